Source: an optimization exercise on an open RTL-to-GDS flow (aim: small area and a short achievable clock period). Production flows keep margins and buffers that such runs may drop.
The RTL was checked by simulation tests, not by an equivalence proof against the original design.
The runs stand in the order in which they began. Some may have run side by side, so a run need not build on the results above it, and the first need not be the original design.
Not every run is shown, and edits may drop behaviour that the tests do not exercise.
Power and IR drop assume default switching activity.

===== constraint.sdc =====
create_clock -name core_clock -period 9.0 [get_ports {clk}]
set_input_delay 1.8000 -clock core_clock [delete_from_list [all_inputs] [get_ports {clk}]]
set_output_delay 1.8000 -clock core_clock [all_outputs]
set_load 0.01 [all_outputs]

===== run.sh =====
#!/bin/bash
# synth_recipe.tcl (not shown) runs the flow's synth.tcl, then flattens the netlist and writes it again
# the make line also repeats each setting of config.mk as NAME=value (left out here)
make -C /OpenROAD-flow-scripts/flow DESIGN_CONFIG=/design/flow/config.mk WORK_HOME=/design/flow/orfs CLKGATE_MAP_FILE= SYNTH_SCRIPT=/design/flow/synth_recipe.tcl finish

===== design.v =====
module pc_prefix_adder(
    input   [31:0] curr_pc,
    output  [31:0] pc_plus_4
);
    wire carry;
    cla_16 low_16bit(
        .src1       (curr_pc[15:0]),
        .src2       (16'h4),
        .carry_in   (1'b0),
        .sub_flag   (1'b0),
        .sum        (pc_plus_4[15:0]),
        .carry_out  (carry)
    );
    cla_16 high_16bit(
        .src1       (curr_pc[31:16]),
        .src2       (16'h0),
        .carry_in   (carry),
        .sub_flag   (1'b0),
        .sum        (pc_plus_4[31:16]),
        .carry_out  ( )
    );
endmodule
module cla_16(
    input [15:0] src1,
    input [15:0] src2,
    input carry_in,
    input sub_flag,
    output [15:0] sum,
    output carry_out
);
    wire carry;
    cla_08 low_8bit(
        .src1       (src1[7:0]),
        .src2       (src2[7:0]),
        .carry_in   (carry_in),
        .sub_flag   (sub_flag),
        .sum        (sum[7:0]),
        .carry_out  (carry)
    );
    cla_08 high_8bit(
        .src1       (src1[15:8]),
        .src2       (src2[15:8]),
        .carry_in   (carry),
        .sub_flag   (sub_flag),
        .sum        (sum[15:8]),
        .carry_out  (carry_out)
    );
endmodule
module cla_08(
    input [7:0] src1,
    input [7:0] src2,
    input carry_in,
    input sub_flag,
    output [7:0] sum,
    output carry_out
);
    wire carry;
    cla_04 low_4bit(
        .src1       (src1[3:0]),
        .src2       (src2[3:0]),
        .carry_in   (carry_in),
        .sub_flag   (sub_flag),
        .sum        (sum[3:0]),
        .carry_out  (carry)
    );
    cla_04 high_4bit(
        .src1       (src1[7:4]),
        .src2       (src2[7:4]),
        .carry_in   (carry),
        .sub_flag   (sub_flag),
        .sum        (sum[7:4]),
        .carry_out  (carry_out)
    );
endmodule
module cla_04(
    input [3:0] src1,
    input [3:0] src2,
    input carry_in,
    input sub_flag,
    output [3:0] sum,
    output carry_out
);
    wire [3:0] _src2;
    wire [3:0] gen;  
    wire [3:0] pro;  
    wire [3:0] carry;
    assign _src2 = sub_flag ? ~src2 : src2;  
    assign gen = src1 & _src2;   
    assign pro = src1 ^ _src2;   
    assign carry[0] = gen[0] | pro[0] & carry_in;
    assign carry[1] = gen[1] | pro[1] & carry[0];
    assign carry[2] = gen[2] | pro[2] & carry[1];
    assign carry[3] = gen[3] | pro[3] & carry[2];
    assign carry_out = carry[3];
    fa fa_00(
        .src1       (src1[0]),
        .src2       (_src2[0]),
        .carry_in   (carry_in),
        .sum        (sum[0]),
        .carry_out  ()   
    );
    fa fa_01(
        .src1       (src1[1]),
        .src2       (_src2[1]),
        .carry_in   (carry[0]),
        .sum        (sum[1]),
        .carry_out  ()   
    );
    fa fa_02(
        .src1       (src1[2]),
        .src2       (_src2[2]),
        .carry_in   (carry[1]),
        .sum        (sum[2]),
        .carry_out  ()   
    );
    fa fa_03(
        .src1       (src1[3]),
        .src2       (_src2[3]),
        .carry_in   (carry[2]),
        .sum        (sum[3]),
        .carry_out  ()   
    );
endmodule
module fa(
    input src1,
    input src2,
    input carry_in,
    output sum,
    output carry_out
);
    assign sum = ((src1 ^ src2) ^ carry_in);
    assign carry_out = (src1 & src2) | (src2 & carry_in) | (carry_in & src1);
endmodule
module extend_logic(
    input   [31:0]    instr,       
    input   [2:0]     imm_src,     
    output  [31:0]    imm_extend   
);
    localparam OPC_LOAD = 7'b000_0011;  
    localparam OPC_STOR = 7'b010_0011;  
    localparam IMM_I    = 3'b000;    
    localparam IMM_S    = 3'b001;    
    localparam IMM_B    = 3'b010;    
    localparam IMM_J    = 3'b011;    
    localparam IMM_U    = 3'b100;    
    localparam F3_SLLI  = 3'b001;
    localparam F3_SRxI  = 3'b101;
    reg [31:0] ext_value;
    wire [6:0]  opcode;
    wire [2:0]  funct3;
    wire        uimm_ext;
    assign opcode    = instr[6:0];
    assign funct3    = instr[14:12];
    assign uimm_ext = (  
        (opcode != OPC_LOAD) &&
        (opcode != OPC_STOR) &&
        ((funct3 == F3_SLLI) || (funct3 == F3_SRxI))
    );
    always @(*)begin
        case(imm_src)
            IMM_I: begin
                if(uimm_ext)         
                    ext_value = {27'h0, instr[24:20]};
                else                 
                    ext_value = {{20{instr[31]}}, instr[31:20]};
            end
            IMM_S: begin  
                ext_value = {{20{instr[31]}}, instr[31:25], instr[11:7]};
            end
            IMM_B: begin  
                ext_value = {{20{instr[31]}}, instr[7], instr[30:25], instr[11:8], 1'b0};
            end
            IMM_J: begin  
                ext_value = {{12{instr[31]}}, instr[31], instr[19:12], instr[20],instr[30:21], 1'b0};
            end
            IMM_U: begin  
                ext_value = {instr[31:12], 12'h0};
            end
            default: begin
                ext_value = 32'h0;
            end
        endcase
    end
    assign imm_extend = ext_value;
endmodule
module reg_file(
    input               clk,
    input               we,
    input   [4  : 0]    rs1,
    input   [4  : 0]    rs2,
    input   [4  : 0]    rd_addr,
    input   [31  : 0]   rd_data,
    output  [31 : 0]    rd1,
    output  [31 : 0]    rd2
);
reg [31:0] mem [0:31];
assign rd1 = (rs1 == 5'h0) ? 32'h0 : mem[rs1];
assign rd2 = (rs2 == 5'h0) ? 32'h0 : mem[rs2];
genvar idx;
generate
    for(idx = 1; idx < 32; idx = idx + 1)begin: REG_FILE
        always @(posedge clk)begin
            if((idx == rd_addr) && (we))begin
                mem[idx] <= rd_data;
            end
        end
    end
endgenerate
endmodule
`timescale 1ns/1ns
module IF_stage#(
    parameter PC_RESET_VALUE = 32'h0
)(
    input   clk,
    input   n_rst,
    input   [1:0]   PC_src,
    input   [31:0]  next_pc,
    input   [31:0]  jump_pc,
    input   [31:0]  branch_pc,
    output  [31:0]  curr_pc,
    output  [31:0]  pc_plus_4
);
    reg [31:0]  PC;
    reg [31:0]  PC_reg;
    assign curr_pc      =   PC_reg;   
    always @(*)begin
        case(PC_src)
            2'b00:      PC = next_pc;
            2'b01:      PC = jump_pc;
            2'b10:      PC = branch_pc;
            default:    PC = PC_RESET_VALUE;
        endcase 
    end
    always @(posedge clk or negedge n_rst)begin
        if(!n_rst)
            PC_reg <= PC_RESET_VALUE;
        else
            PC_reg <= PC;
    end
    pc_prefix_adder u_pc_plus_4(
        .curr_pc    (PC_reg),
        .pc_plus_4  (pc_plus_4)
    );      
endmodule
`timescale 1ns/1ns
module ID_stage(
    input   clk,
    input   n_rst,
    input           RegWrite,
    input   [2:0]   Imm_Src,
    input   [31:0]  instr,
    input   [31:0]  curr_pc_in,
    input   [31:0]  pc_plus_4_in,
    input   [31:0]  reg_wdata,
    output  [31:0] RD1,
    output  [31:0] RD2,
    output  [31:0] imm_value,
    output  [31:0] curr_pc_out,
    output  [31:0] pc_plus_4_out
);
    wire [4:0] rs1  = instr[19:15];
    wire [4:0] rs2  = instr[24:20];
    wire [4:0] rd   = instr[11:7];
    assign curr_pc_out      = curr_pc_in;
    assign pc_plus_4_out    = pc_plus_4_in;
    reg_file u_register_file(
        .clk        (clk),
        .we         (RegWrite),
        .rs1        (rs1),
        .rs2        (rs2),
        .rd_addr    (rd),
        .rd_data    (reg_wdata),
        .rd1        (RD1),
        .rd2        (RD2)
    );
    extend_logic u_extend_logic(
        .instr      (instr),
        .imm_src    (Imm_Src),
        .imm_extend (imm_value)
    );
endmodule
`timescale 1ns/1ns
module if_id_top(
    input           clk,
    input           n_rst,
    input   [1:0]   PC_src,
    input           RegWrite,
    input   [2:0]   Imm_Src,
    input   [31:0]  next_pc,
    input   [31:0]  jump_pc,
    input   [31:0]  branch_pc,
    input   [31:0]  instr,
    input   [31:0]  reg_wdata,
    output  [31:0]  curr_pc,
    output  [31:0]  pc_plus_4,
    output  [31:0]  RD1,
    output  [31:0]  RD2,
    output  [31:0]  imm_value
);
    wire [31:0] if_curr_pc;
    wire [31:0] if_pc_plus_4;
    IF_stage #(
        .PC_RESET_VALUE (32'h0)
    ) u_IF_stage(
        .clk        (clk),
        .n_rst      (n_rst),
        .PC_src     (PC_src),
        .next_pc    (next_pc),
        .jump_pc    (jump_pc),
        .branch_pc  (branch_pc),
        .curr_pc    (if_curr_pc),
        .pc_plus_4  (if_pc_plus_4)
    );
    ID_stage u_ID_stage(
        .clk            (clk),
        .n_rst          (n_rst),
        .RegWrite       (RegWrite),
        .Imm_Src        (Imm_Src),
        .instr          (instr),
        .curr_pc_in     (if_curr_pc),
        .pc_plus_4_in   (if_pc_plus_4),
        .reg_wdata      (reg_wdata),
        .RD1            (RD1),
        .RD2            (RD2),
        .imm_value      (imm_value),
        .curr_pc_out    (curr_pc),
        .pc_plus_4_out  (pc_plus_4)
    );
endmodule

===== config.mk =====
export PLATFORM = sky130hd
export DESIGN_NAME = if_id_top
export DESIGN_NICKNAME = if_id_top
export VERILOG_FILES = /design/flow/design.v
export SDC_FILE = /design/flow/constraint.sdc
export NUM_CORES = 8
export LEC_CHECK = 0
export CAP_MARGIN = 20
export CORE_MARGIN = 2
export CORE_UTILIZATION = 40
export SLEW_MARGIN = 20

==> flow_metrics.env, run 1 <==
export IMPL_viasPerCell=7.80
export IMPL_worstMarginPinSlew_ns=1.40
export IMPL_grt_pass1_wl_mm=340
export IMPL_dr_wl_met3_mm=49.5
export IMPL_rsz0062_at_grt="false"
export IMPL_ant_nets=0
export IMPL_critical_path_class="register to output port"
export IMPL_highest_layer="met5"
export IMPL_cts_hold_buf=0
export IMPL_die_area_um2=120000
export IMPL_wl_per_cell_um=47.7
export IMPL_critPathSlowestCell="clkdlybuf4s50_1"
export IMPL_grt_max_degree=45
export IMPL_yosysWarnings=36
export IMPL_ys_flop_type="edfxtp_1"
export IMPL_wl_met2_mm=102
export IMPL_gp_congestion=1.01
export IMPL_tritoncts="built"
export IMPL_rows=125
export IMPL_track_usage_pct=41.9
export IMPL_async_reset_ff_share_pct=3.13
export IMPL_synth_edf_count=992
export IMPL_yosys_area_top_type="edfxtp_1"
export IMPL_min_path_type="input pin to async pin"
export IMPL_netlist_instances=3452
export IMPL_cts_buffer_depth=3
export IMPL_area_delta_synth_final_pct=20.4
export IMPL_route_vias_total=42500
export IMPL_gr_total_overflow=0
export IMPL_portBuffers=326
export IMPL_worstPathRequired_ns=7.20
export IMPL_max_freq_mhz=117
export IMPL_first_iter_violations=10900
export IMPL_clock_sink_count=1024
export IMPL_final_nets=3986
export IMPL_cts_root_buf="clkbuf_16"
export IMPL_route_detailed_drc=0
export IMPL_ios=328
export IMPL_routed_wl_mm=260
export IMPL_drive_above_1_share_pct=14.5
export IMPL_p_leak_nw=18.5
export IMPL_synth_area_leaders="edfxtp_1, a22oi_1, mux2i_1"
export IMPL_synth_seq_cells=1024
export IMPL_relSlewSlack_pct=6.34
export IMPL_largest_reg_flops=992
export IMPL_crit_top_cell="ha_1"
export IMPL_fin_tns_setup_ns=0
export IMPL_die_y_um=346
export IMPL_instances_no_fill=5456
export IMPL_dp_cells=5201
export IMPL_vdd_drop_max_uv=163
export IMPL_ctsResizeCount=0
export IMPL_yosysSeqAreaShare_pct=65.3
export IMPL_syn_area_um2=46800
export IMPL_clk_pin_slew_worst_paths_ns=0.06
export IMPL_power_density_nw_per_um2=197
export IMPL_final_cell_mix="edfxtp_1, a22oi_1, clkdlybuf4s50_1"
export IMPL_syn_area_per_cell_um2=13.6
export IMPL_core_um2=116000
export IMPL_startpoint_type="register"
export IMPL_cp_max_fo=3
export IMPL_setup_violations=0
export IMPL_first_pass_iters=13
export IMPL_hold_viol=0
export IMPL_grt_pass1_vias=38500
export IMPL_finalCriticalPeriod_ns=8.55
export IMPL_max_stage_delay_ns=0.52
export IMPL_cts_setup_buffers=0
export IMPL_end_kind="output port"
export IMPL_antenna_found_initial=35
export IMPL_start_util_pct=40.3
export IMPL_cts_buffers_inserted=110
export IMPL_htreeDepth=3
export IMPL_finalCritPeriodShare_pct=95.0
export IMPL_arrival_ns=6.75
export IMPL_syn_nets=3648
export IMPL_slew_viol_final=0
export IMPL_wl_met1_mm=82.9
export IMPL_final_common_cell="edfxtp_1"
export IMPL_dp_hpwl_mm=154
export IMPL_die_x_um=346
export IMPL_synth_cell_type_count=79
export IMPL_maxCapViolCount=0
export IMPL_yosysTopAreaCellShare_pct=63.6
export IMPL_status="timing/DRC/antenna clean"
metal layers:
layer | vias to the layer above | global-route usage, %
met5 | - | 0.880
met3 | 1721 | 21.9
li1 | 14800 | -
met2 | 5620 | 57.0
met1 | 20300 | 50.1
met4 | 34 | 30.9
critical path, delay by kind of cell (launching register included):
| family | cells | cell delay [ns] |
|---|---|---|
| flip-flops | 1 | 0.39 |
| buffers and inverters | 1 | 0.52 |
| adder cells (fa/ha/maj) | 27 | 5.13 |
stage by stage:
| step | setup slack (ns) | total power, mW | hold WS [ns] | instance area [um2] | util (%) |
|---|---|---|---|---|---|
| detailed placement | 0.868 | 6.54 | 2.24 | 52600 | 45.3 |
| CTS | 0.107 | 11.0 | 1.49 | 56200 | 48.4 |
| global placement | 0.914 | 6.54 | 2.24 | 52600 | 45.3 |
| floorplan | 1.73 | 5.88 | 1.50 | 46800 | - |
| global route | 0.119 | 11.2 | 1.53 | 56300 | 48.4 |
| finish | 0.446 | 11.1 | 1.50 | 56400 | 48.5 |
report_power, final:
part / switching, mW / internal (mW)
sequential: 0.0425 / 5.30
clock: 1.99 / 2.59
combinational: 0.770 / 0.403
total: 2.81 / 8.30
cell usage after synthesis (11+ instances only):
cell / count
o21ai_0: 78
a221oi_1: 63
buf_2: 154
a21oi_1: 166
nand4_1: 84
nor2b_1: 24
and2_1: 14
nor2_2: 18
a21o_1: 19
a22o_1: 75
o22ai_1: 13
a222oi_1: 17
a31oi_1: 50
dfrtp_1: 32
a32oi_1: 25
ha_1: 28
nor4_1: 20
a22oi_1: 548
a211oi_1: 13
mux2_2: 38
mux2i_1: 140
and3_1: 24
clkbuf_1: 68
buf_4: 88
nand3_1: 45
nor2_1: 151
nor3_1: 66
nand2b_1: 23
nand2_1: 185
edfxtp_1: 992
a2111oi_0: 11
worst max path at each step:
stage	cells after the start	slack [ns]	to	start
detailed placement	30	0.87	pc_plus_4[31]	u_IF_stage.PC_reg[2]
global route	28	0.12	pc_plus_4[29]	u_IF_stage.PC_reg[2]
global placement	30	0.91	pc_plus_4[31]	u_IF_stage.PC_reg[2]
floorplan	30	1.73	pc_plus_4[31]	u_IF_stage.PC_reg[3]
CTS	30	0.11	pc_plus_4[31]	u_IF_stage.PC_reg[2]
finish	28	0.45	pc_plus_4[29]	u_IF_stage.PC_reg[2]
kinds of logic after synthesis:
group,after synthesis,share of synthesized area [%]
AO/OA/AOI/OAI,1161,17.9
flip-flops,1024,65.3
AND/OR/NAND/NOR,721,7.91
buffers and inverters,332,3.81
multiplexers,184,4.20
adder cells (fa/ha/maj),28,0.748
XOR/XNOR,2,0.0374
cell type report:
cell class / count / area (um2)
tap: 1524 / 1910
inverter: 10 / 37.5
sequential: 1024 / 30600
timing repair buffer: 548 / 5080
clock buffer: 143 / 2980
fill: 10000 / 59800
antenna: 46 / 115
clock inverter: 65 / 611
multi-input combinational: 2096 / 15000
==> run 2: changes to the inputs <==
==> design.v (replaced) <==
module pc_prefix_adder(
    input   [31:0] curr_pc,
    output  [31:0] pc_plus_4
);
    assign pc_plus_4 = {curr_pc[31:2] + 30'd1, curr_pc[1:0]};
endmodule
module ext_ao22(
    input   a0,
    input   b0,
    input   a1,
    input   b1,
    output  y
);
    assign y = (a0 & b0) | (a1 & b1);
endmodule
module extend_logic(
    input   [31:0]    instr,       
    input   [2:0]     imm_src,     
    output  [31:0]    imm_extend   
);
    localparam OPC_LOAD = 7'b000_0011;  
    localparam OPC_STOR = 7'b010_0011;  
    localparam IMM_I    = 3'b000;    
    localparam IMM_S    = 3'b001;    
    localparam IMM_B    = 3'b010;    
    localparam IMM_J    = 3'b011;    
    localparam IMM_U    = 3'b100;    
    localparam F3_SLLI  = 3'b001;
    localparam F3_SRxI  = 3'b101;
    wire [6:0]  opcode = instr[6:0];
    wire [2:0]  funct3 = instr[14:12];
    wire uimm_ext = (  
        (opcode != OPC_LOAD) &&
        (opcode != OPC_STOR) &&
        ((funct3 == F3_SLLI) || (funct3 == F3_SRxI))
    );
    wire is_i  = (imm_src == IMM_I);
    wire is_s  = (imm_src == IMM_S);
    wire is_b  = (imm_src == IMM_B);
    wire is_j  = (imm_src == IMM_J);
    wire is_u  = (imm_src == IMM_U);
    wire is_is = is_i & ~uimm_ext;               
    wire f_lo_i  = is_i | is_j;                  
    wire f_lo_s  = is_s | is_b;                  
    wire f_mid   = is_is | is_s | is_b | is_j;   
    wire f_sgn12 = is_is | is_s | is_b;          
    wire f_up12  = is_j | is_u;                  
    wire f_sgn20 = f_mid;                        
    wire f_31    = f_mid | is_u;                 
    wire [31:0] v;
    genvar k;
    ext_ao22 u_b0(.a0(is_i), .b0(instr[20]), .a1(is_s), .b1(instr[7]), .y(v[0]));
    generate
        for(k = 1; k < 5; k = k + 1)begin: LO
            ext_ao22 u_b(.a0(f_lo_i), .b0(instr[20+k]), .a1(f_lo_s), .b1(instr[7+k]), .y(v[k]));
        end
        for(k = 5; k < 11; k = k + 1)begin: MID
            assign v[k] = f_mid & instr[20+k];
        end
    endgenerate
    assign v[11] = ((is_is | is_s) & instr[31]) | (is_b & instr[7]) | (is_j & instr[20]);
    generate
        for(k = 12; k < 20; k = k + 1)begin: UP12
            ext_ao22 u_b(.a0(f_sgn12), .b0(instr[31]), .a1(f_up12), .b1(instr[k]), .y(v[k]));
        end
        for(k = 20; k < 31; k = k + 1)begin: UP20
            ext_ao22 u_b(.a0(f_sgn20), .b0(instr[31]), .a1(is_u), .b1(instr[k]), .y(v[k]));
        end
    endgenerate
    assign v[31] = f_31 & instr[31];
    assign imm_extend = v;
endmodule
module rf_aoi3(
    input   [2:0]   d,
    input   [2:0]   s,
    output          y_n
);
    assign y_n = ~|(d & s);
endmodule
module rf_and4(
    input   [3:0]   a,
    output          y
);
    assign y = &a;
endmodule
module rf_and3(
    input   [2:0]   a,
    output          y
);
    assign y = &a;
endmodule
module rf_nand3(
    input   [2:0]   a,
    output          y
);
    assign y = ~&a;
endmodule
module rf_rdbit(
    input   [31:1]  d,
    input   [31:1]  s,
    output          q
);
    wire [10:0] y_n;
    wire [2:0]  p;
    genvar g;
    generate
        for(g = 0; g < 10; g = g + 1)begin: A3
            rf_aoi3 u_aoi(.d(d[3*g+3:3*g+1]), .s(s[3*g+3:3*g+1]), .y_n(y_n[g]));
        end
    endgenerate
    assign y_n[10] = ~(d[31] & s[31]);
    rf_and4  u_a0(.a(y_n[3:0]),  .y(p[0]));
    rf_and4  u_a1(.a(y_n[7:4]),  .y(p[1]));
    rf_and3  u_a2(.a(y_n[10:8]), .y(p[2]));
    rf_nand3 u_n (.a(p), .y(q));
endmodule
module rf_inv(
    input   a,
    output  y
);
    assign y = ~a;
endmodule
module rf_nand2(
    input   [1:0]   a,
    output          y
);
    assign y = ~&a;
endmodule
module rf_nor2(
    input   [1:0]   a,
    output          y
);
    assign y = ~|a;
endmodule
module rf_dec(
    input   [4:0]   a,
    output  [31:1]  s_lo,
    output  [31:1]  s_hi
);
    wire [4:0] a_n;
    wire [3:0] pa_n;     
    wire [7:0] pb_n;     
    genvar g;
    generate
        for(g = 0; g < 5; g = g + 1)begin: LIT
            rf_inv u_inv(.a(a[g]), .y(a_n[g]));
        end
        for(g = 0; g < 4; g = g + 1)begin: PA
            rf_nand2 u_pa(.a({g[1] ? a[1] : a_n[1], g[0] ? a[0] : a_n[0]}), .y(pa_n[g]));
        end
        for(g = 0; g < 8; g = g + 1)begin: PB
            rf_nand3 u_pb(.a({g[2] ? a[4] : a_n[4], g[1] ? a[3] : a_n[3], g[0] ? a[2] : a_n[2]}), .y(pb_n[g]));
        end
        for(g = 1; g < 32; g = g + 1)begin: SEL
            rf_nor2 u_lo(.a({pb_n[g/4], pa_n[g%4]}), .y(s_lo[g]));
            rf_nor2 u_hi(.a({pb_n[g/4], pa_n[g%4]}), .y(s_hi[g]));
        end
    endgenerate
endmodule
module rf_wdec(
    input           we,
    input   [4:0]   a,
    output  [31:1]  w,
    output  [31:1]  w_n
);
    genvar g;
    generate
        for(g = 1; g < 32; g = g + 1)begin: D
            assign w[g]   = we & (a == g);
            assign w_n[g] = ~(we & (a == g));
        end
    endgenerate
endmodule
module reg_file(
    input               clk,
    input               we,
    input   [4  : 0]    rs1,
    input   [4  : 0]    rs2,
    input   [4  : 0]    rd_addr,
    input   [31  : 0]   rd_data,
    output  [31 : 0]    rd1,
    output  [31 : 0]    rd2
);
reg [31:0] mem [1:31];
wire [31:1] sel1_lo, sel1_hi, sel2_lo, sel2_hi;
rf_dec u_dec1(.a(rs1), .s_lo(sel1_lo), .s_hi(sel1_hi));
rf_dec u_dec2(.a(rs2), .s_lo(sel2_lo), .s_hi(sel2_hi));
genvar idx, b;
generate
    for(b = 0; b < 32; b = b + 1)begin: RD
        wire [31:1] col;
        for(idx = 1; idx < 32; idx = idx + 1)begin: C
            assign col[idx] = mem[idx][b];
        end
        rf_rdbit u_rd1(.d(col), .s(b < 16 ? sel1_lo : sel1_hi), .q(rd1[b]));
        rf_rdbit u_rd2(.d(col), .s(b < 16 ? sel2_lo : sel2_hi), .q(rd2[b]));
    end
endgenerate
wire [31:1] wr, wr_n;
rf_wdec u_wdec(.we(we), .a(rd_addr), .w(wr), .w_n(wr_n));
generate
    for(idx = 1; idx < 32; idx = idx + 1)begin: REG_FILE
        always @(posedge clk)begin
            mem[idx] <= (rd_data & {32{wr[idx]}}) | (mem[idx] & {32{wr_n[idx]}});
        end
    end
endgenerate
endmodule
`timescale 1ns/1ns
module pc_aoi222(
    input   [2:0]   s,
    input   [2:0]   d,
    output          y_n
);
    assign y_n = ~|(s & d);
endmodule
module IF_stage#(
    parameter PC_RESET_VALUE = 32'h0
)(
    input   clk,
    input   n_rst,
    input   [1:0]   PC_src,
    input   [31:0]  next_pc,
    input   [31:0]  jump_pc,
    input   [31:0]  branch_pc,
    output  [31:0]  curr_pc,
    output  [31:0]  pc_plus_4
);
    wire [31:0] PC_n;
    reg  [31:0] PC_reg;
    assign curr_pc      =   PC_reg;   
    wire [2:0] pc_sel = {PC_src == 2'b10, PC_src == 2'b01, PC_src == 2'b00};
    genvar k;
    generate
        for(k = 0; k < 32; k = k + 1)begin: MUX
            pc_aoi222 u_mux(
                .s      (pc_sel),
                .d      ({branch_pc[k], jump_pc[k], next_pc[k]}),
                .y_n    (PC_n[k])
            );
        end
    endgenerate
    always @(posedge clk or negedge n_rst)begin
        if(!n_rst)
            PC_reg <= PC_RESET_VALUE;
        else
            PC_reg <= ~PC_n;
    end
    pc_prefix_adder u_pc_plus_4(
        .curr_pc    (PC_reg),
        .pc_plus_4  (pc_plus_4)
    );      
endmodule
`timescale 1ns/1ns
module ID_stage(
    input   clk,
    input   n_rst,
    input           RegWrite,
    input   [2:0]   Imm_Src,
    input   [31:0]  instr,
    input   [31:0]  reg_wdata,
    output  [31:0] RD1,
    output  [31:0] RD2,
    output  [31:0] imm_value
);
    wire [4:0] rs1  = instr[19:15];
    wire [4:0] rs2  = instr[24:20];
    wire [4:0] rd   = instr[11:7];
    reg_file u_register_file(
        .clk        (clk),
        .we         (RegWrite),
        .rs1        (rs1),
        .rs2        (rs2),
        .rd_addr    (rd),
        .rd_data    (reg_wdata),
        .rd1        (RD1),
        .rd2        (RD2)
    );
    extend_logic u_extend_logic(
        .instr      (instr),
        .imm_src    (Imm_Src),
        .imm_extend (imm_value)
    );
endmodule
`timescale 1ns/1ns
module if_id_top(
    input           clk,
    input           n_rst,
    input   [1:0]   PC_src,
    input           RegWrite,
    input   [2:0]   Imm_Src,
    input   [31:0]  next_pc,
    input   [31:0]  jump_pc,
    input   [31:0]  branch_pc,
    input   [31:0]  instr,
    input   [31:0]  reg_wdata,
    output  [31:0]  curr_pc,
    output  [31:0]  pc_plus_4,
    output  [31:0]  RD1,
    output  [31:0]  RD2,
    output  [31:0]  imm_value
);
    IF_stage #(
        .PC_RESET_VALUE (32'h0)
    ) u_IF_stage(
        .clk        (clk),
        .n_rst      (n_rst),
        .PC_src     (PC_src),
        .next_pc    (next_pc),
        .jump_pc    (jump_pc),
        .branch_pc  (branch_pc),
        .curr_pc    (curr_pc),
        .pc_plus_4  (pc_plus_4)
    );
    ID_stage u_ID_stage(
        .clk            (clk),
        .n_rst          (n_rst),
        .RegWrite       (RegWrite),
        .Imm_Src        (Imm_Src),
        .instr          (instr),
        .reg_wdata      (reg_wdata),
        .RD1            (RD1),
        .RD2            (RD2),
        .imm_value      (imm_value)
    );
endmodule
==> flow/run.sh (new file) <==
#!/bin/bash
# Layout flow: the standard ORFS flow (standard.sh, synthesis unchanged),
# with two changes to how the layout is made:
#  - the input/output port buffers are sky130_fd_sc_hd__buf_1 (the resizer
#    upsizes those on critical paths) instead of the cell buffer_ports picks;
#  - clock tree synthesis uses clkbuf_16 with larger sink clusters and no
#    dummy loads.
set -euo pipefail
export BUFFER_PORTS_ARGS="-buffer_cell sky130_fd_sc_hd__buf_1"
export CTS_ARGS="-sink_clustering_enable -repair_clock_nets -dont_use_dummy_load -buf_list sky130_fd_sc_hd__clkbuf_16 -sink_clustering_size 24 -sink_clustering_max_diameter 60"
bash standard.sh finish > flow_make.log 2>&1
==> standard.sh (new file) <==
#!/bin/bash
# synth_recipe.tcl (not shown) runs the flow's synth.tcl, then flattens the netlist and writes it again
# the make line also repeats each setting of config.mk as NAME=value (left out here)
make -C /OpenROAD-flow-scripts/flow DESIGN_CONFIG=/design/flow/config.mk WORK_HOME=/design/flow/orfs CLKGATE_MAP_FILE= SYNTH_SCRIPT=/design/flow/synth_recipe.tcl "${@:-finish}"
--- a/config.mk
+++ b/config.mk
@@ -9,3 +9,6 @@
 export CORE_MARGIN = 2
-export CORE_UTILIZATION = 40
+export CORE_UTILIZATION = 60
+export PLACE_DENSITY = 0.72
+export SETUP_SLACK_MARGIN = 3.5
 export SLEW_MARGIN = 20
+export SYNTH_HIERARCHICAL = 1
removed: run.sh
==> flow_metrics.env, run 2 <==
export IMPL_status="timing/DRC/antenna clean"
export IMPL_critical_path_class="input pin to output port"
export IMPL_yosysTopAreaCellShare_pct=46.6
export IMPL_die_x_um=270
export IMPL_track_usage_pct=49.9
export IMPL_portBuffers=326
export IMPL_min_path_type="register to register"
export IMPL_cp_top_family="simple AND/OR/NAND/NOR gates"
export IMPL_finalClockSkew_ns=0
export IMPL_syn_nets=3887
export IMPL_synthTopCellsByCount="dfxtp_1, a22o_1, a222oi_1"
export IMPL_max_stage_delay_ns=0.49
export IMPL_tritoncts="built"
export IMPL_fillCellCount=4858
export IMPL_routed_wl_mm=200
export IMPL_crit_top_cell="buf_6"
export IMPL_clk_latency_ns=0.64
export IMPL_cts_root_buf="clkbuf_16"
export IMPL_hold_viol=0
export IMPL_seqPwrFrac_pct=56.4
export IMPL_yosys_area_top_type="dfxtp_1"
export IMPL_first_iter_violations=13400
export IMPL_hold_ws_ns=0.499
export IMPL_netlist_instances=3718
export IMPL_synth_edf_count=0
export IMPL_fin_tns_setup_ns=0
export IMPL_finalCriticalPeriod_ns=5.76
export IMPL_yosysSeqAreaShare_pct=48.5
export IMPL_grt_pass1_wl_mm=276
export IMPL_drive_above_1_share_pct=20.1
export IMPL_largest_reg_flops=992
export IMPL_yosysWarnings=9
export IMPL_die_area_um2=73200
export IMPL_start_util_pct=60.7
export IMPL_ant_nets=0
export IMPL_die_y_um=270
export IMPL_crit_buf_inv=5
export IMPL_worstPathRequired_ns=7.20
export IMPL_cts_buffer_depth=3
export IMPL_area_delta_synth_final_pct=18.0
export IMPL_pwr_share_clk_pct=26.4
export IMPL_setup_violations=0
export IMPL_relSlewSlack_pct=14.3
export IMPL_cp_max_fo=16
export IMPL_final_nets=4345
export IMPL_cts_hold_buf=0
export IMPL_synth_cell_type_count=44
export IMPL_r2r_setup_slack_ns=8.28
export IMPL_power_density_nw_per_um2=219
export IMPL_arrival_ns=3.96
export IMPL_p_sw_mw=3.27
export IMPL_critPathSlowestCell="a222oi_1"
export IMPL_viasPerCell=8.81
export IMPL_gr_total_overflow=0
export IMPL_syn_area_per_cell_um2=11.5
export IMPL_async_reset_ff_share_pct=3.13
export IMPL_vdd_drop_max_uv=194
export IMPL_finalCoreUtilization_pct=71.7
export IMPL_synth_seq_cells=1024
export IMPL_p_sw_share_pct=29.7
export IMPL_finalCritPeriodShare_pct=64.0
export IMPL_route_detailed_drc=0
export IMPL_core_um2=70100
export IMPL_clock_sink_count=1024
export IMPL_route_vias_total=45100
export IMPL_htreeDepth=3
export IMPL_startpoint_type="input pin"
export IMPL_first_pass_iters=15
export IMPL_grt_pass1_vias=42800
export IMPL_end_kind="output port"
export IMPL_syn_area_um2=42600
export IMPL_synth_area_leaders="dfxtp_1, a22o_1, a222oi_1"
export IMPL_clk_pin_slew_worst_paths_ns=0.06
export IMPL_cp_cell_sequence="buf_16, clkinvlp_4, buf_12, nand2_8, nor2_1, buf_6, a222oi_1, and4_4, nand3_4, buf_6"
export IMPL_final_common_cell="dfxtp_1"
export IMPL_maxCapViolCount=0
export IMPL_antenna_found_initial=4
export IMPL_ios=328
export IMPL_gp_congestion=0.989
export IMPL_max_freq_mhz=173
export IMPL_cts_buffers_inserted=68
export IMPL_ys_flop_type="dfxtp_1"
export IMPL_rsz0062_at_grt="true"
export IMPL_p_int_mw=7.73
export IMPL_power_frac_comb_pct=17.1
export IMPL_worstMarginPinSlew_ns=1.28
export IMPL_wl_per_cell_um=39.1
export IMPL_yosysMostFrequentCell="dfxtp_1"
export IMPL_grt_max_degree=33
export IMPL_antennaDiodeCount=0
export IMPL_final_cell_mix="dfxtp_1, a22o_1, a222oi_1"
export IMPL_slew_viol_final=0
export IMPL_dp_hpwl_mm=107
export IMPL_rows=97
export IMPL_p_leak_nw=19.6
-- run 2: cell count changes after synthesis, sizes merged, moves of 73 or more --
cell / delta
a21oi: -164
a222oi: +655
a22o: +941
a22oi: -548
and4: +122
dfxtp: +992
edfxtp: -992
mux2i: -139
nand4: -73
nor3: -73
o21ai: -77
-- run 2: per-stage QoR --
stage	instances	total power, mW	worst slack (ns)	cell area, um2
5_1_grt	5114	11.3	3.25	50300
4_1_cts	5028	10.6	3.45	48400
3_3_place_gp	4841	7.59	2.51	44200
3_5_place_dp	4841	7.74	2.41	44200
6_report	5114	11.0	3.24	50300
2_1_floorplan	3718	7.10	4.01	42600
-- run 2: cells by family (layout without fill, tap and decap cells) --
kind of cell    count (synthesis)  count (layout)  synth area share, %
fa+ha+maj                       1               1               0.0294
mux                             1               1               0.0235
flops                        1024            1024                 48.5
simple gates                  627             634                 8.34
compound gates               1695            1695                 36.9
buf+inv                       341             790                 5.58
xor+xnor                       29              29                0.596
-- run 2: metal layers --
metal / vias to the layer above / part of all wire, % / GRT usage (%)
met5: - / 0.052 / 1.64
met4: 8 / 9.4 / 38.0
met3: 1424 / 18 / 20.7
met2: 5251 / 40 / 70.2
met1: 21300 / 33 / 60.2
li1: 17100 / - / -
-- run 2: timing repair --
item,CTS,global route
setup buffers,111,69
setup endpoints to repair,72,72
pin swaps,118,183
endpoints found under the hold margin,0,0
resized for setup,294,326
gates cloned,8,17
-- run 2: path summary, 6_finish.rpt --
path | from | end | depth (start not counted)
max reg2reg | u_ID_stage.u_register_file.mem[27][4] | u_ID_stage.u_register_file.mem[27][4] | 1
min | u_ID_stage.u_register_file.mem[31][2] | u_ID_stage.u_register_file.mem[31][2] | 1
min reg2reg | u_ID_stage.u_register_file.mem[31][2] | u_ID_stage.u_register_file.mem[31][2] | 1
max in group asynchronous | n_rst | u_IF_stage.PC_reg[12] | 1
min in group asynchronous | n_rst | u_IF_stage.PC_reg[16] | 1
max | instr[15] | RD1[12] | 10
-- run 2: power groups by stage --
stage          Clock [mW]  Combinational, mW  Sequential (mW)
5_1_grt              3.05               1.95             6.27
3_3_place_gp            0               1.47             6.12
3_5_place_dp            0               1.53             6.21
4_1_cts              2.86               1.64             6.13
6_report             2.91               1.89             6.21
2_1_floorplan           0               1.07             6.02
-- run 2: cell type report --
type | instances | area [um2] | area share, %
multi-input cells | 2360 | 21200 | 42.3
flip-flops and latches | 1024 | 20700 | 41.1
repair buffers | 677 | 5290 | 10.5
clock buffers | 68 | 1700 | 3.38
well taps | 940 | 1180 | 2.34
inverters | 45 | 206 | 0.411
-- run 2: modules after synthesis, one instance, submodules excluded, a selection --
module           flops+latches  cell area (um2)  cells inside  times used
rf_aoi3                      0             10.0             1         640
rf_nand2                     0             3.75             1           8
rf_wdec                      0              492            96           1
rf_nor2                      0             3.75             1         124
reg_file                   992            30700          2266           1
extend_logic                 0              220            32           1
rf_inv                       0             3.75             1          10
rf_nand3                     0             5.00             1          80
rf_and3                      0             6.26             1          64
pc_prefix_adder              0              581            83           1
ext_ao22                     0             8.76             1          24
rf_and4                      0             8.76             1         128
pc_aoi222                    0             10.0             1          32
==> run 3: changes to the inputs <==
==> flow/run.sh (replaced) <==
#!/bin/bash
# Layout flow: the standard ORFS flow (standard.sh, synthesis unchanged),
# with two changes to how the layout is made:
#  - the input/output port buffers are sky130_fd_sc_hd__buf_1 (the resizer
#    upsizes those on critical paths) instead of the cell buffer_ports picks;
#  - clock tree synthesis uses clkbuf_8 with sink clusters of up to 16 and
#    no dummy loads.
set -euo pipefail
export BUFFER_PORTS_ARGS="-buffer_cell sky130_fd_sc_hd__buf_1"
export CTS_ARGS="-sink_clustering_enable -repair_clock_nets -dont_use_dummy_load -buf_list sky130_fd_sc_hd__clkbuf_8 -sink_clustering_size 16 -sink_clustering_max_diameter 50"
bash standard.sh finish > flow_make.log 2>&1
--- a/config.mk
+++ b/config.mk
@@ -9,4 +9,4 @@
 export CORE_MARGIN = 2
-export CORE_UTILIZATION = 60
-export PLACE_DENSITY = 0.72
+export CORE_UTILIZATION = 65
+export PLACE_DENSITY = 0.78
 export SETUP_SLACK_MARGIN = 3.5
==> flow_metrics.env, run 3 <==
export IMPL_async_reset_ff_share_pct=3.13
export IMPL_die_area_um2=67600
export IMPL_vdd_drop_max_uv=183
export IMPL_routed_wl_mm=193
export IMPL_finalCritPeriodShare_pct=64.7
export IMPL_max_freq_mhz=172
export IMPL_wl_per_cell_um=38.3
export IMPL_cts_root_buf="clkbuf_8"
export IMPL_clock_sink_count=1024
export IMPL_ios=328
export IMPL_arrival_ns=4.02
export IMPL_maxCapViolCount=0
export IMPL_synth_compound_area_share_pct=36.9
export IMPL_syn_nets=3887
export IMPL_viasPerCell=8.98
export IMPL_worstPathRequired_ns=7.20
export IMPL_netlist_instances=3718
export IMPL_rsz0062_at_grt="true"
export IMPL_worst_path_stages=9
export IMPL_reg2reg_from="u_ID_stage.u_register_file.mem[28][13]"
export IMPL_finalClockSkew_ns=0
export IMPL_critPathSlowestCell="a222oi_1"
export IMPL_gp_congestion=1.10
export IMPL_cp_cell_sequence="buf_12, clkinvlp_4, nand3_4, nor2_4, buf_6, a222oi_1, and4_1, nand3_2, buf_2"
export IMPL_syn_area_um2=42600
export IMPL_route_detailed_drc=0
export IMPL_synth_area_leaders="dfxtp_1, a22o_1, a222oi_1"
export IMPL_final_common_cell="dfxtp_1"
export IMPL_hold_viol=0
export IMPL_power_density_nw_per_um2=215
export IMPL_first_pass_iters=20
export IMPL_cp_max_fo=8
export IMPL_area_delta_synth_final_pct=15.2
export IMPL_ys_flop_type="dfxtp_1"
export IMPL_slew_viol_final=0
export IMPL_dp_slack_ns=2.59
export IMPL_holdPathStages=1
export IMPL_drive_above_1_share_pct=19.6
export IMPL_gr_total_overflow=0
export IMPL_yosysWarnings=9
export IMPL_dp_cells=4782
export IMPL_die_x_um=260
export IMPL_largest_reg_flops=992
export IMPL_crit_path_start="instr[18]"
export IMPL_end_kind="output port"
export IMPL_finalCriticalPeriod_ns=5.82
export IMPL_clk_pin_slew_worst_paths_ns=0.07
export IMPL_portBuffers=326
export IMPL_track_usage_pct=52.3
export IMPL_ant_nets=0
export IMPL_crit_buf_inv=4
export IMPL_rows=93
export IMPL_critical_path_class="input pin to output port"
export IMPL_first_iter_violations=15200
export IMPL_start_util_pct=66.0
export IMPL_hold_ws_ns=0.502
export IMPL_instances_no_fill=5048
export IMPL_fin_ws_ns=3.18
export IMPL_cts_buffer_depth=3
export IMPL_synth_top_family_by_area="compound AO/OA/AOI/OAI gates"
export IMPL_final_cell_mix="dfxtp_1, a22o_1, a222oi_1"
export IMPL_worstMarginPinSlew_ns=1.28
export IMPL_synth_simple_area_share_pct=8.34
export IMPL_yosys_area_top_type="dfxtp_1"
export IMPL_yosysSeqAreaShare_pct=48.5
export IMPL_status="timing/DRC/antenna clean"
export IMPL_htreeDepth=3
export IMPL_grt_max_degree=33
export IMPL_max_stage_delay_ns=0.63
export IMPL_core_um2=64600
export IMPL_synth_xor_area_share_pct=0.596
export IMPL_clk_latency_ns=0.79
export IMPL_yosysTopAreaCellShare_pct=46.6
export IMPL_startpoint_type="input pin"
export IMPL_dp_hpwl_mm=107
export IMPL_fin_tns_setup_ns=0
export IMPL_min_path_type="register to register"
export IMPL_grt_pass1_vias=42400
export IMPL_p_leak_nw=19.3
export IMPL_relSlewSlack_pct=14.8
export IMPL_synth_edf_count=0
export IMPL_final_nets=4358
export IMPL_yosys_area_share_adder_pct=0.0294
export IMPL_cp_top_family="simple AND/OR/NAND/NOR gates"
export IMPL_syn_area_per_cell_um2=11.5
export IMPL_synthTopCellsByCount="dfxtp_1, a22o_1, a222oi_1"
export IMPL_tritoncts="built"
export IMPL_cts_buffers_inserted=98
export IMPL_yosysMostFrequentCell="dfxtp_1"
export IMPL_min_from="u_ID_stage.u_register_file.mem[31][28]"
export IMPL_grt_pass1_wl_mm=268
export IMPL_route_vias_total=45300
export IMPL_synth_mux_area_share_pct=0.0235
export IMPL_synth_seq_cells=1024
export IMPL_rr_worst_depth=1
export IMPL_die_y_um=260
export IMPL_antenna_found_initial=9
export IMPL_synth_cell_type_count=44
export IMPL_setup_violations=0
[run 3: final timing paths]
check                                                         end  slack (ns)
min in group asynchronous                   u_IF_stage.PC_reg[16]        1.14
max                                                        RD1[3]        3.18
max reg2reg                u_ID_stage.u_register_file.mem[28][13]        8.26
min                        u_ID_stage.u_register_file.mem[31][28]        0.50
min reg2reg                u_ID_stage.u_register_file.mem[31][28]        0.50
max in group asynchronous                   u_IF_stage.PC_reg[26]        7.32
[run 3: per-module statistics from Yosys, one instance, submodules excluded, a selection]
module	cell area [um2]	cells inside	times used
reg_file	30700	2266	1
pc_prefix_adder	581	83	1
rf_wdec	492	96	1
extend_logic	220	32	1
pc_aoi222	10.0	1	32
rf_aoi3	10.0	1	640
ext_ao22	8.76	1	24
rf_and4	8.76	1	128
rf_and3	6.26	1	64
rf_nand3	5.00	1	80
rf_inv	3.75	1	10
rf_nand2	3.75	1	8
rf_nor2	3.75	1	124
rf_rdbit	3.75	1	64
[run 3: metal layers]
| layer | vias up | track usage [%] | wire length (um) |
|---|---|---|---|
| met5 | - | 0.926 | 121 |
| met4 | 12 | 41.2 | 20500 |
| met3 | 1543 | 22.8 | 35300 |
| met2 | 5417 | 71.9 | 74900 |
| met1 | 21300 | 63.5 | 62500 |
| li1 | 17100 | - | - |
[run 3: final cells by class]
| type | instances | area [um2] |
|---|---|---|
| fillers | 4202 | 15500 |
| multi-input cells | 2358 | 21000 |
| clock buffers | 98 | 1350 |
| inverters | 45 | 199 |
| well taps | 855 | 1070 |
| diodes | 6 | 15.0 |
| flip-flops and latches | 1024 | 20700 |
| repair buffers | 662 | 4760 |
[run 3: logic make-up after synthesis]
logic type / Yosys count
AO/OA/AOI/OAI: 1695
buffers and inverters: 341
XOR/XNOR: 29
multiplexers: 1
AND/OR/NAND/NOR: 627
adder cells (fa/ha/maj): 1
flip-flops: 1024
[run 3: report_power, final]
group          leakage [nW]  total (mW)  internal [mW]  switching (mW)
logic                  9.92        1.85          0.947           0.905
clock network         0.705        2.51          0.966            1.55
registers              8.66        6.21           5.42           0.784
total                  19.3        10.6           7.34            3.24
[run 3: stage by stage]
step	utilization (%)	power (mW)	instance area [um2]
detailed placement	68.5	7.74	44200
global placement	68.4	7.58	44200
finish	76.0	10.6	49100
floorplan	-	7.10	42600
CTS	72.8	10.2	47000
global route	76.0	10.8	49100
[run 3: repair_timing]
item                       CTS  global route
hold buffers                 0             0
hold endpoints to repair     0             0
pin swaps                   69           171
setup endpoints to repair   68            72
gates resized for setup    216           364
gates cloned                 5            16
buffers inserted            58            83
==> run 4: changes to the inputs <==
==> flow/run.sh (replaced) <==
#!/bin/bash
# Layout flow: the standard ORFS flow (standard.sh; synthesis, floorplan,
# tap cells and power grid unchanged), with these changes to how the layout
# is made:
#  - after the floorplan, place_array2.tcl places the register-file storage
#    (each flip-flop with the and-or hold multiplexer that drives it) in one
#    column block per bit, bits 0-15 in the lower half of the core and 16-31
#    in the upper half, on legal sites between the tap cells (FIRM); the
#    standard placement then places every other cell around them;
#  - io_pins.tcl puts the RD1/RD2 pins of each bit on the die edge next to
#    that bit's block (the other pins are placed by the standard pin placer);
#  - the input/output port buffers are sky130_fd_sc_hd__buf_1 (the resizer
#    upsizes those on critical paths);
#  - clock tree synthesis uses clkbuf_16 with sink clusters of up to 24 and
#    no dummy loads.
# Each tool's output goes to the ORFS logs under orfs/logs and to the
# *.log files written here.
set -euo pipefail
HERE=$(pwd)
export PA_BANDS=2 PA_GAP=0 PA_PITCH=30 PA_X0=61
export BUFFER_PORTS_ARGS="-buffer_cell sky130_fd_sc_hd__buf_1"
export CTS_ARGS="-sink_clustering_enable -repair_clock_nets -dont_use_dummy_load -buf_list sky130_fd_sc_hd__clkbuf_16 -sink_clustering_size 24 -sink_clustering_max_diameter 60"
export PRE_IO_PLACEMENT_TCL="$HERE/flow/io_pins.tcl"

bash standard.sh floorplan > flow_make_floorplan.log 2>&1

FP="$HERE/orfs/results/$FLOW_PLATFORM/if_id_top/base/2_floorplan.odb"
cp "$FP" "$HERE/2_floorplan_standard.odb"
ODB_IN="$HERE/2_floorplan_standard.odb" ODB_OUT="$FP" \
  openroad -no_init -exit "$HERE/flow/place_array2.tcl" > place_array.log 2>&1
rm -f "$HERE/2_floorplan_standard.odb"

bash standard.sh finish > flow_make.log 2>&1
==> flow/io_pins.tcl (new file) <==
# Put the two read-port output pins of each bit on the die edge next to that
# bit's register-file block (bits 0-15 along the bottom, 16-31 along the top),
# matching the block layout of place_array.tcl.
set blk [ord::get_db_block]
set site_w 0.46
set cx0 [expr {[lindex [[lindex [$blk getRows] 0] getOrigin] 0] / 1000.0}]
set bits_per_band [expr {32 / $::env(PA_BANDS)}]
for {set b 0} {$b < 32} {incr b} {
  set col [expr {$b % $bits_per_band}]
  set x1 [expr {$cx0 + ($::env(PA_X0) + $col * $::env(PA_PITCH)) * $site_w}]
  set x2 [expr {$x1 + $::env(PA_PITCH) * $site_w}]
  set edge [expr {$b < $bits_per_band ? "bottom" : "top"}]
  set_io_pin_constraint -pin_names [list "RD1\[$b\]" "RD2\[$b\]"] -region $edge:$x1-$x2
}
==> flow/place_array2.tcl (new file) <==
# Pre-place the register-file storage and the first level of its read
# multiplexers in one column block per bit (bits 0-15 in the lower half of
# the core, 16-31 in the upper half).  In a block, registers 3g+1..3g+3 take
# three rows (each flip-flop beside the and-or hold multiplexer driving its D
# pin) and the row after them holds the two and-or-invert cells (one per read
# port) that read those three registers.  Cells sit on legal sites between
# the tap cells and are marked FIRM; the standard placement places all other
# cells around them.
# usage: openroad -exit place_array2.tcl  (env ODB_IN, ODB_OUT, PA_*)
read_db $::env(ODB_IN)
set blk [ord::get_db_block]
set site_w 460
set rows [$blk getRows]
set nrows [llength $rows]
set cx0 [lindex [[lindex $rows 0] getOrigin] 0]

array set taps {}
foreach inst [$blk getInsts] {
  if {[string match "*tapvpwrvgnd*" [[$inst getMaster] getName]]} {
    set loc [$inst getLocation]
    set s [expr {([lindex $loc 0] - $cx0) / $site_w}]
    set w [expr {[[$inst getMaster] getWidth] / $site_w}]
    lappend taps([lindex $loc 1]) [list $s [expr {$s + $w}]]
  }
}

proc driver_of {it} {
  set net [$it getNet]
  if {$net == "NULL"} { return "" }
  foreach t [$net getITerms] { if {[$t isOutputSignal]} { return [$t getInst] } }
  return ""
}

# flip-flop / hold-mux pairs by register and bit
array set pair {}
array set ffpos {}
foreach inst [$blk getInsts] {
  if {[regexp {u_register_file\.mem(_n)?\\?\[(\d+)\\?\]\\?\[(\d+)\\?\]} [$inst getName] -> x r b]} {
    set pair($r,$b) [list $inst [driver_of [$inst findITerm D]]]
    set ffpos([$inst getName]) [list $r $b]
  }
}
puts "pairs found: [array size pair]"

# and-or-invert read cells by (group, bit)
array set aoi {}
foreach inst [$blk getInsts] {
  if {![string match "*a222oi*" [[$inst getMaster] getName]]} continue
  set regs {}
  set bit -1
  foreach it [$inst getITerms] {
    if {![$it isInputSignal]} continue
    set d [driver_of $it]
    if {$d != "" && [info exists ffpos([$d getName])]} {
      lassign $ffpos([$d getName]) r b
      lappend regs $r
      set bit $b
    }
  }
  if {[llength $regs] != 3} continue
  set g [expr {([lindex [lsort -integer $regs] 0] - 1) / 3}]
  lappend aoi($g,$bit) $inst
}
puts "aoi groups found: [array size aoi]"

proc overlaps {y s e} {
  global taps
  if {![info exists taps($y)]} { return -1 }
  foreach t $taps($y) {
    if {$s < [lindex $t 1] && [lindex $t 0] < $e} { return [lindex $t 1] }
  }
  return -1
}

# place the instances in list insts left to right in row ri from site xs
proc place_row {ri xs xe insts} {
  global rows cx0 site_w
  set row [lindex $rows $ri]
  set y [lindex [$row getOrigin] 1]
  set cur $xs
  foreach inst $insts {
    set w [expr {[[$inst getMaster] getWidth] / $site_w}]
    while {1} {
      if {$cur + $w > $xe} { error "row $ri full" }
      set t [overlaps $y $cur [expr {$cur + $w}]]
      if {$t < 0} break
      set cur $t
    }
    $inst setOrient [$row getOrient]
    $inst setLocation [expr {$cx0 + $cur * $site_w}] $y
    $inst setPlacementStatus FIRM
    set cur [expr {$cur + $w + $::env(PA_GAP)}]
  }
}

set pitch $::env(PA_PITCH)
set x0 $::env(PA_X0)
set half [expr {$nrows / 2}]
set nused 42
set placed 0
for {set b 0} {$b < 32} {incr b} {
  set band [expr {$b / 16}]
  set col [expr {$b % 16}]
  set xs [expr {$x0 + $col * $pitch}]
  set xe [expr {$xs + $pitch}]
  set r0 [expr {$band * $half + ($half - $nused) / 2}]
  set ri $r0
  for {set g 0} {$g < 11} {incr g} {
    for {set r [expr {3 * $g + 1}]} {$r <= 3 * $g + 3 && $r <= 31} {incr r} {
      place_row $ri [expr {$xs + 1}] $xe [lindex $pair($r,$b) 1]
      # hold mux and flip-flop abut
      set mx [lindex $pair($r,$b) 1]
      set ff [lindex $pair($r,$b) 0]
      set mloc [$mx getLocation]
      set mw [[$mx getMaster] getWidth]
      set row [lindex $rows $ri]
      $ff setOrient [$row getOrient]
      $ff setLocation [expr {[lindex $mloc 0] + $mw}] [lindex $mloc 1]
      $ff setPlacementStatus FIRM
      if {[overlaps [lindex $mloc 1] [expr {([lindex $mloc 0] + $mw - $cx0) / $site_w}] [expr {([lindex $mloc 0] + $mw + [[$ff getMaster] getWidth] - $cx0) / $site_w}]] >= 0} {
        error "flip-flop of x$r bit $b overlaps a tap"
      }
      incr placed
      incr ri
    }
    if {[info exists aoi($g,$b)]} {
      place_row $ri [expr {$xs + 1}] $xe $aoi($g,$b)
    }
    incr ri
  }
}
puts "placed $placed pairs"
write_db $::env(ODB_OUT)
--- a/config.mk
+++ b/config.mk
@@ -9,4 +9,4 @@
 export CORE_MARGIN = 2
-export CORE_UTILIZATION = 65
-export PLACE_DENSITY = 0.78
+export CORE_UTILIZATION = 60
+export PLACE_DENSITY = 0.72
 export SETUP_SLACK_MARGIN = 3.5
==> flow_metrics.env, run 4 <==
export IMPL_status="timing/DRC/antenna clean"
export IMPL_synth_area_leaders="dfxtp_1, a22o_1, a222oi_1"
export IMPL_p_int_mw=7.27
export IMPL_synth_cell_type_count=44
export IMPL_setup_violations=0
export IMPL_die_y_um=270
export IMPL_finalCoreUtilization_pct=66.0
export IMPL_relSlewSlack_pct=19.5
export IMPL_ys_flop_type="dfxtp_1"
export IMPL_syn_area_per_cell_um2=11.5
export IMPL_power_frac_comb_pct=14.6
export IMPL_track_usage_pct=37.9
export IMPL_die_x_um=270
export IMPL_yosysWarnings=9
export IMPL_pwr_share_clk_pct=23.3
export IMPL_worstPathRequired_ns=7.20
export IMPL_synth_seq_cells=1024
export IMPL_yosys_area_top_type="dfxtp_1"
export IMPL_gr_total_overflow=0
export IMPL_gp_congestion=0.945
export IMPL_finalCriticalPeriod_ns=5.53
export IMPL_grt_pass1_wl_mm=215
export IMPL_critical_path_class="input pin to output port"
export IMPL_async_reset_ff_share_pct=3.13
export IMPL_ant_nets=0
export IMPL_rows=97
export IMPL_crit_top_cell="buf_6"
export IMPL_end_kind="output port"
export IMPL_yosysSeqAreaShare_pct=48.5
export IMPL_first_pass_iters=20
export IMPL_syn_nets=3887
export IMPL_seqPwrFrac_pct=62.1
export IMPL_route_vias_total=37700
export IMPL_netlist_instances=3718
export IMPL_routed_wl_mm=147
export IMPL_portBuffers=326
export IMPL_viasPerCell=7.69
export IMPL_cts_buffers_inserted=53
export IMPL_max_freq_mhz=181
export IMPL_clock_sink_count=1024
export IMPL_clk_pin_slew_worst_paths_ns=0.07
export IMPL_cts_buffer_depth=3
export IMPL_drive_above_1_share_pct=10.5
export IMPL_p_sw_share_pct=26.9
export IMPL_fin_tns_setup_ns=0
export IMPL_htreeDepth=2
export IMPL_p_sw_mw=2.68
export IMPL_finalCritPeriodShare_pct=61.4
export IMPL_synth_edf_count=0
export IMPL_synthTopCellsByCount="dfxtp_1, a22o_1, a222oi_1"
export IMPL_die_area_um2=73200
export IMPL_finalClockSkew_ns=0
export IMPL_cts_root_buf="clkbuf_16"
export IMPL_yosysTopAreaCellShare_pct=46.6
export IMPL_cp_top_family="simple AND/OR/NAND/NOR gates"
export IMPL_route_detailed_drc=0
export IMPL_cp_max_fo=16
export IMPL_tritoncts="built"
export IMPL_vdd_drop_max_uv=183
export IMPL_crit_buf_inv=4
export IMPL_clk_latency_ns=0.59
export IMPL_ios=328
export IMPL_yosysMostFrequentCell="dfxtp_1"
export IMPL_largest_reg_flops=992
export IMPL_final_nets=4126
export IMPL_area_delta_synth_final_pct=8.72
export IMPL_grt_pass1_vias=32500
export IMPL_p_leak_nw=17.6
export IMPL_startpoint_type="input pin"
export IMPL_power_density_nw_per_um2=215
export IMPL_slew_viol_final=0
export IMPL_antenna_found_initial=6
export IMPL_hold_viol=0
export IMPL_max_stage_delay_ns=0.40
export IMPL_first_iter_violations=18300
export IMPL_final_cell_mix="dfxtp_1, a22o_1, a222oi_1"
export IMPL_total_power_mw=9.95
export IMPL_core_um2=70100
export IMPL_rsz0062_at_grt="true"
export IMPL_grt_max_degree=33
export IMPL_min_path_type="register to register"
export IMPL_maxCapViolCount=0
export IMPL_start_util_pct=60.7
export IMPL_arrival_ns=3.73
export IMPL_wl_per_cell_um=30.0
export IMPL_cp_cell_sequence="buf_6, clkinvlp_4, nand3_4, nor2_1, buf_6, a222oi_1, and4_1, nand3_1, buf_1"
export IMPL_critPathSlowestCell="a222oi_1"
export IMPL_syn_area_um2=42600
export IMPL_dp_hpwl_mm=105
export IMPL_final_common_cell="dfxtp_1"
export IMPL_worstMarginPinSlew_ns=1.20
==> run 4: area by class of cell <==
type / count / area [um2]
multi-input combinational: 2353 / 20200
timing repair buffer: 480 / 2770
sequential: 1024 / 20700
fill: 5521 / 23800
antenna: 5 / 12.5
inverter: 45 / 190
tap: 940 / 1180
clock buffer: 53 / 1330
==> run 4: timing repair <==
item | in CTS | in global routing
buffers inserted | 5 | 10
endpoints found under the setup margin | 72 | 49
endpoints found under the hold margin | 0 | 0
resized for setup | 41 | 60
hold buffers | 0 | 0
gates cloned | 0 | 1
pin swaps | 4 | 21
==> run 4: cells by family after synthesis <==
family / synth area share [%]
simple gates: 8.34
compound gates: 36.9
mux: 0.0235
flops: 48.5
buf+inv: 5.58
xor+xnor: 0.596
fa+ha+maj: 0.0294
==> run 4: Yosys stat by module (local to each module, per instance), excerpt <==
| module | flops+latches | copies in the design | cells inside |
|---|---|---|---|
| ext_ao22 | 0 | 24 | 1 |
| rf_rdbit | 0 | 64 | 1 |
| extend_logic | 0 | 1 | 32 |
| rf_nand3 | 0 | 80 | 1 |
| rf_nand2 | 0 | 8 | 1 |
| rf_and3 | 0 | 64 | 1 |
| pc_aoi222 | 0 | 32 | 1 |
| rf_wdec | 0 | 1 | 96 |
| rf_nor2 | 0 | 124 | 1 |
| rf_inv | 0 | 10 | 1 |
==> run 4: path summary, 6_finish.rpt <==
kind                                                             from                                    end  slack, ns  depth (start not counted)
min in group asynchronous                                       n_rst                  u_IF_stage.PC_reg[13]       1.34                          1
worst max-delay path                                        instr[23]                                RD2[16]       3.47                          9
max in group asynchronous                                       n_rst                  u_IF_stage.PC_reg[22]       7.07                          1
worst min register to register  u_ID_stage.u_register_file.mem[3][31]  u_ID_stage.u_register_file.mem[3][31]       0.50                          1
worst min-delay path            u_ID_stage.u_register_file.mem[3][31]  u_ID_stage.u_register_file.mem[3][31]       0.50                          1
worst max register to register  u_ID_stage.u_register_file.mem[10][0]  u_ID_stage.u_register_file.mem[10][0]       8.33                          1
==> run 4: stage by stage <==
| step | hold slack [ns] | cell area [um2] | instances | setup WS (ns) |
|---|---|---|---|---|
| finish | 0.503 | 46300 | 4900 | 3.47 |
| global placement | 0.487 | 44100 | 4815 | 3.20 |
| global route | 0.534 | 46300 | 4896 | 3.46 |
| detailed placement | 0.488 | 44100 | 4815 | 3.10 |
| CTS | 0.503 | 45600 | 4873 | 3.47 |
| floorplan | 0.461 | 42600 | 3718 | 4.01 |
==> run 4: power groups by stage <==
stage | clock, mW | sequential [mW] | combinational [mW]
detailed placement | 0 | 6.24 | 1.38
CTS | 2.34 | 6.13 | 1.39
global placement | 0 | 6.24 | 1.38
global route | 2.62 | 6.26 | 1.64
floorplan | 0 | 6.02 | 1.07
finish | 2.32 | 6.18 | 1.45
==> run 4: metal layers <==
layer / global-route usage [%] / vias up / routed length [um]
met5: 0 / - / 55
met4: 12.6 / 8 / 6420
met3: 9.77 / 329 / 32100
met2: 48.5 / 4705 / 53100
met1: 60.1 / 16100 / 55500
li1: - / 16600 / -
==> run 5: changes to the inputs <==
--- a/design.v
+++ b/design.v
@@ -15,2 +15,10 @@
 endmodule
+module ext_ao21(
+    input   a0,
+    input   b0,
+    input   c,
+    output  y
+);
+    assign y = (a0 & b0) | c;
+endmodule
 module extend_logic(
@@ -49,2 +57,4 @@
     wire f_31    = f_mid | is_u;                 
+    wire sgn12 = f_sgn12 & instr[31];            
+    wire sgn20 = f_sgn20 & instr[31];            
     wire [31:0] v;
@@ -63,6 +73,6 @@
         for(k = 12; k < 20; k = k + 1)begin: UP12
-            ext_ao22 u_b(.a0(f_sgn12), .b0(instr[31]), .a1(f_up12), .b1(instr[k]), .y(v[k]));
+            ext_ao21 u_b(.a0(f_up12), .b0(instr[k]), .c(sgn12), .y(v[k]));
         end
         for(k = 20; k < 31; k = k + 1)begin: UP20
-            ext_ao22 u_b(.a0(f_sgn20), .b0(instr[31]), .a1(is_u), .b1(instr[k]), .y(v[k]));
+            ext_ao21 u_b(.a0(is_u), .b0(instr[k]), .c(sgn20), .y(v[k]));
         end
--- a/flow/run.sh
+++ b/flow/run.sh
@@ -13,3 +13,3 @@
 #    upsizes those on critical paths);
-#  - clock tree synthesis uses clkbuf_16 with sink clusters of up to 24 and
+#  - clock tree synthesis uses clkbuf_8 with sink clusters of up to 16 and
 #    no dummy loads.
@@ -21,3 +21,3 @@
 export BUFFER_PORTS_ARGS="-buffer_cell sky130_fd_sc_hd__buf_1"
-export CTS_ARGS="-sink_clustering_enable -repair_clock_nets -dont_use_dummy_load -buf_list sky130_fd_sc_hd__clkbuf_16 -sink_clustering_size 24 -sink_clustering_max_diameter 60"
+export CTS_ARGS="-sink_clustering_enable -repair_clock_nets -dont_use_dummy_load -buf_list sky130_fd_sc_hd__clkbuf_8 -sink_clustering_size 16 -sink_clustering_max_diameter 50"
 export PRE_IO_PLACEMENT_TCL="$HERE/flow/io_pins.tcl"
--- a/flow/place_array2.tcl
+++ b/flow/place_array2.tcl
@@ -132,2 +132,3 @@
 puts "placed $placed pairs"
+if {[info exists ::env(SD_SEL)]} { source [file join [file dirname [info script]] size_dec.tcl] }
 write_db $::env(ODB_OUT)
==> flow_metrics.env, run 5 <==
export IMPL_status="timing/DRC/antenna clean"
export IMPL_dp_cells=4814
export IMPL_r2r_setup_slack_ns=8.33
export IMPL_max_freq_mhz=179
export IMPL_worstMarginPinSlew_ns=1.20
export IMPL_area_delta_synth_final_pct=8.65
export IMPL_yosysTopAreaCellShare_pct=46.6
export IMPL_yosys_area_top_type="dfxtp_1"
export IMPL_synth_edf_count=0
export IMPL_gp_congestion=0.957
export IMPL_start_util_pct=60.7
export IMPL_cts_root_buf="clkbuf_8"
export IMPL_cp_max_fo=16
export IMPL_dp_hpwl_mm=105
export IMPL_tritoncts="built"
export IMPL_netlist_instances=3720
export IMPL_place_area_um2=44000
export IMPL_vdd_drop_max_uv=103
export IMPL_fin_tns_setup_ns=0
export IMPL_final_common_cell="dfxtp_1"
export IMPL_ios=328
export IMPL_route_detailed_drc=0
export IMPL_drive_above_1_share_pct=11.4
export IMPL_rsz0062_at_grt="true"
export IMPL_wl_per_cell_um=30.0
export IMPL_setup_violations=0
export IMPL_die_y_um=270
export IMPL_cts_buffers_inserted=84
export IMPL_critical_path_class="input pin to output port"
export IMPL_yosysMostFrequentCell="dfxtp_1"
export IMPL_async_reset_ff_share_pct=3.13
export IMPL_syn_nets=3889
export IMPL_cts_buffer_depth=3
export IMPL_dp_slack_ns=3.08
export IMPL_fin_ws_ns=3.42
export IMPL_p_leak_nw=17.7
export IMPL_synth_mux_area_share_pct=0.0235
export IMPL_grt_pass1_vias=32800
export IMPL_portBuffers=326
export IMPL_routed_wl_mm=148
export IMPL_startpoint_type="input pin"
export IMPL_min_path_type="register to register"
export IMPL_clock_sink_count=1024
export IMPL_gr_total_overflow=0
export IMPL_yosysSeqAreaShare_pct=48.5
export IMPL_cts_hold_buf=0
export IMPL_worstPathRequired_ns=7.20
export IMPL_finalInstanceArea_um2=46300
export IMPL_ys_flop_type="dfxtp_1"
export IMPL_antenna_found_initial=2
export IMPL_maxCapViolCount=0
export IMPL_arrival_ns=3.78
export IMPL_yosys_area_share_adder_pct=0.0294
export IMPL_synth_area_leaders="dfxtp_1, a22o_1, a222oi_1"
export IMPL_relSlewSlack_pct=19.7
export IMPL_largest_reg_flops=992
export IMPL_viasPerCell=7.70
export IMPL_first_pass_iters=17
export IMPL_die_area_um2=73200
export IMPL_synth_compound_area_share_pct=36.9
export IMPL_clk_pin_slew_worst_paths_ns=0.06
export IMPL_hold_viol=0
export IMPL_end_kind="output port"
export IMPL_final_nets=4165
export IMPL_synth_seq_cells=1024
export IMPL_synth_simple_area_share_pct=8.40
export IMPL_slew_viol_final=0
export IMPL_clk_latency_ns=0.71
export IMPL_synth_xor_area_share_pct=0.596
export IMPL_synth_top_family_by_area="compound AO/OA/AOI/OAI gates"
export IMPL_htreeDepth=3
export IMPL_first_iter_violations=17700
export IMPL_finalCritPeriodShare_pct=62.0
export IMPL_core_um2=70100
export IMPL_track_usage_pct=38.0
export IMPL_syn_area_per_cell_um2=11.5
export IMPL_die_x_um=270
export IMPL_syn_area_um2=42600
export IMPL_grt_pass1_wl_mm=215
export IMPL_finalCriticalPeriod_ns=5.58
export IMPL_power_density_nw_per_um2=211
export IMPL_final_cell_mix="dfxtp_1, a22o_1, a222oi_1"
export IMPL_ant_nets=0
export IMPL_yosysWarnings=9
export IMPL_total_power_mw=9.79
export IMPL_synthTopCellsByCount="dfxtp_1, a22o_1, a222oi_1"
export IMPL_instances_no_fill=4936
export IMPL_finalClockSkew_ns=0
export IMPL_rows=97
export IMPL_route_vias_total=38000
export IMPL_synth_cell_type_count=45
export IMPL_grt_max_degree=33
==> run 5: cell count changes in the layout (fill, tap and decap cells not counted), sizes merged, moves of 6 or more <==
cell    change
buf         +6
clkbuf     +28
a22o       -19
a21o       +19
==> run 5: kinds of logic after synthesis <==
logic type               count (synthesis)
buffers and inverters                  341
AO/OA/AOI/OAI                         1694
AND/OR/NAND/NOR                        630
adder cells (fa/ha/maj)                  1
XOR/XNOR                                29
multiplexers                             1
flip-flops                            1024
==> run 5: critical path, cell delays in order <==
cell        delay, ns
buf_6            0.13
clkinvlp_4       0.20
nand3_4          0.24
nor2_1           0.07
buf_4            0.22
a222oi_1         0.47
and4_1           0.32
nand3_1          0.15
clkbuf_2         0.17
==> run 5: layer usage <==
metal  GRT usage [%]  up-vias  share of wire (%)
li1                -    16600                  -
met1            59.2    16200                 37
met2            48.1     4796                 36
met3            10.6      395                 22
met4            14.5        2                4.8
met5               0        -             0.0088
==> run 5: final cells by class <==
class | instances | area [um2]
Inverter | 45 | 203
Clock buffer | 84 | 1160
Fill cell | 5495 | 23900
Timing Repair Buffer | 483 | 2890
Multi-Input combinational cell | 2358 | 20200
Antenna cell | 2 | 5.00
Tap cell | 940 | 1180
Sequential cell | 1024 | 20700
==> run 5: report_power, final <==
group	total [mW]	switching, mW	internal (mW)
registers	6.18	0.758	5.42
logic	1.45	0.637	0.811
clock network	2.16	1.33	0.832
==> run 5: Yosys stat by module, one instance, submodules excluded, excerpt <==
module	times used	cell area, um2	flops+latches
ext_ao22	5	8.76	0
pc_aoi222	32	10.0	0
pc_prefix_adder	1	581	0
ext_ao21	19	7.51	0
rf_nand2	8	3.75	0
rf_aoi3	640	10.0	0
rf_inv	10	3.75	0
extend_logic	1	234	0
rf_nor2	124	3.75	0
reg_file	1	30700	992
rf_nand3	80	5.00	0
rf_wdec	1	492	0
rf_rdbit	64	3.75	0
rf_and3	64	6.26	0
rf_and4	128	8.76	0
==> run 5: final timing paths <==
| path | from | end | depth (start not counted) |
|---|---|---|---|
| worst max-delay path | instr[19] | RD1[1] | 9 |
| worst min-delay path | u_ID_stage.u_register_file.mem[12][31] | u_ID_stage.u_register_file.mem[12][31] | 1 |
| worst max register to register | u_ID_stage.u_register_file.mem[16][1] | u_ID_stage.u_register_file.mem[16][1] | 1 |
| worst min register to register | u_ID_stage.u_register_file.mem[12][31] | u_ID_stage.u_register_file.mem[12][31] | 1 |
| max in group asynchronous | n_rst | u_IF_stage.PC_reg[7] | 2 |
| min in group asynchronous | n_rst | u_IF_stage.PC_reg[14] | 1 |
==> run 5: what timing repair did <==
| action | in CTS | in global routing |
|---|---|---|
| setup endpoints to repair | 72 | 46 |
| setup buffers | 0 | 22 |
| gates cloned | 0 | 3 |
| gates resized for setup | 40 | 75 |
| pin swaps | 1 | 33 |
==> run 5: stage by stage <==
stage,hold WS [ns],utilization [%]
2_1_floorplan,0.461,-
3_3_place_gp,0.485,62.8
3_5_place_dp,0.485,62.8
4_1_cts,0.502,64.6
5_1_grt,0.529,66.0
6_report,0.504,66.0
==> run 6: changes to the inputs <==
--- a/design.v
+++ b/design.v
@@ -15,10 +15,2 @@
 endmodule
-module ext_ao21(
-    input   a0,
-    input   b0,
-    input   c,
-    output  y
-);
-    assign y = (a0 & b0) | c;
-endmodule
 module extend_logic(
@@ -57,4 +49,2 @@
     wire f_31    = f_mid | is_u;                 
-    wire sgn12 = f_sgn12 & instr[31];            
-    wire sgn20 = f_sgn20 & instr[31];            
     wire [31:0] v;
@@ -73,6 +63,6 @@
         for(k = 12; k < 20; k = k + 1)begin: UP12
-            ext_ao21 u_b(.a0(f_up12), .b0(instr[k]), .c(sgn12), .y(v[k]));
+            ext_ao22 u_b(.a0(f_sgn12), .b0(instr[31]), .a1(f_up12), .b1(instr[k]), .y(v[k]));
         end
         for(k = 20; k < 31; k = k + 1)begin: UP20
-            ext_ao21 u_b(.a0(is_u), .b0(instr[k]), .c(sgn20), .y(v[k]));
+            ext_ao22 u_b(.a0(f_sgn20), .b0(instr[31]), .a1(is_u), .b1(instr[k]), .y(v[k]));
         end
==> flow_metrics.env, run 6 <==
export IMPL_yosysSeqAreaShare_pct=48.5
export IMPL_yosysWarnings=9
export IMPL_finalCritPeriodShare_pct=62.1
export IMPL_drive_above_1_share_pct=11.0
export IMPL_vdd_drop_max_uv=127
export IMPL_die_area_um2=73200
export IMPL_synth_edf_count=0
export IMPL_final_nets=4150
export IMPL_setup_violations=0
export IMPL_dp_slack_ns=3.10
export IMPL_final_cell_mix="dfxtp_1, a22o_1, a222oi_1"
export IMPL_netlist_instances=3718
export IMPL_worstMarginPinSlew_ns=1.20
export IMPL_rows=97
export IMPL_synthTopCellsByCount="dfxtp_1, a22o_1, a222oi_1"
export IMPL_fillCellCount=5526
export IMPL_synth_cell_type_count=44
export IMPL_finalCriticalPeriod_ns=5.59
export IMPL_syn_area_per_cell_um2=11.5
export IMPL_cts_buffers_inserted=82
export IMPL_wl_per_cell_um=29.9
export IMPL_hold_viol=0
export IMPL_startpoint_type="input pin"
export IMPL_ios=328
export IMPL_htreeDepth=3
export IMPL_portBuffers=326
export IMPL_die_x_um=270
export IMPL_fin_ws_ns=3.41
export IMPL_antenna_found_initial=7
export IMPL_cp_max_fo=16
export IMPL_rr_worst_depth=1
export IMPL_grt_max_degree=33
export IMPL_slew_viol_final=0
export IMPL_die_y_um=270
export IMPL_core_um2=70100
export IMPL_wl_met1_mm=55.2
export IMPL_reg2reg_from="u_ID_stage.u_register_file.mem[28][0]"
export IMPL_clk_latency_ns=0.71
export IMPL_async_reset_ff_share_pct=3.13
export IMPL_status="timing/DRC/antenna clean"
export IMPL_r2r_end="u_ID_stage.u_register_file.mem[28][0]"
export IMPL_syn_area_um2=42600
export IMPL_end_kind="output port"
export IMPL_track_usage_pct=38.1
export IMPL_crit_path_start="instr[24]"
export IMPL_synth_area_leaders="dfxtp_1, a22o_1, a222oi_1"
export IMPL_clock_sink_count=1024
export IMPL_gp_congestion=0.945
export IMPL_wl_met2_mm=52.4
export IMPL_dp_hpwl_mm=105
export IMPL_dr_wl_met3_mm=32.6
export IMPL_cts_root_buf="clkbuf_8"
export IMPL_power_density_nw_per_um2=212
export IMPL_cts_buffer_depth=3
export IMPL_synth_seq_cells=1024
export IMPL_route_vias_total=38100
export IMPL_yosysMostFrequentCell="dfxtp_1"
export IMPL_route_detailed_drc=0
export IMPL_final_common_cell="dfxtp_1"
export IMPL_maxCapViolCount=0
export IMPL_arrival_ns=3.79
export IMPL_min_path_type="register to register"
export IMPL_ys_flop_type="dfxtp_1"
export IMPL_grt_pass1_vias=32800
export IMPL_yosysTopAreaCellShare_pct=46.6
export IMPL_start_util_pct=60.7
export IMPL_area_delta_synth_final_pct=8.12
export IMPL_syn_nets=3887
export IMPL_routed_wl_mm=147
export IMPL_worstPathRequired_ns=7.20
export IMPL_largest_reg_flops=992
export IMPL_relSlewSlack_pct=19.8
export IMPL_yosys_area_top_type="dfxtp_1"
export IMPL_max_freq_mhz=179
export IMPL_first_iter_violations=18000
export IMPL_highest_layer="met5"
export IMPL_fin_tns_setup_ns=0
export IMPL_ant_nets=0
export IMPL_tritoncts="built"
export IMPL_critical_path_class="input pin to output port"
export IMPL_finalClockSkew_ns=0
export IMPL_r2r_setup_slack_ns=8.33
export IMPL_endpoint="RD2[0]"
export IMPL_clk_pin_slew_worst_paths_ns=0.04
export IMPL_gr_total_overflow=0
export IMPL_p_leak_nw=17.5
export IMPL_rsz0062_at_grt="true"
export IMPL_first_pass_iters=17
export IMPL_viasPerCell=7.73
export IMPL_grt_pass1_wl_mm=215
-- run 6: cell count changes after synthesis, sizes merged --
cell,before,now
a22o,997,1016
and3,67,66
and2,10,9
nand2,116,115
a21boi,0,1
a21o,19,0
-- run 6: how the worst min path moves through the flow --
stage / slack [ns] / end / from / depth (start not counted)
floorplan: 0.46 / u_ID_stage.u_register_file.mem[10][31] / u_ID_stage.u_register_file.mem[10][31] / 1
global placement: 0.49 / u_ID_stage.u_register_file.mem[31][18] / u_ID_stage.u_register_file.mem[31][18] / 1
detailed placement: 0.49 / u_ID_stage.u_register_file.mem[31][18] / u_ID_stage.u_register_file.mem[31][18] / 1
CTS: 0.50 / u_ID_stage.u_register_file.mem[24][31] / u_ID_stage.u_register_file.mem[24][31] / 1
global route: 0.53 / u_ID_stage.u_register_file.mem[24][31] / u_ID_stage.u_register_file.mem[24][31] / 1
finish: 0.50 / u_ID_stage.u_register_file.mem[30][31] / u_ID_stage.u_register_file.mem[30][31] / 1
-- run 6: cell families after synthesis --
kind of cell / count (synthesis) / share of synthesized area [%]
AO/OA/AOI/OAI: 1695 / 36.9
XOR/XNOR: 29 / 0.596
adder cells (fa/ha/maj): 1 / 0.0294
buffers and inverters: 341 / 5.58
flip-flops: 1024 / 48.5
multiplexers: 1 / 0.0235
AND/OR/NAND/NOR: 627 / 8.34
-- run 6: critical path, cell delays in order --
cell and delay [ns]:
buf_6 0.15, clkinvlp_4 0.22, nand3_4 0.22, nor2_1 0.10, buf_4 0.23, a222oi_1 0.44, and4_1 0.32, nand3_1 0.14
clkbuf_2 0.16
-- run 6: Yosys stat by module (local to each module, per instance), a selection --
module	cells inside	cell area, um2	flip-flops and latches
reg_file	2266	30700	992
rf_nor2	1	3.75	0
rf_nand2	1	3.75	0
rf_nand3	1	5.00	0
rf_inv	1	3.75	0
pc_aoi222	1	10.0	0
extend_logic	32	220	0
rf_aoi3	1	10.0	0
-- run 6: repair_timing --
action,CTS,global route
setup buffers,5,8
pin swaps,4,22
resized for setup,42,65
hold buffers,0,0
endpoints found under the setup margin,72,63
-- run 6: layout make-up --
| class | instances | area (um2) | area share, % |
|---|---|---|---|
| inverter | 45 | 191 | 0.416 |
| antenna | 5 | 12.5 | 0.0272 |
| timing repair buffer | 475 | 2710 | 5.89 |
| multi-input combinational | 2353 | 20200 | 43.8 |
| sequential | 1024 | 20700 | 44.8 |
| clock buffer | 82 | 1130 | 2.45 |
| tap | 940 | 1180 | 2.55 |
-- run 6: power by group --
part           leakage (nW)  internal [mW]  switching, mW
clock network         0.590          0.813           1.32
registers              8.66           5.42          0.756
logic                  8.24          0.806          0.643
-- run 6: stage by stage --
step / utilization, % / area (um2) / power, mW / cells / hold WS [ns]
floorplan: - / 42600 / 7.10 / 3718 / 0.461
global placement: 62.8 / 44100 / 7.61 / 4815 / 0.487
detailed placement: 62.8 / 44100 / 7.62 / 4815 / 0.488
CTS: 64.7 / 45400 / 9.62 / 4902 / 0.498
global route: 65.7 / 46100 / 10.3 / 4921 / 0.527
finish: 65.7 / 46100 / 9.76 / 4924 / 0.498
-- run 6: routing by layer --
layer | vias up | track usage [%]
met1 | 16200 | 60.1
met3 | 404 | 10.2
met5 | - | 0
li1 | 16600 | -
met4 | 10 | 15.0
met2 | 4844 | 47.7

-- port drivers added, routing unchanged --
How much do the figures lean on ideal ports? The routed layouts below were timed once more, with nothing changed but the port constraints.
Step 1 (the two cells are an assumption about what drives the block):
set clk [get_ports {clk}]
set_driving_cell -lib_cell sky130_fd_sc_hd__clkbuf_16 $clk
set_driving_cell -lib_cell sky130_fd_sc_hd__buf_2 [delete_from_list [all_inputs] $clk]
Step 2 adds t to the input delays and takes it off the output delays; t is the mean of the earliest and latest rising clock arrival at the registers after step 1. Input paths then give back, and output paths get back, about the clock's delay inside the block.
Three values: no drivers, after step 1, after step 2; two values: the first two.
run	t (ns)	setup WS [ns]	latest minus earliest clock arrival (ns)	cell pins on the clock port's net
run 1	0.797	0.446 / 0.369 / 1.014	0.043 / 0.044	1
run 2	0.701	3.236 / 3.145 / 3.145	0.058 / 0.058	1
run 3	0.829	3.177 / 3.114 / 3.114	0.089 / 0.088	1
run 4	0.645	3.471 / 3.430 / 3.430	0.057 / 0.058	1
run 5	0.744	3.416 / 3.377 / 3.377	0.079 / 0.080	1
run 6	0.732	3.413 / 3.355 / 3.355	0.096 / 0.097	1
After both steps setup and hold are still met in every run listed. For run 2, which loses most, drivers alone change the setup slack by -0.091 ns; drivers and shift together by -0.091 ns.
